This is an optimization exercise on Yosys and OpenROAD, whose aim is a short achievable clock period and few clock cycles, not a production implementation. Only simulation tests tie the RTL to the original design; equivalence was not proved. Runs are listed by start time; runs that overlapped did not see each other's results, and the first one shown may already differ from the original design. Some runs may be left out. An edit can pass the tests and still lose a function that they never use.

==> design/flow/design.v <==
`timescale 1ns / 1ps
module ALUmod(
    input wire [15:0] A,
    input wire [15:0] B,
    input wire [3:0] opcode,
    output reg [15:0] S,
    input wire [3:0] opext,
    output reg [4:0] CLFZN
    );
always@(A,B,opcode,opext) 
	begin
	  casex({opcode, opext})
	    8'b0000_0101:  
		 begin
		   CLFZN = 0;
		   {CLFZN[4], S} = A + B;
			CLFZN[2] = (~A[15]&~B[15]&S[15]) | (A[15]&B[15]&~S[15]);
		 end
		 8'b0101_xxxx:  
		 begin
			CLFZN = 0;		 
		   {CLFZN[4], S} = A + B;
			CLFZN[2] = (~A[15]&~B[15]&S[15]) | (A[15]&B[15]&S[15]);
		 end
		 8'b0000_0110:  
		 begin
			CLFZN = 0;		 
		   {CLFZN[4], S} = A + B;			 
			CLFZN[2] = CLFZN[4];
		 end
		 8'b0110_xxxx:  
		 begin
			CLFZN = 0;
		   {CLFZN[4],S} = A + B;			 
			CLFZN[2] = CLFZN[4];	 
		 end
		8'b0000_1001:  
		begin
			CLFZN = 0;
			S = B - A;			
			if( A[15] != B[15] && B[15] == S[15]) CLFZN[2] = 1'b1;  
		end
		8'b1001_xxxx:  
		begin
			CLFZN = 0;
			S = B - A;			
			if( A[15] != B[15] && B[15] == S[15]) CLFZN[2] = 1'b1;  
		end 
		8'b0011_xxxx:  
		begin
			CLFZN = {1'b0,
				A > B,
				1'b0,
				A == B,
				$signed(A) > $signed(B)};
			S = 0;
		end 
		8'b1011_xxxx:  
		begin
			CLFZN = {1'b0,
						A > B,
						1'b0,
						A == B,
						$signed(A) > $signed(B)};
		   S = 0;
		end 		
		8'b0000_0001:  
		begin
		   CLFZN = 0;  
			S = A & B;
		end
		8'b0000_0010:  
		begin
			CLFZN = 0; 
			S = A | B;
		end
		8'b0000_0011:  
		begin
			CLFZN = 0;
			S = A ^ B;
		end
		8'b0000_0100:  
		begin
			CLFZN = 0;
			S = !A;
		end
		8'b0000_1100:  
		begin
			CLFZN = 0;
			S = A << 1;
		end
		8'b0000_1110:  
		begin
			CLFZN = 0;
			S = A >> 1;
		end
		8'b1110_xxxx:  
		begin
			CLFZN = 0;
			S = A >> 1;
		end
		8'b0000_0111:  
		begin
			CLFZN = 0;
			S = {A[14:0], A[0]};
		end
		8'b0000_1000:  
		begin
			CLFZN = 0;
			S = {A[15], A[15:1]};
		end
		8'b0000_1101:  
		begin
			CLFZN = 0;
			S = A;
		end
		8'b1000_xxxx:  
		begin
			CLFZN = 0;
			S = A;
		end
		8'b0111_xxxx:  
		begin
			CLFZN = 0;
			S = {A[15:8],B[7:0]};
		end
		default:
		begin
			CLFZN = 0;
			S = 0;
		end
	  endcase
	end
endmodule
`timescale 1ns / 1ps
module BusMux(
    input [1:0] Select,
    input [15:0] InputA,
    input [15:0] InputB,
    input [15:0] InputC,
	 input [15:0] InputD,
    output reg [15:0] Output
    );
	always @(*)
	begin
		case(Select)
			2'h0: Output = InputA;
			2'h1: Output = InputB;
			2'h2: Output = InputC;
			2'h3: Output = InputD;
		endcase
	end
endmodule
module Mux2(
    input [0:0] Select,
    input [15:0] InputA,
    input [15:0] InputB,
    output reg [15:0] Output
    );
	always @(*)
	begin
		case(Select)
			2'h0: Output = InputA;
			2'h1: Output = InputB;
		endcase
	end
endmodule
`timescale 1ns / 1ps
module program_counter(
    input Clock,
    input Reset,
    input increment,
	 input [7:0] In,
    input [15:0] ImmIn,
    input WriteEnable,
    output reg [15:0] PC
    );
always @(posedge Clock, negedge Reset)
begin
	if(~Reset)
		begin
		PC <= 16'H0000;
		end
	else if(WriteEnable == 1'b1)
		begin
		PC <= ImmIn;
		end
	else if(increment == 1'b1)
		begin
		PC <= PC + In;
		PC <= {PC[15],PC[15:0]} + {{9{In[7]}},In[7:0]};
		end
	else
		begin
		PC <= PC;
		end
end
endmodule
`timescale 1ns / 1ps
module Processor_Status_Register(
	 input clock,
	 input reset,
	 input enable,
    input [4:0] CZLFM_in,
    output reg[4:0] CZLFN_out 
    );
always@(posedge clock, negedge reset)
begin
	if (~reset)
		CZLFN_out <= 0;
	else	
	if (enable)
		CZLFN_out <= CZLFM_in;
end
endmodule
`timescale 1ns / 1ps
module Reg16(
    input Clock,
    input Reset,
    input Write,
    input [15:0] In,
    output reg [15:0] Out
    );
	always @(posedge Clock, negedge Reset)
	begin
		if (~Reset)
			Out <= 0;
		else if (Write)
			Out <= In;
	end
endmodule
`timescale 1ns / 1ps
module RegFile2(
    input Clock,
    input Reset,
    input WriteEnable,
    input [3:0] SelectInput,
    input [3:0] SelectA,
    input [3:0] SelectB,
    input [15:0] In,
    output [15:0] A,
    output [15:0] B
    ); 
	 reg [15:0] registers [15:0];
	 always @(posedge Clock, negedge Reset)
	 begin
		if (~Reset)
		begin
		registers[0] <= 16'h0000;
		registers[1] <= 16'h0000;
		registers[2] <= 16'h0000;
		registers[3] <= 16'h0000;
		registers[4] <= 16'h0000;
		registers[5] <= 16'h0000;
		registers[6] <= 16'h0000;
		registers[7] <= 16'h0000;
		registers[8] <= 16'h0000;
		registers[9] <= 16'h0000;
		registers[10] <= 16'h0000;
		registers[11] <= 16'h0000;
		registers[12] <= 16'h0000;
		registers[13] <= 16'h0000;
		registers[14] <= 16'h0000;
		registers[15] <= 16'h0000; 
		end
		else
		begin
			if (WriteEnable)
				registers[SelectInput] <= In;
		end
	end 
	assign A = registers[SelectA];
	assign B = registers[SelectB];
endmodule
`timescale 1ns / 1ps
module SystemClock(
    input Clock,
    input Reset,
    output reg [15:0] Time
    );
	reg [15:0] count;
	always @(posedge Clock, negedge Reset)
	begin
		if (~Reset)
			begin
				Time <= 0;
				count <= 0;
			end
		else
			begin
				if (count > 16'h61a8)
					begin
						Time <= Time + 16'h0001;
						count <= 16'h0000;
					end
				else
					count <= count + 16'h0001;
			end
	end
endmodule
`timescale 1ns / 1ps
module CPU_Controller(
    input Clock,
    input Reset,
    input [15:0] INS,
    input [4:0] PSR,
	 input [7:0] GamePad,
	 input [15:0] SerialDataIn,
	 input SerialValid,
	 input [15:0] Time,
    output reg [3:0] OpCode,
    output reg [3:0] OpExt,
    output reg RegWrite,
    output reg [3:0] RegIn,
    output reg [3:0] RegA,
    output reg [3:0] RegB,
    output reg [15:0] Immediate,
	 output reg [7:0] PCImmediate,
    output reg [1:0] SelALU,
    output reg SelMEM,
    output reg MemRW,
    output reg PCWrite,
    output reg PCIncrement,
    output reg PCReset,
    output reg IRReset,
    output reg IRWrite,
    output reg PSRReset,
	 output reg PSREnable,
	 output reg VGAS_R,
	 output reg VGAS_E,
	 output reg VGAR_R,
	 output reg VGAR_E,
	 output reg SerialWrite,
	 output reg SerialRead
    );
	 reg state;
	always@(posedge Clock, negedge Reset)
	begin
		if (~Reset)
		begin
			state <= 0;
		end
		else
		begin
			state <= ~state;
		end
	end
	always@(*)
	begin
		if (~Reset)
		begin
			OpCode = 0;
			OpExt = 0;
			RegWrite = 0;
			RegA = 0;
			RegB = 0; 
			RegIn = 0;
			Immediate = 0; 
			PCImmediate = 0;
			SelALU = 0;
			SelMEM = 0;
			MemRW = 0;
			PCWrite = 0; 
			PCIncrement = 0;
			PCReset = 0;
			IRReset = 0;
			IRWrite = 0;
			PSRReset = 0;
			PSREnable = 0;
		   VGAS_R = 0;
	      VGAS_E = 0;
	      VGAR_R = 0;
	      VGAR_E = 0;
	      SerialWrite = 0;
			SerialRead = 0;
		end
		else  
		begin
		if (~state)
		begin
			OpCode = 0;
			OpExt = 0;
			RegWrite = 0;
			RegA = 0;
			RegB = 0; 
			RegIn = 0;
			Immediate = 0; 
			PCImmediate = 0;
			SelALU = 0;
			SelMEM = 1;
			MemRW = 0;
			IRWrite = 1;
			PCWrite = 0;
			PCIncrement = 0;
			PCReset = 1;
			IRReset = 1;
			PSRReset = 1;
			PSREnable = 0;
			VGAS_R = 1;
	      VGAS_E = 0;
	      VGAR_R = 1;
	      VGAR_E = 0;
	      SerialWrite = 0;
			SerialRead = 0;
		end
		else
			begin
				PSREnable = 1;
			casex (INS[15:0])
				16'b0000_xxxx_xxxx_xxxx:
					begin
						OpCode = INS[15:12];
						OpExt = INS[11:8];
						RegWrite = 1'b1; 
						RegIn = INS[3:0];
						RegA = INS[7:4];
						RegB = INS[3:0];
						PCImmediate = 8'h01; 
						Immediate = 16'h0000; 
						SelALU = 2'b01; 
						SelMEM = 1'b0; 
						MemRW = 1'b0;
						IRWrite = 1'b0;
						PCWrite = 1'b0;
						PCIncrement = 1'b1; 
						PCReset = 1'b1;
						IRReset = 1'b1;
						PSRReset = 1'b1;
						VGAS_R = 1;
						VGAS_E = 0;
						VGAR_R = 1;
						VGAR_E = 0;
						SerialWrite = 0;
						SerialRead = 0;	
					end
				16'b0001_0000_xxxx_xxxx:
				begin
						OpCode = 4'h0;
						OpExt = 4'h0;
						RegWrite = 1'b0; 
						RegIn = 4'b0;
						RegA = 4'b0;
						RegB = 4'b0;
						if(PSR[1] == 1 || PSR[0] == 1)
							PCImmediate = 8'h01;
						else
							PCImmediate = 8'h02; 
						Immediate = 16'h0000; 
						SelALU = 2'b01; 
						SelMEM = 1'b0; 
						MemRW = 1'b0;
						IRWrite = 1'b0;
						PCWrite = 1'b0;
						PCIncrement = 1'b1; 
						PCReset = 1'b1;
						IRReset = 1'b1;
						PSRReset = 1'b1;
						VGAS_R = 1;
						VGAS_E = 0;
						VGAR_R = 1;
						VGAR_E = 0;
						SerialWrite = 0;
						SerialRead = 0;
				end
				16'b0001_0001_xxxx_xxxx:
				begin
						OpCode = 4'h0;
						OpExt = 4'h0;
						RegWrite = 1'b0; 
						RegIn = 4'b0;
						RegA = 4'b0;
						RegB = 4'b0;
						if(PSR[3] == 1 || PSR[1] == 1)
							PCImmediate = 8'h01;
						else
							PCImmediate = 8'h02; 
						Immediate = 16'h0000; 
						SelALU = 2'b01; 
						SelMEM = 1'b0; 
						MemRW = 1'b0;
						IRWrite = 1'b0;
						PCWrite = 1'b0;
						PCIncrement = 1'b1; 
						PCReset = 1'b1;
						IRReset = 1'b1;
						PSRReset = 1'b1;
						VGAS_R = 1;
						VGAS_E = 0;
						VGAR_R = 1;
						VGAR_E = 0;
						SerialWrite = 0;
						SerialRead = 0;	
				end
				16'b0001_0010_xxxx_xxxx:
				begin
						OpCode = 4'h0;
						OpExt = 4'h0;
						RegWrite = 1'b0; 
						RegIn = 4'b0;
						RegA = 4'b0;
						RegB = 4'b0;
						if(PSR[1] == 1)
							PCImmediate = 8'h01;
						else
							PCImmediate = 8'h02; 
						Immediate = 16'h0000; 
						SelALU = 2'b01; 
						SelMEM = 1'b0; 
						MemRW = 1'b0;
						IRWrite = 1'b0;
						PCWrite = 1'b0;
						PCIncrement = 1'b1; 
						PCReset = 1'b1;
						IRReset = 1'b1;
						PSRReset = 1'b1;
						VGAS_R = 1;
						VGAS_E = 0;
						VGAR_R = 1;
						VGAR_E = 0;
						SerialWrite = 0;
						SerialRead = 0;	
				end
				16'b0001_0011_xxxx_xxxx:
				begin
						OpCode = 4'h0;
						OpExt = 4'h0;
						RegWrite = 1'b0; 
						RegIn = 4'b0;
						RegA = 4'b0;
						RegB = 4'b0;
						if(PSR[1] == 0 && PSR[0] == 0)
							PCImmediate = 8'h01;
						else
							PCImmediate = 8'h02; 
						Immediate = 16'h0000; 
						SelALU = 2'b01; 
						SelMEM = 1'b0; 
						MemRW = 1'b0;
						IRWrite = 1'b0;
						PCWrite = 1'b0;
						PCIncrement = 1'b1; 
						PCReset = 1'b1;
						IRReset = 1'b1;
						PSRReset = 1'b1;
						VGAS_R = 1;
						VGAS_E = 0;
						VGAR_R = 1;
						VGAR_E = 0;
						SerialRead = 0;
						SerialWrite = 0;						
				end
				16'b0001_0100_xxxx_xxxx:
				begin
						OpCode = 4'h0;
						OpExt = 4'h0;
						RegWrite = 1'b0; 
						RegIn = 4'b0;
						RegA = 4'b0;
						RegB = 4'b0;
						if(PSR[3] == 0)
							PCImmediate = 8'h01;
						else
							PCImmediate = 8'h02; 
						Immediate = 16'h0000; 
						SelALU = 2'b01; 
						SelMEM = 1'b0; 
						MemRW = 1'b0;
						IRWrite = 1'b0;
						PCWrite = 1'b0;
						PCIncrement = 1'b1; 
						PCReset = 1'b1;
						IRReset = 1'b1;
						PSRReset = 1'b1;
						VGAS_R = 1;
						VGAS_E = 0;
						VGAR_R = 1;
						VGAR_E = 0;
						SerialRead = 0;
						SerialWrite = 0;						
				end				
				16'b0011_xxxx_xxxx_xxxx:
				begin 
						OpCode = INS[15:12];
						OpExt = INS[11:8];
						RegWrite = 1'b0;
						RegIn = 4'h0;
						RegA = INS[7:4];
						RegB = INS[3:0];
						PCImmediate = 8'h01;
						Immediate = 16'h0000; 
						SelALU = 2'b01; 
						SelMEM = 1'b0; 
						MemRW = 1'b0;
						IRWrite = 1'b0;
						PCWrite = 1'b0;
						PCIncrement = 1'b1; 
						PCReset = 1'b1;
						IRReset = 1'b1;
						PSRReset = 1'b1;
						VGAS_R = 1;
						VGAS_E = 0;
						VGAR_R = 1;
						VGAR_E = 0;
						SerialRead = 0;
						SerialWrite = 0;						
				end
				16'b0101_xxxx_xxxx_xxxx:
				begin
						OpCode = INS[15:12];
						OpExt = INS[11:8];
						RegWrite = 1'b1;
						RegIn = INS[3:0];
						RegA = 4'h0;
						RegB = INS[3:0];
						PCImmediate = 8'h01;
						Immediate = {{8{INS[11]}},INS[11:4]}; 
						SelALU = 2'b00; 
						SelMEM = 1'b0; 
						MemRW = 1'b0;
						IRWrite = 1'b0;
						PCWrite = 1'b0;
						PCIncrement = 1'b1; 
						PCReset = 1'b1;
						IRReset = 1'b1;
						PSRReset = 1'b1;
						VGAS_R = 1;
						VGAS_E = 0;
						VGAR_R = 1;
						VGAR_E = 0;
						SerialRead = 0;
						SerialWrite = 0;						
				end
				16'b0110_xxxx_xxxx_xxxx:
				begin
						OpCode = INS[15:12];
						OpExt = INS[11:8];
						RegWrite = 1'b1;
						RegIn = INS[3:0];
						RegA = 4'h0;
						RegB = INS[3:0];
						PCImmediate = 8'h01;
						Immediate = {{8{1'b0}},INS[11:4]}; 
						SelALU = 2'b00; 
						SelMEM = 1'b0; 
						MemRW = 1'b0;
						IRWrite = 1'b0;
						PCWrite = 1'b0;
						PCIncrement = 1'b1; 
						PCReset = 1'b1;
						IRReset = 1'b1;
						PSRReset = 1'b1;
						VGAS_R = 1;
						VGAS_E = 0;
						VGAR_R = 1;
						VGAR_E = 0;
						SerialRead = 0;
						SerialWrite = 0;						
				end
				16'b0111_xxxx_xxxx_xxxx:
				begin
						OpCode = INS[15:12];
						OpExt = INS[11:8];
						RegWrite = 1'b1;
						RegIn = INS[3:0];
						RegA = 4'h0;
						RegB = INS[3:0];
						PCImmediate = 8'h01;
						Immediate = {INS[11:4],{8{1'b0}}}; 
						SelALU = 2'b00; 
						SelMEM = 1'b0; 
						MemRW = 1'b0;
						IRWrite = 1'b0;
						PCWrite = 1'b0;
						PCIncrement = 1'b1; 
						PCReset = 1'b1;
						IRReset = 1'b1;
						PSRReset = 1'b1;
						VGAS_R = 1;
						VGAS_E = 0;
						VGAR_R = 1;
						VGAR_E = 0;
						SerialRead = 0;
						SerialWrite = 0;						
				end		
				16'b1000_xxxx_xxxx_xxxx:
				begin
						OpCode = INS[15:12];
						OpExt = INS[11:8];
						RegWrite = 1'b1;
						RegIn = INS[3:0];
						RegA = 4'h0;
						RegB = INS[3:0];
						PCImmediate = 8'h01;
						Immediate = {{8{1'b0}},INS[11:4]}; 
						SelALU = 2'b00; 
						SelMEM = 1'b0; 
						MemRW = 1'b0;
						IRWrite = 1'b0;
						PCWrite = 1'b0;
						PCIncrement = 1'b1; 
						PCReset = 1'b1;
						IRReset = 1'b1;
						PSRReset = 1'b1;
						VGAS_R = 1;
						VGAS_E = 0;
						VGAR_R = 1;
						VGAR_E = 0;
						SerialRead = 0;
						SerialWrite = 0;						
				end
				16'b1001_xxxx_xxxx_xxxx:
				begin
						OpCode = INS[15:12];
						OpExt = INS[11:8];
						RegWrite = 1'b1;
						RegIn = INS[3:0];
						RegA = 4'h0;
						RegB = INS[3:0];
						PCImmediate = 8'h01;
						Immediate = {{8{INS[11]}},INS[11:4]}; 
						SelALU = 2'b00; 
						SelMEM = 1'b0; 
						MemRW = 1'b0;
						IRWrite = 1'b0;
						PCWrite = 1'b0;
						PCIncrement = 1'b1; 
						PCReset = 1'b1;
						IRReset = 1'b1;
						PSRReset = 1'b1;
						VGAS_R = 1;
						VGAS_E = 0;
						VGAR_R = 1;
						VGAR_E = 0;
						SerialRead = 0;
						SerialWrite = 0;						
				end
				16'b1010_0000_xxxx_xxxx:
				begin
						OpCode = 4'h0;
						OpExt = 4'h0;
						RegWrite = 1'b0; 
						RegIn = 4'b0;
						RegA = 4'b0;
						RegB = 4'b0;
						if(PSR[1] == 1 || PSR[0] == 1)
							PCImmediate = INS[7:0];
						else
							PCImmediate = 8'h01; 
						Immediate = 16'h0000; 
						SelALU = 2'b01; 
						SelMEM = 1'b0; 
						MemRW = 1'b0;
						IRWrite = 1'b0;
						PCWrite = 1'b0;
						PCIncrement = 1'b1; 
						PCReset = 1'b1;
						IRReset = 1'b1;
						PSRReset = 1'b1;
						VGAS_R = 1;
						VGAS_E = 0;
						VGAR_R = 1;
						VGAR_E = 0;
						SerialRead = 0;
						SerialWrite = 0;						
				end
				16'b1010_0001_xxxx_xxxx:
				begin
						OpCode = 4'h0;
						OpExt = 4'h0;
						RegWrite = 1'b0; 
						RegIn = 4'b0;
						RegA = 4'b0;
						RegB = 4'b0;
						if(PSR[3] == 1 || PSR[1] == 1)
							PCImmediate = INS[7:0];
						else
							PCImmediate = 8'h01; 
						Immediate = 16'h0000; 
						SelALU = 2'b01; 
						SelMEM = 1'b0; 
						MemRW = 1'b0;
						IRWrite = 1'b0;
						PCWrite = 1'b0;
						PCIncrement = 1'b1; 
						PCReset = 1'b1;
						IRReset = 1'b1;
						PSRReset = 1'b1;
						VGAS_R = 1;
						VGAS_E = 0;
						VGAR_R = 1;
						VGAR_E = 0;
						SerialRead = 0;
						SerialWrite = 0;						
				end
				16'b1010_0010_xxxx_xxxx:
				begin
						OpCode = 4'h0;
						OpExt = 4'h0;
						RegWrite = 1'b0; 
						RegIn = 4'b0;
						RegA = 4'b0;
						RegB = 4'b0;
						if(PSR[1] == 1)
							PCImmediate = INS[7:0];
						else
							PCImmediate = 8'h01; 
						Immediate = 16'h0000; 
						SelALU = 2'b01; 
						SelMEM = 1'b0; 
						MemRW = 1'b0;
						IRWrite = 1'b0;
						PCWrite = 1'b0;
						PCIncrement = 1'b1; 
						PCReset = 1'b1;
						IRReset = 1'b1;
						PSRReset = 1'b1;
						VGAS_R = 1;
						VGAS_E = 0;
						VGAR_R = 1;
						VGAR_E = 0;
						SerialRead = 0;
						SerialWrite = 0;						
				end
				16'b1010_0011_xxxx_xxxx:
				begin
						OpCode = 4'h0;
						OpExt = 4'h0;
						RegWrite = 1'b0; 
						RegIn = 4'b0;
						RegA = 4'b0;
						RegB = 4'b0;
						if(PSR[1] == 0 && PSR[0] == 0)
							PCImmediate = INS[7:0];
						else
							PCImmediate = 8'h01; 
						Immediate = 16'h0000; 
						SelALU = 2'b01; 
						SelMEM = 1'b0; 
						MemRW = 1'b0;
						IRWrite = 1'b0;
						PCWrite = 1'b0;
						PCIncrement = 1'b1; 
						PCReset = 1'b1;
						IRReset = 1'b1;
						PSRReset = 1'b1;
						VGAS_R = 1;
						VGAS_E = 0;
						VGAR_R = 1;
						VGAR_E = 0;
						SerialRead = 0;
						SerialWrite = 0;						
				end
				16'b1010_0100_xxxx_xxxx:
				begin
						OpCode = 4'h0;
						OpExt = 4'h0;
						RegWrite = 1'b0; 
						RegIn = 4'b0;
						RegA = 4'b0;
						RegB = 4'b0;
						if(PSR[3] == 0)
							PCImmediate = INS[7:0];
						else
							PCImmediate = 8'h01; 
						Immediate = 16'h0000; 
						SelALU = 2'b01; 
						SelMEM = 1'b0; 
						MemRW = 1'b0;
						IRWrite = 1'b0;
						PCWrite = 1'b0;
						PCIncrement = 1'b1; 
						PCReset = 1'b1;
						IRReset = 1'b1;
						PSRReset = 1'b1;
						VGAS_R = 1;
						VGAS_E = 0;
						VGAR_R = 1;
						VGAR_E = 0;
						SerialRead = 0;
						SerialWrite = 0;						
				end
				16'b1010_0101_xxxx_xxxx:
				begin
						OpCode = 4'h0;
						OpExt = 4'h0;
						RegWrite = 1'b0; 
						RegIn = 4'b0;
						RegA = 4'b0;
						RegB = 4'b0;
						PCImmediate = INS[7:0]; 
						Immediate = 16'h0000; 
						SelALU = 2'b01; 
						SelMEM = 1'b0; 
						MemRW = 1'b0;
						IRWrite = 1'b0;
						PCWrite = 1'b0;
						PCIncrement = 1'b1; 
						PCReset = 1'b1;
						IRReset = 1'b1;
						PSRReset = 1'b1;
						VGAS_R = 1;
						VGAS_E = 0;
						VGAR_R = 1;
						VGAR_E = 0;
						SerialRead = 0;
						SerialWrite = 0;						
				end				
				16'b1100_0000_xxxx_xxxx:
				begin
						OpCode = 4'b0000;
						OpExt = 4'b1101;
						RegWrite = 1'b0; 
						RegIn = 4'b0;
						RegA = INS[7:4];
						RegB = 4'b0;
						PCImmediate = 8'h00;
						Immediate = 16'h0000; 
						SelALU = 2'b01; 
						SelMEM = 1'b0; 
						MemRW = 1'b0;
						IRWrite = 1'b0;
						PCWrite = 1'b1;
						PCIncrement = 1'b0; 
						PCReset = 1'b1;
						IRReset = 1'b1;
						PSRReset = 1'b1;
						VGAS_R = 1;
						VGAS_E = 0;
						VGAR_R = 1;
						VGAR_E = 0;
						SerialRead = 0;
						SerialWrite = 0;						
				end
				16'b1100_0001_xxxx_xxxx:
				begin
						OpCode = 4'b0000;
						OpExt = 4'b1101;
						RegWrite = 1'b1; 
						RegIn = INS[3:0];
						RegA = 4'b0;
						RegB = 4'b0;
						PCImmediate = 8'h01;
						Immediate = 16'h0000; 
						SelALU = 2'b11; 
						SelMEM = 1'b0; 
						MemRW = 1'b0;
						IRWrite = 1'b0;
						PCWrite = 1'b0;
						PCIncrement = 1'b1; 
						PCReset = 1'b1;
						IRReset = 1'b1;
						PSRReset = 1'b1;
						VGAS_R = 1;
						VGAS_E = 0;
						VGAR_R = 1;
						VGAR_E = 0;
						SerialRead = 0;
						SerialWrite = 0;						
				end
				16'b1011_xxxx_xxxx_xxxx:
				begin 
						OpCode = INS[15:12];
						OpExt = INS[11:8];
						RegWrite = 1'b0;
						RegIn = 4'h0;
						RegA = INS[7:4];
						RegB = INS[3:0];
						PCImmediate = 8'h01;
						Immediate = {{8{INS[11]}},INS[11:4]}; 
						SelALU = 2'b00; 
						SelMEM = 1'b0; 
						MemRW = 1'b0;
						IRWrite = 1'b0;
						PCWrite = 1'b0;
						PCIncrement = 1'b1; 
						PCReset = 1'b1;
						IRReset = 1'b1;
						PSRReset = 1'b1;
						VGAS_R = 1;
						VGAS_E = 0;
						VGAR_R = 1;
						VGAR_E = 0;
						SerialRead = 0;
						SerialWrite = 0;						
				end
				16'b0100_0000_XXXX_XXXX:
				begin
						OpCode = 4'b0000;
						OpExt = 4'b1101;
						RegWrite = 1'b1;
						RegIn = INS[3:0];
						RegA = 4'h0;
						RegB = INS[7:4];
						PCImmediate = 8'h01;
						Immediate = 16'h0000; 
						SelALU = 2'b10; 
						SelMEM = 1'b0; 
						MemRW = 1'b0;
						IRWrite = 1'b0;
						PCWrite = 1'b0;
						PCIncrement = 1'b1; 
						PCReset = 1'b1;
						IRReset = 1'b1;
						PSRReset = 1'b1;
						VGAS_R = 1;
						VGAS_E = 0;
						VGAR_R = 1;
						VGAR_E = 0;
						SerialRead = 0;
						SerialWrite = 0;						
				end
				16'b0100_0001_XXXX_XXXX:
				begin
						OpCode = 4'b0000;
						OpExt = 4'b1101;
						RegWrite = 1'b0;
						RegIn = 4'h0;
						RegA = INS[3:0];
						RegB = INS[7:4];
						PCImmediate = 8'h01;
						Immediate = 16'h0000; 
						SelALU = 2'b01; 
						SelMEM = 1'b0; 
						MemRW = 1'b1;
						IRWrite = 1'b1;
						PCWrite = 1'b0;
						PCIncrement = 1'b1; 
						PCReset = 1'b1;
						IRReset = 1'b1;
						PSRReset = 1'b1;
						VGAS_R = 1;
						VGAS_E = 0;
						VGAR_R = 1;
						VGAR_E = 0;
						SerialRead = 0;
						SerialWrite = 0;						
				end
				16'b1101_0000_xxxx_xxxx:
				begin
						OpCode = 4'b0000;
						OpExt = 4'b1101;
						RegWrite = 1'b0;
						RegIn = 4'h0;
						RegA = INS[7:4];
						RegB = 4'h0;
						PCImmediate = 8'h01;
						Immediate = 16'h0000; 
						SelALU = 2'b01; 
						SelMEM = 1'b0; 
						MemRW = 1'b0;
						IRWrite = 1'b0;
						PCWrite = 1'b0;
						PCIncrement = 1'b1; 
						PCReset = 1'b1;
						IRReset = 1'b1;
						PSRReset = 1'b1;
						VGAS_R = 1;
						VGAS_E = 1;
						VGAR_R = 1;
						VGAR_E = 0;
						SerialRead = 0;
						SerialWrite = 0;						
				end	
				16'b1101_0001_xxxx_xxxx:
				begin
						OpCode = 4'b0000;
						OpExt = 4'b1101;
						RegWrite = 1'b0;
						RegIn = 4'h0;
						RegA = INS[7:4];
						RegB = 4'h0;
						PCImmediate = 8'h01;
						Immediate = 16'h0000; 
						SelALU = 2'b01; 
						SelMEM = 1'b0; 
						MemRW = 1'b0;
						IRWrite = 1'b0;
						PCWrite = 1'b0;
						PCIncrement = 1'b1; 
						PCReset = 1'b1;
						IRReset = 1'b1;
						PSRReset = 1'b1;
						VGAS_R = 1;
						VGAS_E = 0;
						VGAR_R = 1;
						VGAR_E = 1;
						SerialRead = 0;
						SerialWrite = 0;						
				end	
				16'b1101_0010_xxxx_xxxx:
				begin
						OpCode = 4'b0000;
						OpExt = 4'b1101;
						RegWrite = SerialValid; 
						RegIn = INS[3:0];
						RegA = 4'b0;
						RegB = 4'b0;
						if(~SerialValid)
							PCImmediate = 8'h01;
						else
							PCImmediate = 8'h02; 
						Immediate = SerialDataIn; 
						SelALU = 2'b00; 
						SelMEM = 1'b0; 
						MemRW = 1'b0;
						IRWrite = 1'b0;
						PCWrite = 1'b0;
						PCIncrement = 1'b1; 
						PCReset = 1'b1;
						IRReset = 1'b1;
						PSRReset = 1'b1;
						VGAS_R = 1;
						VGAS_E = 0;
						VGAR_R = 1;
						VGAR_E = 0;
						SerialRead = 1;
						SerialWrite = 0;						
				end
				16'b1101_0011_xxxx_xxxx:
				begin
						OpCode = 4'b0000;
						OpExt = 4'b1101;
						RegWrite = 1'b0; 
						RegIn = 4'b0;
						RegA = INS[7:4];
						RegB = 4'b0;
						PCImmediate = 8'h01; 
						Immediate = 16'h0000; 
						SelALU = 2'b01; 
						SelMEM = 1'b0; 
						MemRW = 1'b0;
						IRWrite = 1'b0;
						PCWrite = 1'b0;
						PCIncrement = 1'b1; 
						PCReset = 1'b1;
						IRReset = 1'b1;
						PSRReset = 1'b1;
						VGAS_R = 1;
						VGAS_E = 0;
						VGAR_R = 1;
						VGAR_E = 0;
						SerialRead = 0;
						SerialWrite = 1;						
				end				
				16'b1101_0100_xxxx_xxxx:
				begin
						OpCode = 4'b0000;
						OpExt = 4'b1101;
						RegWrite = 1'b1;
						RegIn = INS[3:0];
						RegA = 4'h0;
						RegB = 4'h0;
						PCImmediate = 8'h01;
						Immediate = {8'h00,GamePad[7:0]}; 
						SelALU = 2'b00; 
						SelMEM = 1'b0; 
						MemRW = 1'b0;
						IRWrite = 1'b0;
						PCWrite = 1'b0;
						PCIncrement = 1'b1; 
						PCReset = 1'b1;
						IRReset = 1'b1;
						PSRReset = 1'b1;
						VGAS_R = 1;
						VGAS_E = 0;
						VGAR_R = 1;
						VGAR_E = 0;
						SerialRead = 0;
						SerialWrite = 0;						
				end
				16'b1101_0101_xxxx_xxxx:
				begin
						OpCode = 4'b0000;
						OpExt = 4'b1101;
						RegWrite = 1'b1;
						RegIn = INS[3:0];
						RegA = 4'h0;
						RegB = 4'h0;
						PCImmediate = 8'h01;
						Immediate = Time; 
						SelALU = 2'b00; 
						SelMEM = 1'b0; 
						MemRW = 1'b0;
						IRWrite = 1'b0;
						PCWrite = 1'b0;
						PCIncrement = 1'b1; 
						PCReset = 1'b1;
						IRReset = 1'b1;
						PSRReset = 1'b1;
						VGAS_R = 1;
						VGAS_E = 0;
						VGAR_R = 1;
						VGAR_E = 0;
						SerialRead = 0;
						SerialWrite = 0;						
				end								
				16'bXXXX_XXXX_XXXX_XXXX:
				begin
						OpCode = 0;
						OpExt = 0;
						RegWrite = 1'b0;
						RegIn = 0;
						RegA = 0;
						RegB = 0;
						PCImmediate = 8'h01;
						Immediate = {{8{1'b1}},INS[11:4]}; 
						SelALU = 2'b00; 
						SelMEM = 2'b00; 
						MemRW = 1'b0;
						IRWrite = 1'b0;
						PCWrite = 1'b0;
						PCIncrement = 1'b1; 
						PCReset = 1'b1;
						IRReset = 1'b1;
						PSRReset = 1'b1;
						VGAS_R = 1;
						VGAS_E = 0;
						VGAR_R = 1;
						VGAR_E = 0;
						SerialRead = 0;
						SerialWrite = 0;						
				end
			endcase
			end
		end
	end
endmodule
`timescale 1ns / 1ps
module CPU(
    input Clock,
    input Reset,
    input [15:0] Mem_Data,
	 input SerialValid,
	 input [15:0] SerialDataIn,
	 input [7:0] GamePad,
    output [15:0] Mem_Addr,
    output Mem_Write,
    output [15:0] Data_Out,
	 output [15:0] VGA_Start,
	 output [15:0] VGA_Row,
	 output SerialSend,
	 output SerialRead,
	 output [15:0] SerialDataOut
    );
	 wire [15:0] INS_TO_CPU;
	 wire [4:0] PSR_TO_CPU;
	 wire [3:0] OpCode;
	 wire [3:0] OpExt;
	 wire [3:0] RegIn;
	 wire [3:0] RegA;
	 wire [3:0] RegB;
	 wire [15:0] Immediate;
	 wire [7:0] PCImmediate;
	 wire [1:0] SelALU;
	 wire [15:0] A_to_Mux;
	 wire [15:0] A_to_ALU;
	 wire [15:0] B;
	 wire [15:0] S;
	 wire [15:0] PC_OUT;
	 wire [4:0] ALU_TO_PSR;
	 wire [15:0] Time;
	 CPU_Controller CPU_Control(Clock, Reset, INS_TO_CPU, PSR_TO_CPU, 
											GamePad, SerialDataIn, SerialValid, Time,
											OpCode, OpExt, RegWrite, RegIn, RegA, RegB, 
											Immediate, PCImmediate, SelALU, SelMEM, 
											Mem_Write, PCWrite, PCIncrement, 
											PCReset, IRReset, IRWrite, PSRReset, PSREnable,
											VGAS_R, VGAS_E, VGAR_R, VGAR_E,
											SerialSend, SerialRead);
	 RegFile2 rf(Clock, Reset, RegWrite, RegIn, RegA, RegB, S, A_to_Mux, B);
	 ALUmod brain(A_to_ALU, B, OpCode, S, OpExt, ALU_TO_PSR);
	 BusMux alu_mux(SelALU, Immediate, A_to_Mux, Mem_Data, PC_OUT, A_to_ALU);
	 Mux2 mem_mux(SelMEM, B, PC_OUT, Mem_Addr);
	 program_counter pc(Clock, PCReset, PCIncrement, PCImmediate, S, PCWrite, PC_OUT);
	 Processor_Status_Register psr( Clock, PSRReset, PSREnable, ALU_TO_PSR, PSR_TO_CPU);
	 Reg16 InstructionRegister( Clock, IRReset,IRWrite, Mem_Data, INS_TO_CPU);
	 Reg16 VGASRegister( Clock, VGAS_R, VGAS_E, S, VGA_Start);
	 Reg16 VGARRegister( Clock, VGAR_R, VGAR_E, S, VGA_Row);
	 SystemClock timer(Clock, Reset, Time);
	 assign Data_Out = S;
	 assign SerialDataOut = S;
endmodule
==> design/flow/run.sh <==
#!/bin/bash
# synth_recipe.tcl (not shown) runs the flow's synth.tcl, then flattens the netlist and writes it again
# the make line also repeats each setting of config.mk as NAME=value (left out here)
make -C /OpenROAD-flow-scripts/flow DESIGN_CONFIG=/design/flow/config.mk WORK_HOME=/design/flow/orfs CLKGATE_MAP_FILE= SYNTH_SCRIPT=/design/flow/synth_recipe.tcl finish
==> design/flow/config.mk <==
export PLATFORM = sky130hd
export DESIGN_NAME = CPU
export DESIGN_NICKNAME = CPU
export VERILOG_FILES = /design/flow/design.v
export SDC_FILE = /design/flow/constraint.sdc
export NUM_CORES = 4
export LEC_CHECK = 0
export CAP_MARGIN = 20
export CORE_MARGIN = 2
export CORE_UTILIZATION = 40
export PLACE_DENSITY = 0.6
export SLEW_MARGIN = 20
==> design/flow/constraint.sdc <==
create_clock -name core_clock -period 13.0 [get_ports {Clock}]
set_input_delay 2.6000 -clock core_clock [delete_from_list [all_inputs] [get_ports {Clock}]]
set_output_delay 2.6000 -clock core_clock [all_outputs]
set_load 0.01 [all_outputs]
==> results of run 1 <==
-- tightest hold or removal path, cell delays in order (launching register included) --
cell and delay, ps:
dfrtp_1 340, nand2_1 40, o21ai_0 60
-- state kept, by name, summed over array words and instances, names as in the netlist, 3 cells and up --
register	count
InstructionRegister.Out	16
timer.count	16
VGASRegister.Out	16
rf.registers	256
timer.Time	16
pc.PC	16
psr.CZLFN_out	3
VGARRegister.Out	16
-- cells by family after synthesis --
logic type / count (synthesis) / share of synthesized area
other: 1 / 0.000160
muxes: 135 / 0.0643
adders and majority gates: 85 / 0.0462
and+or+nand+nor: 801 / 0.167
xor gates and xnor gates: 40 / 0.0149
buffers and inverters: 317 / 0.0577
AOI/OAI and AO/OA: 910 / 0.271
DFF: 356 / 0.379
-- final cells by class --
| cell class | instances | area [µm²] |
|---|---|---|
| flip-flops and latches | 356 | 8910 |
| diodes | 1 | 2.50 |
| multi-input cells | 1972 | 13400 |
| repair buffers | 268 | 2350 |
| well taps | 765 | 957 |
| inverters | 90 | 339 |
| clock inverters | 30 | 352 |
| clock buffers | 48 | 1130 |
| fillers | 5683 | 30500 |
-- Yosys cell counts, drive strengths merged (47+ instances only) --
master	n
clkbuf	163
buf	64
a21oi	218
a222oi	47
mux2	128
dfrtp	356
o21ai	177
nor2	262
ha	82
inv	88
nand2	208
a22oi	102
nand3	68
-- per-stage QoR --
step	utilization	cell area, µm²	std cells
2_1_floorplan	-	23500	2645
3_3_place_gp	0.447	25900	3449
3_5_place_dp	0.448	25900	3450
4_1_cts	0.473	27400	3528
5_1_grt	0.474	27400	3529
6_report	0.474	27400	3530
-- routing by layer --
metal | vias to the layer above | wire length (µm) | share of wire | GRT usage
met5 | - | 11 | 0.000095 | 0
met4 | 2 | 7720 | 0.067 | 0.214
met2 | 1500 | 50800 | 0.44 | 0.577
met1 | 11900 | 46300 | 0.40 | 0.491
met3 | 428 | 10900 | 0.094 | 0.0814
li1 | 10100 | - | - | -
-- how the worst max path moves through the flow --
stage / from / end
5_1_grt: Reset / SerialDataOut[14]
2_1_floorplan: Reset / SerialDataOut[14]
6_report: Reset / Data_Out[14]
3_5_place_dp: Reset / Data_Out[14]
3_3_place_gp: Reset / SerialDataOut[14]
4_1_cts: Reset / Data_Out[14]
==> results.yml, run 1 <==
outcome:
  status: "timing/DRC/antenna clean"
worst_setup_path:
  cp_slowest_cell: "a221oi_1"
  crit_chain: "buf_8 -> nand2_2 -> nor4_1 -> o21ai_1 -> and2_1 -> buf_4 -> a221oi_1 -> a21oi_1 -> a2111o_1 -> o21a_1 -> ha_1 -> o21ai_0 -> a21oi_1 -> o211ai_1 -> a2111oi_0 -> buf_4 -> o31ai_1 -> o31ai_1 -> o221a_2 -> o2111a_1 -> inv_1 -> clkdlybuf4s50_1"
  critPathRequiredTime_ps: 10400
  path_delay_family: "compound AO/OA/AOI/OAI gates"
  cpPeakStageDelay_ps: 630
  endpoint_kind: "primary output"
  cp.arrival_ps: 10030
  r2r_cells: 21
  r2r-end: "rf.registers[11][14]$_DFFE_PN0P_"
  regToRegSetupSlack_ps: 4620
  path_class: "in -> out"
  crit_buf_inv: 5
  cp.depth: 22
  start_kind: "input pin"
  crit_fanout: 59
  r2r-start: "InstructionRegister.Out[9]$_DFFE_PN0P_"
synthesis:
  syn_area_per_cell_um2: 8.88
  synth_ff_type: "dfrtp_1"
  synthTopCellsByArea: "dfrtp_1, mux2_2, a21oi_1"
  yosysTopAreaCellShare: 0.379
  yosysSeqAreaShare: 0.379
  async_reset_ff_frac: 1.00
  synth_edf_count: 0
  synth_fp_nets: 2773
  ys_warn_count: 23
  ys_ff_latch: 356
  synth.distinct_cells: 101
  synthesis.area_um2: 23500
  netlist_instances: 2645
  synth_top_area_cell: "dfrtp_1"
run:
  drv_cap: 0
sta:
  rsz0062_at_grt: "false"
  finalWorstSetupSlack_ps: 370
  final_max_slew_viol_count: 0
  relSlewSlack: 0.225
  tightest_slew_ps: 1160
  worst_hold_slack_ps: 487
  setup_viol: 0
  hold_viol_final: 0
  period_needed_ps: 12630
  fin_skew_ps: 31.2
  fin_crit_sh: 0.972
  fin_tns_setup_ps: 0
  fmax_ghz: 0.0792
clocking:
  clk_pin_slew_ps: 60
  postCtsHoldBufs: 0
  clock_latency_ps: 600
  cts_buffers: 43
  cts_tree: "done"
  cts_setup_buffers: 0
  cts-root-buf: "clkbuf_16"
  clock-sinks: 356
  clock_path_buffers: 3
  cts_resized: 0
  cts_max_level: 2
hold_path:
  worstHoldStart: "VGARRegister.Out[6]$_DFFE_PN0P_"
  min_path_cells: 2
  min_path_type: "reg -> reg"
  worstHoldEndpoint: "VGARRegister.Out[6]$_DFFE_PN0P_"
place:
  io_buffers: 125
  place_hpwl_mm: 83.8
  place_ws_ps: 724
  place.gp.congestion: 1.04
routing:
  drt.antenna.violating_nets: 0
  drt-initial-drc-count: 3309
  wire_per_inst_um: 32.8
  vias_per_cell: 6.79
  drt_drc_violations_left: 0
  drt_wl_total_mm: 116
  num_vias: 24000
  drtPass1Iterations: 9
global_routing:
  grt_usage: 0.377
  overflow: 0
  grt_pass1_wl_mm: 165
  grt_pass1_vias: 22900
  antenna_found_initial: 4
  grt_max_degree: 82
die:
  start_util: 0.406
  fp.dieW_um: 246
  io_pins: 126
  die_y_um: 246
  num_rows: 88
  coreArea_um2: 57900
  die-area_um2: 60700
final_layout:
  final_cell_mix: "dfrtp_1, nor2_1, a21oi_1, nand2_1, o21ai_0"
  final_common_cell: "dfrtp_1"
  drive_gt1_frac: 0.156
  syn2layout_area_growth_pct: 16.7
  fin_nets: 2859
Testbench counts, summed over its fixed seeds: cycles 134,012.
Power of run 1 is not shown: the default activity estimate is doubtful for this run.
==> run 2: changes to the inputs <==
==> design/flow/design.v (replaced) <==
`timescale 1ns / 1ps
module CPU(
    input Clock,
    input Reset,
    input [15:0] Mem_Data,
    input SerialValid,
    input [15:0] SerialDataIn,
    input [7:0] GamePad,
    output [15:0] Mem_Addr,
    output Mem_Write,
    output [15:0] Data_Out,
    output [15:0] VGA_Start,
    output [15:0] VGA_Row,
    output SerialSend,
    output SerialRead,
    output [15:0] SerialDataOut
    );
    reg        mop;           
    reg        mld;           
    reg [15:0] mrd_oh;        
    reg [15:0] maddr;         
    reg [15:0] mdata;         
    reg        mwe;           
    reg        irv;           
    reg [15:0] fpc;           
    reg        s_mad, s_fpc, s_tgt, s_pc2, s_pc1;    
    reg [15:0] ir;
    reg [15:0] pc1, pc2, tgt;        
    reg [15:0] ra_oh;         
    reg [15:0] rb_oh;         
    reg [15:0] rd_oh;         
    reg [15:0] immv;          
    reg        p_wr, p_cmp, p_ld, p_st, p_jr, p_vgas, p_vgar, p_send, p_rdser;
    reg        a_add, a_sub, a_and, a_or, a_xor, a_not, a_lsh, a_rsh, a_alsh, a_arsh, a_mov, a_moviu;
    reg        fl, fz, fn;    
    reg        sr_q, ss_q;
    reg [15:0] sdo;
    reg [15:0] vgas, vgar;
    reg [7:0]  pad;
    reg [15:0] rf [0:15];
    reg [15:0] count, Time;
    wire [15:0] addr = ({16{s_mad}} & maddr) | ({16{s_fpc}} & fpc) | ({16{s_tgt}} & tgt)
                     | ({16{s_pc2}} & pc2) | ({16{s_pc1}} & pc1);
    assign Mem_Addr = addr;
    assign Mem_Write = mwe & Reset;
    assign Data_Out = mdata;
    assign VGA_Start = vgas;
    assign VGA_Row = vgar;
    assign SerialSend = ss_q & Reset;
    assign SerialRead = sr_q & Reset;
    assign SerialDataOut = sdo;
    wire exec = irv & ~mop;
    reg [15:0] rfa, rfb;
    integer k;
    always @(*) begin
        rfa = 16'h0000;
        rfb = 16'h0000;
        for (k = 0; k < 16; k = k + 1) begin
            rfa = rfa | ({16{ra_oh[k]}} & rf[k]);
            rfb = rfb | ({16{rb_oh[k]}} & rf[k]);
        end
    end
    wire [15:0] opa = rfa | immv;
    wire [15:0] opb = rfb;
    wire [15:0] r_add = opa + opb;
    wire [15:0] r_sub = opb - opa;
    wire [15:0] result =
          ({16{a_add}}   & r_add)
        | ({16{a_sub}}   & r_sub)
        | ({16{a_and}}   & (opa & opb))
        | ({16{a_or}}    & (opa | opb))
        | ({16{a_xor}}   & (opa ^ opb))
        | ({16{a_not}}   & {15'b0, ~|opa})
        | ({16{a_lsh}}   & {opa[14:0], 1'b0})
        | ({16{a_rsh}}   & {1'b0, opa[15:1]})
        | ({16{a_alsh}}  & {opa[14:0], opa[0]})
        | ({16{a_arsh}}  & {opa[15], opa[15:1]})
        | ({16{a_mov}}   & opa)
        | ({16{a_moviu}} & {opa[15:8], opb[7:0]});
    wire c_l = opa > opb;
    wire c_z = opa == opb;
    wire c_n = $signed(opa) > $signed(opb);
    wire nf_l = exec ? (p_cmp & c_l) : fl;
    wire nf_z = exec ? (p_cmp & c_z) : fz;
    wire nf_n = exec ? (p_cmp & c_n) : fn;
    wire x_jr   = exec & p_jr;
    wire x_ldst = exec & (p_ld | p_st);
    wire x_sv   = exec & p_rdser & SerialValid;    
    wire [15:0] wdata = mop ? Mem_Data : (p_rdser ? SerialDataIn : result);
    wire        wen_m = mop & mld;
    wire        wen_e = exec & (p_wr | (p_rdser & SerialValid));
    wire [15:0] ins = Mem_Data;
    wire [3:0] op  = ins[15:12];
    wire [3:0] ext = ins[11:8];
    wire [7:0] imm = ins[11:4];
    wire d_alu   = op == 4'h0;
    wire d_cmp   = op == 4'h3;
    wire d_ld    = op == 4'h4 && ext == 4'h0;
    wire d_st    = op == 4'h4 && ext == 4'h1;
    wire d_addi  = op == 4'h5;
    wire d_addui = op == 4'h6;
    wire d_moviu = op == 4'h7;
    wire d_movi  = op == 4'h8;
    wire d_subi  = op == 4'h9;
    wire d_cmpi  = op == 4'hB;
    wire d_jr    = op == 4'hC && ext == 4'h0;
    wire d_spc   = op == 4'hC && ext == 4'h1;
    wire d_vgas  = op == 4'hD && ext == 4'h0;
    wire d_vgar  = op == 4'hD && ext == 4'h1;
    wire d_rdser = op == 4'hD && ext == 4'h2;
    wire d_send  = op == 4'hD && ext == 4'h3;
    wire d_pad   = op == 4'hD && ext == 4'h4;
    wire d_clk   = op == 4'hD && ext == 4'h5;
    wire d_immA = d_addi | d_addui | d_moviu | d_movi | d_subi | d_cmpi | d_spc | d_pad | d_clk;
    wire d_regA = d_alu | d_cmp | d_ld | d_st | d_jr | d_vgas | d_vgar | d_send;
    wire d_regB = d_alu | d_cmp | d_st | d_addi | d_addui | d_moviu | d_subi | d_cmpi;
    wire [15:0] d_immv =
          (d_addi | d_subi | d_cmpi) ? {{8{imm[7]}}, imm}
        : (d_addui | d_movi)         ? {8'h00, imm}
        : d_moviu                    ? {imm, 8'h00}
        : d_spc                      ? addr
        : d_pad                      ? {8'h00, pad}
        : d_clk                      ? Time
        :                              16'h0000;
    wire [15:0] oh_a = 16'h0001 << ins[7:4];
    wire [15:0] oh_b = 16'h0001 << ins[3:0];
    wire [3:0] j_op  = mop ? ir[15:12] : op;
    wire [3:0] j_ext = mop ? ir[11:8]  : ext;
    wire j_isj = (j_op == 4'hA) && (j_ext <= 4'h5);
    wire j_isb = (j_op == 4'h1) && (j_ext <= 4'h4);
    wire j_rdser = mop ? p_rdser : d_rdser;
    reg cond;
    always @(*) begin
        case (j_ext)
            4'h0: cond = nf_z | nf_n;
            4'h1: cond = nf_l | nf_z;
            4'h2: cond = nf_z;
            4'h3: cond = ~nf_z & ~nf_n;
            4'h4: cond = ~nf_l;
            default: cond = 1'b1;
        endcase
    end
    wire n_mop = x_ldst;
    wire n_fo_kill = x_jr | x_sv;              
    wire n_norm = ~n_mop & ~n_fo_kill;         
    always @(posedge Clock, negedge Reset) begin
        if (~Reset) begin
            mop <= 1'b0;
            mld <= 1'b0;
            mwe <= 1'b0;
            irv <= 1'b0;
            fpc <= 16'h0000;
            s_mad <= 1'b0; s_fpc <= 1'b1; s_tgt <= 1'b0; s_pc2 <= 1'b0; s_pc1 <= 1'b0;
            fl <= 1'b0; fz <= 1'b0; fn <= 1'b0;
            sr_q <= 1'b0;
            ss_q <= 1'b0;
            vgas <= 16'h0000;
            vgar <= 16'h0000;
        end else begin
            mop <= n_mop;
            mld <= exec & p_ld;
            mwe <= exec & p_st;
            if (~mop) irv <= ~n_fo_kill;
            if (x_jr) fpc <= rfa;
            else if (x_sv) fpc <= pc2;
            s_mad <= n_mop;
            s_fpc <= ~n_mop & n_fo_kill;
            s_tgt <= n_norm & j_isj & cond;
            s_pc2 <= n_norm & j_isb & ~cond;
            s_pc1 <= n_norm & ~(j_isj & cond) & ~(j_isb & ~cond);
            if (exec) begin
                fl <= p_cmp & c_l;
                fz <= p_cmp & c_z;
                fn <= p_cmp & c_n;
            end
            sr_q <= n_norm & j_rdser;
            ss_q <= exec & p_send;
            if (exec & p_vgas) vgas <= opa;
            if (exec & p_vgar) vgar <= opa;
        end
    end
    always @(posedge Clock) begin
        pad <= GamePad;
        sdo <= opa;
        maddr <= opa;
        mdata <= opb;
        mrd_oh <= rd_oh;
        if (~mop) begin
            ir <= ins;
            pc1 <= addr + 16'h0001;
            pc2 <= addr + 16'h0002;
            tgt <= addr + {{8{ins[7]}}, ins[7:0]};
            ra_oh <= d_regA ? oh_a : 16'h0000;
            rb_oh <= d_regB ? oh_b : 16'h0000;
            rd_oh <= oh_b;
            immv <= d_immv;
            p_wr <= d_alu | d_addi | d_addui | d_moviu | d_movi | d_subi | d_spc | d_pad | d_clk;
            p_cmp <= d_cmp | d_cmpi;
            p_ld <= d_ld;
            p_st <= d_st;
            p_jr <= d_jr;
            p_vgas <= d_vgas;
            p_vgar <= d_vgar;
            p_send <= d_send;
            p_rdser <= d_rdser;
            a_and  <= d_alu & ext == 4'h1;
            a_or   <= d_alu & ext == 4'h2;
            a_xor  <= d_alu & ext == 4'h3;
            a_not  <= d_alu & ext == 4'h4;
            a_add  <= (d_alu & (ext == 4'h5 || ext == 4'h6)) | d_addi | d_addui;
            a_alsh <= d_alu & ext == 4'h7;
            a_arsh <= d_alu & ext == 4'h8;
            a_sub  <= (d_alu & ext == 4'h9) | d_subi;
            a_lsh  <= d_alu & ext == 4'hC;
            a_mov  <= (d_alu & ext == 4'hD) | d_movi | d_spc | d_pad | d_clk;
            a_rsh  <= d_alu & ext == 4'hE;
            a_moviu <= d_moviu;
        end
    end
    integer i;
    always @(posedge Clock, negedge Reset) begin
        if (~Reset) begin
            for (i = 0; i < 16; i = i + 1) rf[i] <= 16'h0000;
        end else begin
            for (i = 0; i < 16; i = i + 1)
                if ((wen_m & mrd_oh[i]) | (wen_e & rd_oh[i])) rf[i] <= wdata;
        end
    end
    always @(posedge Clock, negedge Reset) begin
        if (~Reset) begin
            Time <= 16'h0000;
            count <= 16'h0000;
        end else if (count > 16'h61a8) begin
            Time <= Time + 16'h0001;
            count <= 16'h0000;
        end else begin
            count <= count + 16'h0001;
        end
    end
endmodule
==> run 2 against run 1 <==
Net effect: still clean on timing, DRC and antenna; core utilization is 0.78 points lower; via count down 6.1%; setup slack better by 6000 ps; critical path depth down 18; highest routed layer unchanged.
==> results.yml, run 2 <==
outcome:
  status: "timing/DRC/antenna clean"
synthesis:
  synth-xor-area-share: 0.0232
  synthMuxAreaShare: 0.0887
  synth_top_family_by_area: "compound AO/OA/AOI/OAI gates"
  synth_compound_area_frac: 0.189
  yosysSeqAreaShare: 0.511
  yosys-top-cells-count: "dfrtp_1, nand2_1, mux2_2, nor2_1, edfxtp_1"
  synth_ff_type: "dfrtp_1"
  synth_fp_nets: 2658
  netlist_instances: 2530
  synth.distinct_cells: 84
  syn_area_per_cell_um2: 10.9
  synth_top_area_cell: "dfrtp_1"
  synthesis.area_um2: 27600
  synthTopCellsByArea: "dfrtp_1, edfxtp_1, mux2_2"
  async_reset_ff_frac: 0.639
  synth_edf_count: 140
  synthSimpleGateAreaFrac: 0.111
  yosysMostFrequentCell: "dfrtp_1"
  ys_warn_count: 2
  synth_fa_ha_area_frac: 0.0394
  yosysTopAreaCellShare: 0.316
  ys_ff_latch: 546
die:
  coreArea_um2: 68500
  io_pins: 126
  num_rows: 96
  fp.dieW_um: 267
  start_util: 0.403
  die-area_um2: 71000
  die_y_um: 267
worst_setup_path:
  cpPeakStageDelay_ps: 540
  regToRegSetupSlack_ps: 6800
  start_kind: "input pin"
  crit_fanout: 35
  cp.arrival_ps: 4030
  cp_slowest_cell: "clkdlybuf4s50_1"
  path_class: "in -> out"
  endpoint_kind: "primary output"
  critPathRequiredTime_ps: 10400
  crit_buf_inv: 3
  crit_chain: "buf_8 -> buf_4 -> and2_1 -> clkdlybuf4s50_1"
  path_delay_family: "buffers and inverters"
routing:
  drt.antenna.violating_nets: 0
  drt-initial-drc-count: 3151
  wire_per_inst_um: 28.1
  drt_wl_total_mm: 99.7
  vias_per_cell: 6.35
  drt_drc_violations_left: 0
  num_vias: 22500
  drtPass1Iterations: 6
place:
  place.gp.congestion: 0.941
  place_hpwl_mm: 64.5
  placed_cells: 3427
  io_buffers: 125
clocking:
  cts_max_level: 2
  clock_path_buffers: 3
  cts_setup_buffers: 0
  clock_latency_ps: 630
  clk_pin_slew_ps: 60
  clock-sinks: 546
  cts_buffers: 59
  postCtsHoldBufs: 0
  cts-root-buf: "clkbuf_16"
  cts_tree: "done"
  cts_resized: 0
final_layout:
  syn2layout_area_growth_pct: 15.7
  fin_nets: 2736
  largest_reg_flops: 256
  final_cell_mix: "dfrtp_1, nand2_1, mux2_2, nor2_1, edfxtp_1"
  fin_cells: 3545
  top_register: "rf"
  final_common_cell: "dfrtp_1"
  drive_gt1_frac: 0.167
global_routing:
  grt_pass1_wl_mm: 146
  grt_pass1_vias: 22000
  overflow: 0
  antenna_found_initial: 8
  grt_usage: 0.278
  grt_max_degree: 124
sta:
  final_max_slew_viol_count: 0
  relSlewSlack: 0.163
  period_needed_ps: 6630
  fin_crit_sh: 0.510
  setup_viol: 0
  fin_tns_setup_ps: 0
  hold_viol_final: 0
  fin_skew_ps: 32.3
  rsz0062_at_grt: "false"
  fmax_ghz: 0.151
  tightest_slew_ps: 1260
hold_path:
  min_path_type: "reg -> reg"
run:
  drv_cap: 0
-- run 2: cells by family (layout without fill, tap and decap cells) --
| group | count (synthesis) | after routing |
|---|---|---|
| muxes | 218 | 218 |
| xor gates and xnor gates | 73 | 73 |
| other | 1 | 5 |
| adders and majority gates | 85 | 85 |
| AOI/OAI and AO/OA | 709 | 709 |
| DFF | 546 | 546 |
| buffers and inverters | 256 | 385 |
| and+or+nand+nor | 642 | 642 |
-- run 2: path summary, 6_finish.rpt --
check / startpoint / endpoint / cells past startpoint
worst min-delay path: rd_oh[10]$_DFFE_PN_ / mrd_oh[10]$_DFF_P_ / 0
worst min register to register: rd_oh[10]$_DFFE_PN_ / mrd_oh[10]$_DFF_P_ / 0
worst max register to register: ra_oh[10]$_SDFFCE_PN0N_ / rf[8][13]$_DFFE_PN0P_ / 14
min in group asynchronous: Reset / vgar[9]$_DFFE_PN0P_ / 1
max in group asynchronous: Reset / rf[4][9]$_DFFE_PN0P_ / 3
worst max-delay path: Reset / SerialRead / 4
-- run 2: metal layers --
layer,global-route usage,up-vias,share of wire
met4,0.120,2,0.049
li1,-,9646,-
met3,0.0799,302,0.12
met5,0,-,0.00011
met2,0.396,1392,0.41
met1,0.392,11200,0.42
-- run 2: worst register-to-register path, delay by kind of cell (launching register included) --
kind / cells / cell delay [ps]
compound gates: 6 / 2350
fa+ha+maj: 1 / 440
buf+inv: 2 / 550
flops: 1 / 890
mux: 1 / 310
simple gates: 4 / 1590
-- run 2: cell type report --
cell class              count  area (µm²)
fillers                  6219       36600
flip-flops and latches    546       14100
multi-input cells        1728       12500
repair buffers            198        1850
clock buffers              84        1700
well taps                 882        1100
clock inverters            28         320
inverters                  75         287
diodes                      4        10.0
-- run 2: through the flow --
| stage | utilization | setup WS (ps) | hold slack (ps) | area, µm² |
|---|---|---|---|---|
| floorplan | - | 6840 | 348 | 27600 |
| global placement | 0.435 | 5290 | 378 | 29800 |
| detailed placement | 0.435 | 5250 | 380 | 29800 |
| CTS | 0.465 | 5250 | 393 | 31800 |
| global route | 0.466 | 6230 | 397 | 31900 |
| finish | 0.466 | 6370 | 392 | 31900 |
Testbench counts for the RTL of run 2, summed over its fixed seeds: cycles 74,209.
Power of run 2 is not shown: the default activity estimate is doubtful for this run.
==> run 3: changes to the inputs <==
--- a/design/flow/config.mk
+++ b/design/flow/config.mk
@@ -5,6 +5,7 @@
 export SDC_FILE = /design/flow/constraint.sdc
 export NUM_CORES = 4
 export LEC_CHECK = 0
+export ABC_CLOCK_PERIOD_IN_PS = 4000
 export CAP_MARGIN = 20
 export CORE_MARGIN = 2
 export CORE_UTILIZATION = 40
==> run 3 against run 2 <==
Net effect: synthesized cell count did not move; count of clock-buffer cells in the layout did not move; global-route usage is the same; setup slack unchanged.
==> results.yml, run 3 <==
worst_setup_path:
  start_kind: "input pin"
  cp.depth: 4
  cpPeakStageDelay_ps: 540
  crit_buf_inv: 3
  r2r_cells: 14
  critPathRequiredTime_ps: 10400
  crit_chain: "buf_8 -> buf_4 -> and2_1 -> clkdlybuf4s50_1"
  cp_slowest_cell: "clkdlybuf4s50_1"
  path_delay_family: "buffers and inverters"
  cp.arrival_ps: 4030
  endpoint_kind: "primary output"
  path_class: "in -> out"
  crit_fanout: 35
final_layout:
  n_fill_cell: 6219
  drive_gt1_frac: 0.167
  top_register: "rf"
  final_cell_mix: "dfrtp_1, nand2_1, mux2_2, nor2_1, edfxtp_1"
  syn2layout_area_growth_pct: 15.7
  largest_reg_flops: 256
  final_common_cell: "dfrtp_1"
  fin_nets: 2736
  postLayoutCoreUtil: 0.466
die:
  io_pins: 126
  num_rows: 96
  start_util: 0.403
  die_y_um: 267
  fp.dieW_um: 267
  coreArea_um2: 68500
  die-area_um2: 71000
sta:
  tightest_slew_ps: 1260
  fin_skew_ps: 32.3
  relSlewSlack: 0.163
  finalWorstSetupSlack_ps: 6370
  fmax_ghz: 0.151
  worst_hold_slack_ps: 392
  setup_viol: 0
  rsz0062_at_grt: "false"
  final_max_slew_viol_count: 0
  period_needed_ps: 6630
  hold_viol_final: 0
  fin_tns_setup_ps: 0
  fin_crit_sh: 0.510
routing:
  vias_per_cell: 6.35
  drt-initial-drc-count: 3151
  drt.antenna.violating_nets: 0
  wire_per_inst_um: 28.1
  drtPass1Iterations: 6
  num_vias: 22500
  drt_wl_total_mm: 99.7
  drt_drc_violations_left: 0
synthesis:
  synth_edf_count: 140
  yosys-top-cells-count: "dfrtp_1, nand2_1, mux2_2, nor2_1, edfxtp_1"
  ys_warn_count: 2
  synth_ff_type: "dfrtp_1"
  synth.distinct_cells: 84
  synth_fp_nets: 2658
  yosysMostFrequentCell: "dfrtp_1"
  ys_ff_latch: 546
  synth_top_area_cell: "dfrtp_1"
  yosysSeqAreaShare: 0.511
  synthesis.area_um2: 27600
  netlist_instances: 2530
  synthTopCellsByArea: "dfrtp_1, edfxtp_1, mux2_2"
  syn_area_per_cell_um2: 10.9
  async_reset_ff_frac: 0.639
  yosysTopAreaCellShare: 0.316
place:
  io_buffers: 125
  place_hpwl_mm: 64.5
  place.gp.congestion: 0.941
  place_ws_ps: 5250
clocking:
  cts-root-buf: "clkbuf_16"
  clock_path_buffers: 3
  cts_setup_buffers: 0
  cts_max_level: 2
  cts_buffers: 59
  clock_latency_ps: 630
  postCtsHoldBufs: 0
  clock-sinks: 546
  clk_pin_slew_ps: 60
  cts_resized: 0
  cts_tree: "done"
run:
  drv_cap: 0
hold_path:
  min_path_cells: 0
  min_path_type: "reg -> reg"
global_routing:
  overflow: 0
  antenna_found_initial: 8
  grt_pass1_wl_mm: 146
  grt_pass1_vias: 22000
  grt_max_degree: 124
  grt_usage: 0.278
outcome:
  status: "timing/DRC/antenna clean"
## run 3: cell counts after synthesis
Identical to the previous run, type by type.
## run 3: per-stage QoR
stage                     instance area [µm²]  instances
after floorplan                         27600       2530
after global placement                  29800       3427
after detailed placement                29800       3427
after CTS                               31800       3539
after global routing                    31900       3541
final                                   31900       3545
## run 3: final timing paths
| kind | end | startpoint | slack, ps |
|---|---|---|---|
| worst max-delay path | SerialRead | Reset | 6370 |
| worst min-delay path | mrd_oh[10]$_DFF_P_ | rd_oh[10]$_DFFE_PN_ | 390 |
| worst max register to register | rf[8][13]$_DFFE_PN0P_ | ra_oh[10]$_SDFFCE_PN0N_ | 6800 |
| worst min register to register | mrd_oh[10]$_DFF_P_ | rd_oh[10]$_DFFE_PN_ | 390 |
| max in group asynchronous | rf[4][9]$_DFFE_PN0P_ | Reset | 9430 |
| min in group asynchronous | vgar[9]$_DFFE_PN0P_ | Reset | 1840 |
## run 3: cell families after synthesis
kind of cell | count (synthesis) | share of synthesized area
xor+xnor | 73 | 0.0232
simple gates | 642 | 0.111
compound gates | 709 | 0.189
mux | 218 | 0.0887
other cells | 1 | 0.000136
flops | 546 | 0.511
buf+inv | 256 | 0.0380
fa+ha+maj | 85 | 0.0394
## run 3: layout make-up
type                    count  area [µm²]  area share
clock inverters            28         320      0.0100
clock buffers              84        1700      0.0534
inverters                  75         287     0.00898
multi-input cells        1728       12500       0.393
diodes                      4        10.0    0.000314
flip-flops and latches    546       14100       0.442
repair buffers            198        1850      0.0579
well taps                 882        1100      0.0346
## run 3: metal layers
| layer | track usage | vias up | part of all wire |
|---|---|---|---|
| met4 | 0.120 | 2 | 0.049 |
| met5 | 0 | - | 0.00011 |
| met1 | 0.392 | 11200 | 0.42 |
| li1 | - | 9646 | - |
| met2 | 0.396 | 1392 | 0.41 |
| met3 | 0.0799 | 302 | 0.12 |
Power of run 3 is not shown: the default activity estimate is doubtful for this run.
==> run 4: changes to the inputs <==
--- a/design/flow/design.v
+++ b/design/flow/design.v
@@ -23,7 +23,8 @@
     reg        mwe;           
     reg        irv;           
     reg [15:0] fpc;           
-    reg        s_mad, s_fpc, s_tgt, s_pc2, s_pc1;    
+    reg        s_mad, s_fpc, s_tgt, s_pc2, s_pc1, s_jrt;    
+    reg [15:0] jrt;           
     reg [15:0] ir;
     reg [15:0] pc1, pc2, tgt;        
     reg [15:0] ra_oh;         
@@ -39,7 +40,7 @@
     reg [7:0]  pad;
     reg [15:0] rf [0:15];
     reg [15:0] count, Time;
-    wire [15:0] addr = ({16{s_mad}} & maddr) | ({16{s_fpc}} & fpc) | ({16{s_tgt}} & tgt)
+    wire [15:0] addr = ({16{s_mad}} & maddr) | ({16{s_fpc}} & fpc) | ({16{s_tgt}} & tgt) | ({16{s_jrt}} & jrt)
                      | ({16{s_pc2}} & pc2) | ({16{s_pc1}} & pc1);
     assign Mem_Addr = addr;
     assign Mem_Write = mwe & Reset;
@@ -83,7 +84,6 @@
     wire nf_l = exec ? (p_cmp & c_l) : fl;
     wire nf_z = exec ? (p_cmp & c_z) : fz;
     wire nf_n = exec ? (p_cmp & c_n) : fn;
-    wire x_jr   = exec & p_jr;
     wire x_ldst = exec & (p_ld | p_st);
     wire x_sv   = exec & p_rdser & SerialValid;    
     wire [15:0] wdata = mop ? Mem_Data : (p_rdser ? SerialDataIn : result);
@@ -140,8 +140,18 @@
             default: cond = 1'b1;
         endcase
     end
+    wire j_jr = mop ? p_jr : d_jr;
+    reg [15:0] rfj;
+    always @(*) begin
+        rfj = 16'h0000;
+        for (k = 0; k < 16; k = k + 1)
+            rfj = rfj | ({16{oh_a[k]}} & rf[k]);
+    end
+    wire [15:0] ir_ra_oh = 16'h0001 << ir[7:4];
+    wire [15:0] jrt_next = mop ? (((mld & |(mrd_oh & ir_ra_oh)) ? Mem_Data : jrt))
+                               : ((wen_e & |(rd_oh & oh_a)) ? wdata : rfj);
     wire n_mop = x_ldst;
-    wire n_fo_kill = x_jr | x_sv;              
+    wire n_fo_kill = x_sv;                     
     wire n_norm = ~n_mop & ~n_fo_kill;         
     always @(posedge Clock, negedge Reset) begin
         if (~Reset) begin
@@ -150,7 +160,7 @@
             mwe <= 1'b0;
             irv <= 1'b0;
             fpc <= 16'h0000;
-            s_mad <= 1'b0; s_fpc <= 1'b1; s_tgt <= 1'b0; s_pc2 <= 1'b0; s_pc1 <= 1'b0;
+            s_mad <= 1'b0; s_fpc <= 1'b1; s_tgt <= 1'b0; s_pc2 <= 1'b0; s_pc1 <= 1'b0; s_jrt <= 1'b0;
             fl <= 1'b0; fz <= 1'b0; fn <= 1'b0;
             sr_q <= 1'b0;
             ss_q <= 1'b0;
@@ -161,13 +171,13 @@
             mld <= exec & p_ld;
             mwe <= exec & p_st;
             if (~mop) irv <= ~n_fo_kill;
-            if (x_jr) fpc <= rfa;
-            else if (x_sv) fpc <= pc2;
+            if (x_sv) fpc <= pc2;
             s_mad <= n_mop;
             s_fpc <= ~n_mop & n_fo_kill;
             s_tgt <= n_norm & j_isj & cond;
             s_pc2 <= n_norm & j_isb & ~cond;
-            s_pc1 <= n_norm & ~(j_isj & cond) & ~(j_isb & ~cond);
+            s_jrt <= n_norm & j_jr;
+            s_pc1 <= n_norm & ~j_jr & ~(j_isj & cond) & ~(j_isb & ~cond);
             if (exec) begin
                 fl <= p_cmp & c_l;
                 fz <= p_cmp & c_z;
@@ -185,6 +195,7 @@
         maddr <= opa;
         mdata <= opb;
         mrd_oh <= rd_oh;
+        jrt <= jrt_next;
         if (~mop) begin
             ir <= ins;
             pc1 <= addr + 16'h0001;
--- a/design/flow/config.mk
+++ b/design/flow/config.mk
@@ -5,7 +5,6 @@
 export SDC_FILE = /design/flow/constraint.sdc
 export NUM_CORES = 4
 export LEC_CHECK = 0
-export ABC_CLOCK_PERIOD_IN_PS = 4000
 export CAP_MARGIN = 20
 export CORE_MARGIN = 2
 export CORE_UTILIZATION = 40
==> run 4 against run 3 <==
Net effect: still clean; fmax grew 4.5%; routed wire length grew 44%; flip-flop and latch count grew 21; die area grew 9.4%; non-clock buffer count grew 42; critical path type unchanged; critical endpoint unchanged; largest cell class unchanged.
==> results.yml, run 4 <==
outcome:
  status: "timing/DRC/antenna clean"
sta:
  fin_tns_setup_ps: 0
  period_needed_ps: 6340
  fin_crit_sh: 0.488
  hold_viol_final: 0
  fin_skew_ps: 35.6
  setup_viol: 0
  final_max_slew_viol_count: 0
  tightest_slew_ps: 1210
  relSlewSlack: 0.193
  rsz0062_at_grt: "false"
  fmax_ghz: 0.158
die:
  fp.dieW_um: 279
  start_util: 0.405
  die-area_um2: 77700
  coreArea_um2: 74600
  die_y_um: 279
  io_pins: 126
  num_rows: 100
clocking:
  clock_latency_ps: 640
  postCtsHoldBufs: 0
  cts_tree: "done"
  cts-root-buf: "clkbuf_16"
  cts_resized: 0
  cts_setup_buffers: 0
  clock_path_buffers: 3
  cts_buffers: 67
  clock-sinks: 567
  clk_pin_slew_ps: 60
  cts_max_level: 3
synthesis:
  async_reset_ff_frac: 0.617
  syn_area_per_cell_um2: 9.72
  netlist_instances: 3107
  synth_ff_type: "dfrtp_1"
  synth_top_area_cell: "dfrtp_1"
  synth_fp_nets: 3236
  yosysSeqAreaShare: 0.487
  yosys-top-cells-count: "nor2_1, dfrtp_1, a22oi_1, clkbuf_1, nand2_1"
  ys_warn_count: 2
  ys_ff_latch: 567
  synthTopCellsByArea: "dfrtp_1, edfxtp_1, a22oi_1"
  synth.distinct_cells: 80
  synthesis.area_um2: 30200
  yosysMostFrequentCell: "nor2_1"
  synth_edf_count: 159
  yosysTopAreaCellShare: 0.289
final_layout:
  finalInstanceArea_um2: 35000
  fin_nets: 3304
  final_common_cell: "nor2_1"
  largest_reg_flops: 256
  top_register: "rf"
  syn2layout_area_growth_pct: 15.8
  final_cell_mix: "nor2_1, dfrtp_1, a22oi_1, nand2_1, edfxtp_1"
  drive_gt1_frac: 0.113
  n_fill_cell: 6993
routing:
  num_vias: 28100
  vias_per_cell: 6.69
  drt-initial-drc-count: 4621
  drt_wl_total_mm: 144
  drt.antenna.violating_nets: 0
  drtPass1Iterations: 13
  drt_drc_violations_left: 0
  route.met3.wl_mm: 15.6
  wl_met2_mm: 60.9
  wl_met1_mm: 57.9
  top_layer: "met4"
  wire_per_inst_um: 34.2
worst_setup_path:
  start_kind: "input pin"
  critPathRequiredTime_ps: 10400
  cpPeakStageDelay_ps: 540
  regToRegSetupSlack_ps: 6750
  crit_fanout: 55
  crit_buf_inv: 2
  cp_slowest_cell: "clkdlybuf4s50_1"
  crit_chain: "buf_8 -> and2_1 -> clkdlybuf4s50_1"
  path_class: "in -> out"
  endpoint_kind: "primary output"
  cp.arrival_ps: 3740
  path_delay_family: "buffers and inverters"
run:
  drv_cap: 0
place:
  place.gp.congestion: 0.976
  dpl_cell_area_um2: 32700
  place_hpwl_mm: 94.9
  io_buffers: 125
global_routing:
  grt_max_degree: 82
  antenna_found_initial: 2
  grt_pass1_wl_mm: 202
  grt_pass1_vias: 26900
  grt_usage: 0.363
  overflow: 0
hold_path:
  min_path_type: "reg -> reg"
## run 4: through the flow
step | hold slack, ps | cells | utilization | setup WS, ps
CTS | 462 | 4197 | 0.469 | 6660
floorplan | 393 | 3107 | - | 6310
global route | 489 | 4198 | 0.469 | 6480
global placement | 445 | 4072 | 0.438 | 6480
detailed placement | 447 | 4074 | 0.438 | 6660
finish | 468 | 4199 | 0.469 | 6660
## run 4: area by class of cell
class / instances / area, µm² / area share
Tap cell: 969 / 1210 / 0.0346
Clock buffer: 96 / 1990 / 0.0569
Timing Repair Buffer: 240 / 2130 / 0.0609
Clock inverter: 27 / 322 / 0.00919
Inverter: 74 / 283 / 0.00808
Multi-Input combinational cell: 2225 / 14400 / 0.410
Antenna cell: 1 / 2.50 / 0.0000715
Sequential cell: 567 / 14700 / 0.420
## run 4: final timing paths
path | cells after the start | start | end
setup / recovery | 3 | Reset | SerialRead
hold / removal | 0 | rd_oh[2]$_DFFE_PN_ | mrd_oh[2]$_DFF_P_
setup reg to reg | 16 | rb_oh[0]$_SDFFCE_PN0N_ | rf[6][13]$_DFFE_PN0P_
hold reg to reg | 0 | rd_oh[2]$_DFFE_PN_ | mrd_oh[2]$_DFF_P_
max in group asynchronous | 3 | Reset | rf[3][13]$_DFFE_PN0P_
min in group asynchronous | 1 | Reset | rf[2][8]$_DFFE_PN0P_
## run 4: metal layers
layer / global-route usage / up-vias
met2: 0.537 / 1982
met4: 0.201 / 0
met3: 0.0831 / 488
li1: - / 11700
met5: 0 / -
met1: 0.491 / 14000
## run 4: cell families after synthesis
logic type / after synthesis / share of synthesized area
XOR/XNOR: 82 / 0.0238
flip-flops: 567 / 0.487
buffers and inverters: 315 / 0.0427
other: 1 / 0.000124
AND/OR/NAND/NOR: 1042 / 0.151
AO/OA/AOI/OAI: 939 / 0.231
multiplexers: 75 / 0.0278
adder cells (fa/ha/maj): 86 / 0.0364
## run 4: worst register-to-register path, cell delays in order, from the launching register on
cell	delay, ps
edfxtp_1	370
buf_4	270
a22o_1	260
a221oi_1	290
nand3_1	120
nor2_1	820
inv_1	220
ha_1	470
nor3b_2	310
nor4_1	110
o31ai_1	550
a221oi_1	270
o31ai_1	320
xnor2_1	110
a221oi_1	780
a211o_1	590
o21ai_0	220
Testbench counts for the RTL of run 4, summed over its fixed seeds: cycles 73,441.
Power of run 4 is not shown: the default activity estimate is doubtful for this run.
==> run 5: changes to the inputs <==
==> design/flow/flow/run.sh (new file) <==
#!/bin/bash
set -euo pipefail
bash standard.sh SETUP_SLACK_MARGIN=8 finish > make_finish.log 2>&1
==> design/flow/standard.sh (new file) <==
#!/bin/bash
# synth_recipe.tcl (not shown) runs the flow's synth.tcl, then flattens the netlist and writes it again
# the make line also repeats each setting of config.mk as NAME=value (left out here)
make -C /OpenROAD-flow-scripts/flow DESIGN_CONFIG=/design/flow/config.mk WORK_HOME=/design/flow/orfs CLKGATE_MAP_FILE= SYNTH_SCRIPT=/design/flow/synth_recipe.tcl "${@:-finish}"
removed: design/flow/run.sh
==> run 5 against run 4 <==
Net effect: via count grew 2.1%; global-route usage shrank 0.82 points; worst hold slack gained 6.7 ps; critical path type unchanged; critical path depth is the same; sequential share of layout area shrank 1.1 points; flip-flop and latch count is the same; fmax grew 13%; die area is the same; register-to-register slack gained 1300 ps.
==> results.yml, run 5 <==
synthesis:
  async_reset_ff_frac: 0.617
  synth_edf_count: 159
  yosysTopAreaCellShare: 0.289
  yosysMostFrequentCell: "nor2_1"
  yosysSeqAreaShare: 0.487
  synthTopCellsByArea: "dfrtp_1, edfxtp_1, a22oi_1"
  ys_warn_count: 2
  yosys-top-cells-count: "nor2_1, dfrtp_1, a22oi_1, clkbuf_1, nand2_1"
  ys_ff_latch: 567
  netlist_instances: 3107
  synthesis.area_um2: 30200
  synth_ff_type: "dfrtp_1"
  syn_area_per_cell_um2: 9.72
  synth_fp_nets: 3236
  synth_top_area_cell: "dfrtp_1"
  synth.distinct_cells: 80
global_routing:
  antenna_found_initial: 4
  use_met2: 0.515
  overflow: 0
  grt_pass1_wl_mm: 199
  grt_usage: 0.355
  busiest_layer: "met2"
  use_met1: 0.453
  grt_max_degree: 77
  grtUsageMet3: 0.122
  grt_pass1_vias: 27400
clocking:
  clock_path_buffers: 3
  postCtsHoldBufs: 0
  clock_latency_ps: 630
  cts_buffers: 67
  clock-sinks: 567
  cts_tree: "done"
  clk_pin_slew_ps: 60
  cts-root-buf: "clkbuf_16"
  cts_max_level: 3
final_layout:
  final_cell_mix: "nor2_1, dfrtp_1, a22oi_1, nand2_1, buf_4"
  multi_input_area_um2: 14800
  seq_area_um2: 14700
  largest_reg_flops: 256
  syn2layout_area_growth_pct: 18.9
  fin_nets: 3373
  drive_gt1_frac: 0.152
  top_register: "rf"
  n_fill_cell: 6918
  final_common_cell: "nor2_1"
sta:
  setup_viol: 0
  fin_tns_setup_ps: 0
  final_max_slew_viol_count: 0
  tightest_slew_ps: 1210
  rsz0062_at_grt: "true"
  fin_crit_sh: 0.431
  period_needed_ps: 5600
  fmax_ghz: 0.179
  fin_skew_ps: 31.1
  relSlewSlack: 0.184
  hold_viol_final: 0
place:
  place_hpwl_mm: 90.0
  place.gp.congestion: 1.00
  io_buffers: 125
die:
  die_y_um: 279
  fp.dieW_um: 279
  die-area_um2: 77700
  coreArea_um2: 74600
  num_rows: 100
  start_util: 0.405
  io_pins: 126
worst_setup_path:
  r2r-start: "ra_oh[3]$_SDFFCE_PN0N_"
  crit_fanout: 7
  regToRegSetupSlack_ps: 8050
  endpoint_kind: "primary output"
  start_kind: "input pin"
  r2r-end: "rf[13][14]$_DFFE_PN0P_"
  r2r_cells: 19
  cp.arrival_ps: 3000
  critPathRequiredTime_ps: 10400
  path_class: "in -> out"
hold_path:
  worstHoldEndpoint: "Time[15]$_DFFE_PN0N_"
  min_path_cells: 1
  worstHoldStart: "Time[15]$_DFFE_PN0N_"
  min_path_type: "reg -> reg"
routing:
  drt_drc_violations_left: 0
  drt-initial-drc-count: 5254
  drt_wl_total_mm: 141
  drt.antenna.violating_nets: 0
  vias_per_cell: 6.73
  wire_per_inst_um: 33.0
  drtPass1Iterations: 12
  num_vias: 28700
outcome:
  status: "timing/DRC/antenna clean"
run:
  drv_cap: 0
==> run 5: cell types whose count changed in the layout (fill, tap and decap cells not counted), moves of 5 or more <==
cell / previous run / this run
buf_4: 112 / 160
nand3_1: 75 / 58
a21oi_1: 124 / 108
a21oi_2: 1 / 16
nand3_2: 0 / 15
buf_6: 1 / 15
clkdlybuf4s50_1: 124 / 114
a22o_1: 62 / 68
a22o_2: 9 / 3
buf_12: 0 / 6
clkbuf_8: 12 / 7
clkinv_2: 9 / 14
o21ai_1: 3 / 8
==> run 5: area by class of cell <==
cell class	count	area share
clock inverter	29	0.00641
antenna	1	0.0000697
clock buffer	89	0.0518
multi-input combinational	2225	0.411
sequential	567	0.409
inverter	74	0.00798
tap	969	0.0337
timing repair buffer	309	0.0790
==> run 5: worst max-delay path, stage by stage <==
cell and delay (ps):
buf_16 130, and2_4 140, buf_6 110
==> run 5: repair_timing <==
item | CTS | global route
endpoints found under the setup margin | 182 | 218
resized for setup | 73 | 86
cloned | 2 | 1
setup buffers | 28 | 35
pin swaps | 12 | 21
==> run 5: layer usage <==
metal | part of all wire | wire, µm
met3 | 0.13 | 18100
met1 | 0.37 | 52500
met4 | 0.076 | 10600
met5 | 0.000092 | 13
met2 | 0.42 | 59500
==> run 5: worst max path at each step <==
stage,endpoint,startpoint,cells after the start
after floorplan,Mem_Write,Reset,1
final,SerialRead,Reset,3
after global placement,Mem_Write,Reset,3
after detailed placement,Mem_Write,Reset,3
after CTS,SerialRead,Reset,3
after global routing,SerialSend,Reset,3
==> run 5: through the flow <==
| stage | area (µm²) | cells | utilization | hold slack, ps | setup slack, ps |
|---|---|---|---|---|---|
| final | 35900 | 4263 | 0.482 | 474 | 7400 |
| after global routing | 35900 | 4263 | 0.482 | 485 | 7400 |
| after CTS | 35300 | 4225 | 0.473 | 472 | 7400 |
| after detailed placement | 32700 | 4077 | 0.438 | 461 | 6460 |
| after global placement | 32600 | 4077 | 0.438 | 460 | 6470 |
| after floorplan | 30200 | 3107 | - | 393 | 7680 |
==> run 5: cells by family after synthesis <==
| logic type | synth area share |
|---|---|
| compound gates | 0.231 |
| fa+ha+maj | 0.0364 |
| other cells | 0.000124 |
| mux | 0.0278 |
| simple gates | 0.151 |
| xor+xnor | 0.0238 |
| buf+inv | 0.0427 |
| flops | 0.487 |
Power of run 5 is not shown: the default activity estimate is doubtful for this run.
==> run 6: changes to the inputs <==
--- a/design/flow/design.v
+++ b/design/flow/design.v
@@ -23,7 +23,7 @@
     reg        mwe;           
     reg        irv;           
     reg [15:0] fpc;           
-    reg        s_mad, s_fpc, s_tgt, s_pc2, s_pc1, s_jrt;    
+    reg        s_fpc, s_tgt, s_pc2, s_pc1, s_jrt;    
     reg [15:0] jrt;           
     reg [15:0] ir;
     reg [15:0] pc1, pc2, tgt;        
@@ -40,9 +40,12 @@
     reg [7:0]  pad;
     reg [15:0] rf [0:15];
     reg [15:0] count, Time;
-    wire [15:0] addr = ({16{s_mad}} & maddr) | ({16{s_fpc}} & fpc) | ({16{s_tgt}} & tgt) | ({16{s_jrt}} & jrt)
-                     | ({16{s_pc2}} & pc2) | ({16{s_pc1}} & pc1);
-    assign Mem_Addr = addr;
+    reg        cv   [0:31];
+    reg [10:0] ctag [0:31];
+    reg [15:0] cdat [0:31];
+    wire [15:0] faddr = ({16{s_fpc}} & fpc) | ({16{s_tgt}} & tgt) | ({16{s_jrt}} & jrt)
+                      | ({16{s_pc2}} & pc2) | ({16{s_pc1}} & pc1);
+    assign Mem_Addr = mop ? maddr : faddr;
     assign Mem_Write = mwe & Reset;
     assign Data_Out = mdata;
     assign VGA_Start = vgas;
@@ -50,7 +53,11 @@
     assign SerialSend = ss_q & Reset;
     assign SerialRead = sr_q & Reset;
     assign SerialDataOut = sdo;
-    wire exec = irv & ~mop;
+    wire [4:0]  cidx  = faddr[4:0];
+    wire        chit  = cv[cidx] & (ctag[cidx] == faddr[15:5]);
+    wire [15:0] cword = cdat[cidx];
+    wire dep  = mld & |(mrd_oh & (ra_oh | rb_oh));    
+    wire exec = irv & ~(mop & dep);
     reg [15:0] rfa, rfb;
     integer k;
     always @(*) begin
@@ -85,11 +92,14 @@
     wire nf_z = exec ? (p_cmp & c_z) : fz;
     wire nf_n = exec ? (p_cmp & c_n) : fn;
     wire x_ldst = exec & (p_ld | p_st);
-    wire x_sv   = exec & p_rdser & SerialValid;    
-    wire [15:0] wdata = mop ? Mem_Data : (p_rdser ? SerialDataIn : result);
+    wire x_nv   = exec & p_rdser & ~SerialValid;
+    wire [15:0] wdata = p_rdser ? SerialDataIn : result;
+    wire        wen_e = exec & (p_wr | (p_rdser & SerialValid));
     wire        wen_m = mop & mld;
-    wire        wen_e = exec & (p_wr | (p_rdser & SerialValid));
-    wire [15:0] ins = Mem_Data;
+    wire ir_free = ~irv | exec;
+    wire got     = ~mop | chit;
+    wire load_ir = ir_free & got;
+    wire [15:0] ins = mop ? cword : Mem_Data;
     wire [3:0] op  = ins[15:12];
     wire [3:0] ext = ins[11:8];
     wire [7:0] imm = ins[11:4];
@@ -111,24 +121,34 @@
     wire d_send  = op == 4'hD && ext == 4'h3;
     wire d_pad   = op == 4'hD && ext == 4'h4;
     wire d_clk   = op == 4'hD && ext == 4'h5;
-    wire d_immA = d_addi | d_addui | d_moviu | d_movi | d_subi | d_cmpi | d_spc | d_pad | d_clk;
     wire d_regA = d_alu | d_cmp | d_ld | d_st | d_jr | d_vgas | d_vgar | d_send;
     wire d_regB = d_alu | d_cmp | d_st | d_addi | d_addui | d_moviu | d_subi | d_cmpi;
     wire [15:0] d_immv =
           (d_addi | d_subi | d_cmpi) ? {{8{imm[7]}}, imm}
         : (d_addui | d_movi)         ? {8'h00, imm}
         : d_moviu                    ? {imm, 8'h00}
-        : d_spc                      ? addr
+        : d_spc                      ? faddr
         : d_pad                      ? {8'h00, pad}
         : d_clk                      ? Time
         :                              16'h0000;
     wire [15:0] oh_a = 16'h0001 << ins[7:4];
     wire [15:0] oh_b = 16'h0001 << ins[3:0];
-    wire [3:0] j_op  = mop ? ir[15:12] : op;
-    wire [3:0] j_ext = mop ? ir[11:8]  : ext;
-    wire j_isj = (j_op == 4'hA) && (j_ext <= 4'h5);
-    wire j_isb = (j_op == 4'h1) && (j_ext <= 4'h4);
-    wire j_rdser = mop ? p_rdser : d_rdser;
+    reg [15:0] rfj;
+    always @(*) begin
+        rfj = 16'h0000;
+        for (k = 0; k < 16; k = k + 1)
+            rfj = rfj | ({16{oh_a[k]}} & rf[k]);
+    end
+    wire [15:0] ir_ra_oh = 16'h0001 << ir[7:4];
+    wire [15:0] jrt_new  = (wen_e & |(rd_oh & oh_a)) ? wdata
+                         : (wen_m & |(mrd_oh & oh_a)) ? Mem_Data : rfj;
+    wire [15:0] jrt_held = (wen_m & |(mrd_oh & ir_ra_oh)) ? Mem_Data : jrt;
+    wire [3:0] j_op  = load_ir ? op  : ir[15:12];
+    wire [3:0] j_ext = load_ir ? ext : ir[11:8];
+    wire j_isj   = (j_op == 4'hA) && (j_ext <= 4'h5);
+    wire j_isb   = (j_op == 4'h1) && (j_ext <= 4'h4);
+    wire j_rdser = load_ir ? d_rdser : p_rdser;
+    wire j_jr    = load_ir ? d_jr : p_jr;
     reg cond;
     always @(*) begin
         case (j_ext)
@@ -140,19 +160,9 @@
             default: cond = 1'b1;
         endcase
     end
-    wire j_jr = mop ? p_jr : d_jr;
-    reg [15:0] rfj;
-    always @(*) begin
-        rfj = 16'h0000;
-        for (k = 0; k < 16; k = k + 1)
-            rfj = rfj | ({16{oh_a[k]}} & rf[k]);
-    end
-    wire [15:0] ir_ra_oh = 16'h0001 << ir[7:4];
-    wire [15:0] jrt_next = mop ? (((mld & |(mrd_oh & ir_ra_oh)) ? Mem_Data : jrt))
-                               : ((wen_e & |(rd_oh & oh_a)) ? wdata : rfj);
-    wire n_mop = x_ldst;
-    wire n_fo_kill = x_sv;                     
-    wire n_norm = ~n_mop & ~n_fo_kill;         
+    wire n_irv = ir_free ? (got & ~x_nv) : 1'b1;
+    wire j_tk  = j_isj & cond;
+    wire j_sk  = (j_isb & ~cond) | j_rdser;
     always @(posedge Clock, negedge Reset) begin
         if (~Reset) begin
             mop <= 1'b0;
@@ -160,30 +170,30 @@
             mwe <= 1'b0;
             irv <= 1'b0;
             fpc <= 16'h0000;
-            s_mad <= 1'b0; s_fpc <= 1'b1; s_tgt <= 1'b0; s_pc2 <= 1'b0; s_pc1 <= 1'b0; s_jrt <= 1'b0;
+            s_fpc <= 1'b1; s_tgt <= 1'b0; s_pc2 <= 1'b0; s_pc1 <= 1'b0; s_jrt <= 1'b0;
             fl <= 1'b0; fz <= 1'b0; fn <= 1'b0;
             sr_q <= 1'b0;
             ss_q <= 1'b0;
             vgas <= 16'h0000;
             vgar <= 16'h0000;
         end else begin
-            mop <= n_mop;
+            mop <= x_ldst;
             mld <= exec & p_ld;
             mwe <= exec & p_st;
-            if (~mop) irv <= ~n_fo_kill;
-            if (x_sv) fpc <= pc2;
-            s_mad <= n_mop;
-            s_fpc <= ~n_mop & n_fo_kill;
-            s_tgt <= n_norm & j_isj & cond;
-            s_pc2 <= n_norm & j_isb & ~cond;
-            s_jrt <= n_norm & j_jr;
-            s_pc1 <= n_norm & ~j_jr & ~(j_isj & cond) & ~(j_isb & ~cond);
+            irv <= n_irv;
+            if (x_nv) fpc <= pc1;
+            else if (ir_free & ~got) fpc <= faddr;
+            s_fpc <= ~n_irv;
+            s_tgt <= n_irv & j_tk;
+            s_pc2 <= n_irv & j_sk;
+            s_jrt <= n_irv & j_jr;
+            s_pc1 <= n_irv & ~j_jr & ~j_tk & ~j_sk;
             if (exec) begin
                 fl <= p_cmp & c_l;
                 fz <= p_cmp & c_z;
                 fn <= p_cmp & c_n;
             end
-            sr_q <= n_norm & j_rdser;
+            sr_q <= n_irv & j_rdser;
             ss_q <= exec & p_send;
             if (exec & p_vgas) vgas <= opa;
             if (exec & p_vgar) vgar <= opa;
@@ -192,15 +202,17 @@
     always @(posedge Clock) begin
         pad <= GamePad;
         sdo <= opa;
-        maddr <= opa;
-        mdata <= opb;
-        mrd_oh <= rd_oh;
-        jrt <= jrt_next;
-        if (~mop) begin
+        if (exec) begin
+            maddr <= opa;
+            mdata <= opb;
+            mrd_oh <= rd_oh;
+        end
+        jrt <= load_ir ? jrt_new : jrt_held;
+        if (load_ir) begin
             ir <= ins;
-            pc1 <= addr + 16'h0001;
-            pc2 <= addr + 16'h0002;
-            tgt <= addr + {{8{ins[7]}}, ins[7:0]};
+            pc1 <= faddr + 16'h0001;
+            pc2 <= faddr + 16'h0002;
+            tgt <= faddr + {{8{ins[7]}}, ins[7:0]};
             ra_oh <= d_regA ? oh_a : 16'h0000;
             rb_oh <= d_regB ? oh_b : 16'h0000;
             rd_oh <= oh_b;
@@ -234,7 +246,24 @@
             for (i = 0; i < 16; i = i + 1) rf[i] <= 16'h0000;
         end else begin
             for (i = 0; i < 16; i = i + 1)
-                if ((wen_m & mrd_oh[i]) | (wen_e & rd_oh[i])) rf[i] <= wdata;
+                if (wen_e & rd_oh[i]) rf[i] <= wdata;
+                else if (wen_m & mrd_oh[i]) rf[i] <= Mem_Data;
+        end
+    end
+    wire [4:0] sidx = maddr[4:0];
+    always @(posedge Clock, negedge Reset) begin
+        if (~Reset) begin
+            for (i = 0; i < 32; i = i + 1) cv[i] <= 1'b0;
+        end else if (~mop) begin
+            cv[cidx] <= 1'b1;
+        end
+    end
+    always @(posedge Clock) begin
+        if (~mop) begin
+            ctag[cidx] <= faddr[15:5];
+            cdat[cidx] <= Mem_Data;
+        end else if (mwe & cv[sidx] & (ctag[sidx] == maddr[15:5])) begin
+            cdat[sidx] <= mdata;
         end
     end
     always @(posedge Clock, negedge Reset) begin
==> run 6 against run 5 <==
Net effect: worst hold slack better by 2.3 ps; core utilization increased by 1.6 points; synthesized cell count grew 97%; sequential share of layout area is 6.2 points higher; setup slack worse by 210 ps; die area grew 140%; routed wire length is 120% higher; cell count increased by 110%; first-iteration DRC count grew 97%; fmax fell by 3.5%; largest cell class is now registers.
==> results.yml, run 6 <==
outcome:
  status: "timing/DRC/antenna clean"
final_layout:
  syn2layout_area_growth_pct: 23.6
  reg.largest.list: "cdat (512), ctag (352), rf (256)"
  multi_input_area_um2: 29900
  finalInstanceArea_um2: 89900
  largest_reg_flops: 512
  final_cell_mix: "edfxtp_1, nand2_1, o21ai_0, buf_4, dfrtp_1"
  top_register: "cdat"
  drive_gt1_frac: 0.253
  n_fill_cell: 15600
  fin_nets: 6714
  seq_area_um2: 42400
  final_common_cell: "edfxtp_1"
synthesis:
  ys_ff_latch: 1484
  netlist_instances: 6107
  synth_fp_nets: 6240
  synthesis.area_um2: 72700
  synth.distinct_cells: 106
  syn_area_per_cell_um2: 11.9
  synth_edf_count: 1071
  synthTopCellsByArea: "edfxtp_1, dfrtp_1, nand2_1"
  async_reset_ff_frac: 0.257
  synth_top_area_cell: "edfxtp_1"
  yosysTopAreaCellShare: 0.442
  yosysSeqAreaShare: 0.582
  synth_ff_type: "edfxtp_1"
  yosysMostFrequentCell: "edfxtp_1"
  ys_warn_count: 3
  yosys-top-cells-count: "edfxtp_1, nand2_1, o21ai_0, dfrtp_1, clkbuf_1"
worst_setup_path:
  start_kind: "register"
  cpPeakStageDelay_ps: 510
  cp_slowest_cell: "dfstp_4"
  critPathRequiredTime_ps: 13590
  r2r_cells: 27
  r2r-end: "tgt[14]$_DFFE_PP_"
  path_class: "reg -> reg"
  crit_fanout: 25
  endpoint_kind: "register"
  regToRegSetupSlack_ps: 7190
  cp.arrival_ps: 6390
  r2r-start: "s_fpc$_DFF_PN1_"
die:
  io_pins: 126
  fp.dieW_um: 430
  start_util: 0.402
  die_y_um: 430
  die-area_um2: 185000
  num_rows: 156
  coreArea_um2: 181000
place:
  place.gp.congestion: 1.03
  place_hpwl_mm: 179
  dpl_cell_area_um2: 77000
  io_buffers: 125
routing:
  drt_drc_violations_left: 0
  drt.antenna.violating_nets: 0
  drtPass1Iterations: 15
  vias_per_cell: 6.61
  num_vias: 60100
  wire_per_inst_um: 34.6
  drt-initial-drc-count: 10300
  drt_wl_total_mm: 314
global_routing:
  grt_pass1_vias: 55300
  grt_max_degree: 146
  grt_pass1_wl_mm: 426
  overflow: 0
  antenna_found_initial: 11
  grt_usage: 0.324
clocking:
  cts_max_level: 4
  clock-sinks: 1484
  clock_latency_ps: 870
  clock_path_buffers: 3
  cts_buffers: 157
  clk_pin_slew_ps: 70
  cts_tree: "done"
  cts-root-buf: "clkbuf_16"
  postCtsHoldBufs: 0
sta:
  worst_hold_slack_ps: 477
  rsz0062_at_grt: "true"
  fin_skew_ps: 46.5
  final_max_slew_viol_count: 0
  fmax_ghz: 0.172
  fin_tns_setup_ps: 0
  period_needed_ps: 5810
  hold_viol_final: 0
  relSlewSlack: 0.153
  setup_viol: 0
  fin_crit_sh: 0.447
  tightest_slew_ps: 1260
run:
  drv_cap: 0
hold_path:
  worstHoldEndpoint: "Time[15]$_DFFE_PN0N_"
  min_path_cells: 1
  worstHoldStart: "Time[15]$_DFFE_PN0N_"
  min_path_type: "reg -> reg"
-- run 6: timing repair --
action,CTS,global route
gates cloned,49,20
buffers inserted,274,100
resized for setup,527,270
pin swaps,125,118
setup endpoints to repair,1564,956
-- run 6: cell families after synthesis --
group,after synthesis,synth area share
other cells,1,0.0000516
fa+ha+maj,90,0.0158
flops,1484,0.582
simple gates,1807,0.112
mux,564,0.101
buf+inv,587,0.0361
compound gates,1478,0.141
xor+xnor,96,0.0116
-- run 6: cell type report --
cell class              instances  area share
inverters                     107     0.00537
flip-flops and latches       1484       0.471
repair buffers                784       0.101
repair inverters                6    0.000932
clock buffers                 233      0.0493
multi-input cells            4041       0.332
diodes                          5    0.000139
clock inverters                56     0.00685
well taps                    2370      0.0330
-- run 6: critical path, delay by kind of cell (launching register included) --
family / cells / cell delay (ps)
AND/OR/NAND/NOR: 6 / 1070
buffers and inverters: 5 / 790
AO/OA/AOI/OAI: 13 / 2460
adder cells (fa/ha/maj): 2 / 580
XOR/XNOR: 1 / 80
flip-flops: 1 / 510
-- run 6: worst max path at each step --
stage | startpoint | to | cells after the start
2_1_floorplan | s_jrt$_DFF_PN0_ | jrt[5]$_DFFE_PP_ | 26
3_3_place_gp | s_jrt$_DFF_PN0_ | jrt[13]$_DFFE_PP_ | 18
3_5_place_dp | s_jrt$_DFF_PN0_ | jrt[13]$_DFFE_PP_ | 17
4_1_cts | jrt[0]$_DFFE_PP_ | tgt[14]$_DFFE_PP_ | 28
5_1_grt | s_fpc$_DFF_PN1_ | tgt[15]$_DFFE_PP_ | 28
6_report | s_fpc$_DFF_PN1_ | tgt[14]$_DFFE_PP_ | 27
-- run 6: routing by layer --
layer / wire length [µm] / share of wire / GRT usage / vias up
li1: - / - / - / 24200
met1: 115000 / 0.37 / 0.425 / 29800
met2: 132000 / 0.42 / 0.466 / 4811
met3: 43800 / 0.14 / 0.107 / 1225
met4: 23200 / 0.074 / 0.194 / 6
met5: 39 / 0.00012 / 0.00182 / -
-- run 6: metrics by stage --
stage | worst slack, ps | cells | util
after floorplan | 7170 | 6107 | -
after global placement | 4940 | 8347 | 0.426
after detailed placement | 4880 | 8348 | 0.426
after CTS | 7270 | 8960 | 0.485
after global routing | 7060 | 9082 | 0.497
final | 7190 | 9086 | 0.497
Testbench counts for the RTL of run 6, summed over its fixed seeds: cycles 70,277.
Power of run 6 is not shown: default switching activity piles up to over one toggle a cycle in this logic, so the estimate is an artifact.
==> run 7: changes to the inputs <==
==> design/flow/run.sh (new file) <==
#!/bin/bash
# synth_recipe.tcl (not shown) runs the flow's synth.tcl, then flattens the netlist and writes it again
# the make line also repeats each setting of config.mk as NAME=value (left out here)
make -C /OpenROAD-flow-scripts/flow DESIGN_CONFIG=/design/flow/config.mk WORK_HOME=/design/flow/orfs CLKGATE_MAP_FILE= SYNTH_SCRIPT=/design/flow/synth_recipe.tcl finish
removed: design/flow/flow/run.sh
removed: design/flow/standard.sh
==> run 7 against run 6 <==
Net effect: design area fell by 8.4%; still clean on timing, DRC and antenna; largest cell class unchanged; critical path depth shrank 12; fmax fell by 32%; flip-flop and latch count is the same; highest routed layer unchanged.
==> results.yml, run 7 <==
synthesis:
  synth_fp_nets: 6240
  synth.distinct_cells: 106
  netlist_instances: 6107
  yosysTopAreaCellShare: 0.442
  ys_warn_count: 3
  synthTopCellsByArea: "edfxtp_1, dfrtp_1, nand2_1"
  synth_edf_count: 1071
  yosysSeqAreaShare: 0.582
  yosysMostFrequentCell: "edfxtp_1"
  yosys-top-cells-count: "edfxtp_1, nand2_1, o21ai_0, dfrtp_1, clkbuf_1"
  syn_area_per_cell_um2: 11.9
  synth_top_area_cell: "edfxtp_1"
  ys_ff_latch: 1484
  synthesis.area_um2: 72700
  synth_ff_type: "edfxtp_1"
  async_reset_ff_frac: 0.257
die:
  start_util: 0.402
  die-area_um2: 185000
  num_rows: 156
  fp.dieW_um: 430
  die_y_um: 430
  coreArea_um2: 181000
  io_pins: 126
routing:
  wl_met2_mm: 125
  route.met3.wl_mm: 37.2
  drt_drc_violations_left: 0
  drt_wl_total_mm: 290
  wl_met1_mm: 111
  num_vias: 56400
  drtPass1Iterations: 10
  vias_per_cell: 6.52
  top_layer: "met5"
  wire_per_inst_um: 33.5
  drt.antenna.violating_nets: 0
  drt-initial-drc-count: 9069
sta:
  tightest_slew_ps: 1240
  setup_viol: 0
  rsz0062_at_grt: "false"
  fin_tns_setup_ps: 0
  relSlewSlack: 0.173
  period_needed_ps: 8600
  fmax_ghz: 0.116
  fin_skew_ps: 31.4
  hold_viol_final: 0
  final_max_slew_viol_count: 0
  fin_crit_sh: 0.662
worst_setup_path:
  critPathRequiredTime_ps: 13580
  start_kind: "register"
  endpoint_kind: "register"
  cp.arrival_ps: 9180
  path_class: "reg -> reg"
  crit_fanout: 130
clocking:
  cts-root-buf: "clkbuf_16"
  clock_latency_ps: 840
  cts_tree: "done"
  cts_resized: 0
  clock-sinks: 1484
  cts_max_level: 4
  postCtsHoldBufs: 0
  cts_buffers: 159
  cts_setup_buffers: 0
  clk_pin_slew_ps: 60
  clock_path_buffers: 3
run:
  drv_cap: 0
hold_path:
  min_path_type: "reg -> reg"
final_layout:
  final_common_cell: "edfxtp_1"
  syn2layout_area_growth_pct: 13.2
  final_cell_mix: "edfxtp_1, nand2_1, o21ai_0, dfrtp_1, mux2_2"
  reg.largest.list: "cdat (512), ctag (352), rf (256)"
  seq_area_um2: 42400
  top_register: "cdat"
  fin_nets: 6278
  multi_input_area_um2: 28200
  n_fill_cell: 16200
  drive_gt1_frac: 0.164
  largest_reg_flops: 512
global_routing:
  grt_pass1_vias: 53300
  grt_pass1_wl_mm: 406
  antenna_found_initial: 14
  grt_max_degree: 166
  grt_usage: 0.306
  overflow: 0
place:
  place.gp.congestion: 1.03
  io_buffers: 125
  place_hpwl_mm: 180
outcome:
  status: "timing/DRC/antenna clean"
-- run 7: layout make-up --
class / count / area share
clock inverters: 85 / 0.0123
multi-input cells: 4036 / 0.343
diodes: 6 / 0.000182
flip-flops and latches: 1484 / 0.514
inverters: 107 / 0.00500
clock buffers: 207 / 0.0522
repair buffers: 357 / 0.0372
well taps: 2370 / 0.0360
-- run 7: final timing paths --
path                               startpoint               endpoint  slack, ps  depth (start not counted)
setup reg to reg              s_jrt$_DFF_PN0_       jrt[6]$_DFFE_PP_       4400                         15
max in group asynchronous               Reset  rf[12][1]$_DFFE_PN0P_       8940                          3
hold reg to reg            rd_oh[7]$_DFFE_PP_    mrd_oh[7]$_DFFE_PP_        480                          0
min in group asynchronous               Reset   vgas[15]$_DFFE_PN0P_       1760                          1
setup / recovery              s_jrt$_DFF_PN0_       jrt[6]$_DFFE_PP_       4400                         15
hold / removal             rd_oh[7]$_DFFE_PP_    mrd_oh[7]$_DFFE_PP_        480                          0
-- run 7: kinds of logic (layout without fill, tap and decap cells) --
kind of cell	Yosys count	after routing	share of synthesized area
and+or+nand+nor	1807	1807	0.112
DFF	1484	1484	0.582
buffers and inverters	587	756	0.0361
AOI/OAI and AO/OA	1478	1478	0.141
xor gates and xnor gates	96	96	0.0116
muxes	564	564	0.101
adders and majority gates	90	90	0.0158
other	1	7	0.0000516
-- run 7: stage by stage --
stage / worst slack, ps / hold slack (ps) / util / std cells / cell area, µm²
after CTS: 4760 / 475 / 0.455 / 8645 / 82300
after global placement: 4940 / 452 / 0.426 / 8352 / 76900
after global routing: 4260 / 501 / 0.455 / 8647 / 82300
after floorplan: 5880 / 427 / - / 6107 / 72700
after detailed placement: 4780 / 469 / 0.426 / 8353 / 77000
final: 4400 / 482 / 0.455 / 8652 / 82300
-- run 7: worst max-delay path, stage by stage (launching register included) --
cell and delay, ps:
dfrtp_1 580, a222oi_1 410, buf_4 570, nand2_8 610, inv_8 880, buf_4 610, mux2i_1 300, o22ai_1 110
nor4_1 800, o221ai_4 520, or2_1 550, nor2_4 710, a221oi_2 180, a41oi_2 340, o21ai_2 300, a221o_1 470
-- run 7: layer usage --
layer / GRT usage / vias to the layer above
met4: 0.157 / 12
met5: 0 / -
met1: 0.404 / 28000
met3: 0.0990 / 941
li1: - / 23300
met2: 0.450 / 4123
Power of run 7 is not shown: the default activity estimate is doubtful for this run.
==> run 8: changes to the inputs <==
==> design/flow/design.v (replaced) <==
`timescale 1ns / 1ps
module CPU(
    input Clock,
    input Reset,
    input [15:0] Mem_Data,
    input SerialValid,
    input [15:0] SerialDataIn,
    input [7:0] GamePad,
    output [15:0] Mem_Addr,
    output Mem_Write,
    output [15:0] Data_Out,
    output [15:0] VGA_Start,
    output [15:0] VGA_Row,
    output SerialSend,
    output SerialRead,
    output [15:0] SerialDataOut
    );
    function [11:0] dec_aop;
        input [15:0] w;
        reg [3:0] o, e;
        begin
            o = w[15:12];
            e = w[11:8];
            dec_aop = 12'b0;
            if (o == 4'h0) begin
                case (e)
                    4'h1: dec_aop[2] = 1'b1;
                    4'h2: dec_aop[3] = 1'b1;
                    4'h3: dec_aop[4] = 1'b1;
                    4'h4: dec_aop[5] = 1'b1;
                    4'h5, 4'h6: dec_aop[0] = 1'b1;
                    4'h7: dec_aop[8] = 1'b1;
                    4'h8: dec_aop[9] = 1'b1;
                    4'h9: dec_aop[1] = 1'b1;
                    4'hC: dec_aop[6] = 1'b1;
                    4'hD: dec_aop[10] = 1'b1;
                    4'hE: dec_aop[7] = 1'b1;
                    default: ;
                endcase
            end
            if (o == 4'h5 || o == 4'h6) dec_aop[0] = 1'b1;
            if (o == 4'h9) dec_aop[1] = 1'b1;
            if (o == 4'h7) dec_aop[11] = 1'b1;
            if (o == 4'h8 || (o == 4'hC && e == 4'h1) || (o == 4'hD && (e == 4'h4 || e == 4'h5)))
                dec_aop[10] = 1'b1;
        end
    endfunction
    function [16:0] fadd;
        input [15:0] a, b;
        input ci;
        reg [4:0] s0, s1;
        reg c;
        integer n;
        begin
            s0 = {1'b0, a[3:0]} + {1'b0, b[3:0]} + {4'b0, ci};
            fadd[3:0] = s0[3:0];
            c = s0[4];
            for (n = 1; n < 4; n = n + 1) begin
                s0 = {1'b0, a[4*n +: 4]} + {1'b0, b[4*n +: 4]};
                s1 = {1'b0, a[4*n +: 4]} + {1'b0, b[4*n +: 4]} + 5'd1;
                fadd[4*n +: 4] = c ? s1[3:0] : s0[3:0];
                c = c ? s1[4] : s0[4];
            end
            fadd[16] = c;
        end
    endfunction
    function gt16;
        input [15:0] a, b;
        reg [15:0] g, e;
        integer d, n;
        begin
            g = a & ~b;
            e = ~(a ^ b);
            for (d = 1; d < 16; d = d * 2)
                for (n = 0; n < 16; n = n + 2 * d) begin
                    g[n + 2 * d - 1] = g[n + 2 * d - 1] | (e[n + 2 * d - 1] & g[n + d - 1]);
                    e[n + 2 * d - 1] = e[n + 2 * d - 1] & e[n + d - 1];
                end
            gt16 = g[15];
        end
    endfunction
    function [15:0] alu;
        input [15:0] a, b, sum, diff;
        input [11:0] f;
        begin
            alu = ({16{f[0]}}  & sum)
                | ({16{f[1]}}  & diff)
                | ({16{f[2]}}  & (a & b))
                | ({16{f[3]}}  & (a | b))
                | ({16{f[4]}}  & (a ^ b))
                | ({16{f[5]}}  & {15'b0, ~|a})
                | ({16{f[6]}}  & {a[14:0], 1'b0})
                | ({16{f[7]}}  & {1'b0, a[15:1]})
                | ({16{f[8]}}  & {a[14:0], a[0]})
                | ({16{f[9]}}  & {a[15], a[15:1]})
                | ({16{f[10]}} & a)
                | ({16{f[11]}} & {a[15:8], b[7:0]});
        end
    endfunction
    function dec_wr;
        input [15:0] w;
        reg [3:0] o, e;
        begin
            o = w[15:12];
            e = w[11:8];
            dec_wr = o == 4'h0 || o == 4'h5 || o == 4'h6 || o == 4'h7 || o == 4'h8 || o == 4'h9
                  || (o == 4'hC && e == 4'h1) || (o == 4'hD && (e == 4'h4 || e == 4'h5));
        end
    endfunction
    function dec_rega;
        input [15:0] w;
        reg [3:0] o, e;
        begin
            o = w[15:12];
            e = w[11:8];
            dec_rega = o == 4'h0 || o == 4'h3 || (o == 4'h4 && (e == 4'h0 || e == 4'h1))
                    || (o == 4'hC && e == 4'h0) || (o == 4'hD && (e == 4'h0 || e == 4'h1 || e == 4'h3));
        end
    endfunction
    function dec_regb;
        input [15:0] w;
        reg [3:0] o, e;
        begin
            o = w[15:12];
            e = w[11:8];
            dec_regb = o == 4'h0 || o == 4'h3 || (o == 4'h4 && e == 4'h1) || o == 4'h5 || o == 4'h6
                    || o == 4'h7 || o == 4'h9 || o == 4'hB;
        end
    endfunction
    function dec_simple;
        input [15:0] w;
        reg [3:0] o, e;
        begin
            o = w[15:12];
            e = w[11:8];
            dec_simple = ~((o == 4'h1 && e <= 4'h4) || (o == 4'hA && e <= 4'h5)
                        || (o == 4'h4 && (e == 4'h0 || e == 4'h1)) || (o == 4'hC && e == 4'h0)
                        || (o == 4'hD && e <= 4'h3));
        end
    endfunction
    function dec_cmp;
        input [15:0] w;
        begin
            dec_cmp = w[15:12] == 4'h3 || w[15:12] == 4'hB;
        end
    endfunction
    reg        mop;           
    reg        mld;           
    reg [15:0] mrd_oh;        
    reg [15:0] maddr;         
    reg [15:0] mdata;         
    reg        mwe;           
    reg        dep;           
    reg        irv;           
    reg [15:0] fpc;           
    reg        s_fpc, s_tgt, s_pc2, s_pc1, s_jrt;    
    reg        c_fpc, c_tgt, c_pc2, c_pc1, c_jrt;    
    reg        o_mad, o_fpc, o_tgt, o_pc2, o_pc1, o_jrt;    
    reg [15:0] jrt;           
    reg        jhaz;          
    reg [15:0] ir;
    reg [15:0] pc1, pc2, tgt;        
    reg [15:0] pc3, tgt1, fpc1;      
    reg [15:0] ra_oh;         
    reg [15:0] rb_oh;         
    reg [15:0] rd_oh;         
    reg [15:0] immv;          
    reg        p_wr, p_cmp, p_ld, p_st, p_jr, p_vgas, p_vgar, p_send, p_rdser;
    reg [11:0] aop;
    reg        pv;            
    reg [15:0] ra2_oh, rb2_oh, rd2_oh, immv2, immb2;
    reg        p2_wr, p2_cmp;
    reg [11:0] aop2;
    reg        fl, fz, fn;    
    reg        sr_q, ss_q;
    reg [15:0] sdo;
    reg [15:0] vgas, vgar;
    reg [7:0]  pad;
    reg [15:0] rf [0:15];
    reg [15:0] count, Time;
    reg        cv   [0:31];
    reg [10:0] ctag [0:31];
    reg [15:0] cdat [0:31];
    wire [15:0] faddr = ({16{s_fpc}} & fpc) | ({16{s_tgt}} & tgt) | ({16{s_jrt}} & jrt)
                      | ({16{s_pc2}} & pc2) | ({16{s_pc1}} & pc1);
    assign Mem_Addr = ({16{o_mad}} & maddr) | ({16{o_fpc}} & fpc) | ({16{o_tgt}} & tgt)
                    | ({16{o_jrt}} & jrt) | ({16{o_pc2}} & pc2) | ({16{o_pc1}} & pc1);
    assign Mem_Write = mwe & Reset;
    assign Data_Out = mdata;
    assign VGA_Start = vgas;
    assign VGA_Row = vgar;
    assign SerialSend = ss_q & Reset;
    assign SerialRead = sr_q & Reset;
    assign SerialDataOut = sdo;
    wire [15:0] caddr = ({16{c_fpc}} & fpc) | ({16{c_tgt}} & tgt) | ({16{c_jrt}} & jrt)
                      | ({16{c_pc2}} & pc2) | ({16{c_pc1}} & pc1);
    wire [4:0]  cidx  = faddr[4:0];
    wire [4:0]  cridx = caddr[4:0];
    wire        chit  = cv[cridx] & (ctag[cridx] == caddr[15:5]);
    wire [15:0] cword = cdat[cridx];
    wire [16:0] faddr1_c = fadd(faddr, 16'h0001, 1'b0);
    wire [16:0] faddr2_c = fadd(faddr, 16'h0002, 1'b0);
    wire [15:0] faddr1 = faddr1_c[15:0];
    wire [15:0] faddr2 = faddr2_c[15:0];
    wire [15:0] faddr1r = ({16{s_fpc}} & fpc1) | ({16{s_tgt}} & tgt1)
                        | ({16{s_pc2}} & pc3) | ({16{s_pc1}} & pc2);
    wire [4:0]  cidx2  = faddr1r[4:0];
    wire        chit2  = ~s_jrt & cv[cidx2] & (ctag[cidx2] == faddr1r[15:5]);
    wire [15:0] cword2 = cdat[cidx2];
    wire exec = irv & ~dep;
    wire exec2 = exec & pv;
    reg [15:0] rfa, rfb, rfa2, rfb2;
    integer k;
    always @(*) begin
        rfa = 16'h0000;
        rfb = 16'h0000;
        rfa2 = 16'h0000;
        rfb2 = 16'h0000;
        for (k = 0; k < 16; k = k + 1) begin
            rfa = rfa | ({16{ra_oh[k]}} & rf[k]);
            rfb = rfb | ({16{rb_oh[k]}} & rf[k]);
            rfa2 = rfa2 | ({16{ra2_oh[k]}} & rf[k]);
            rfb2 = rfb2 | ({16{rb2_oh[k]}} & rf[k]);
        end
    end
    wire [15:0] opa = rfa | immv;
    wire [15:0] opb = rfb;
    wire [15:0] opa2 = rfa2 | immv2;
    wire [15:0] opb2 = rfb2 | immb2;
    wire [16:0] sum1 = fadd(opa, opb, 1'b0);
    wire [16:0] dif1 = fadd(opb, ~opa, 1'b1);
    wire [16:0] sum2 = fadd(opa2, opb2, 1'b0);
    wire [16:0] dif2 = fadd(opb2, ~opa2, 1'b1);
    wire [15:0] result = alu(opa, opb, sum1[15:0], dif1[15:0], aop);
    wire [15:0] result2 = alu(opa2, opb2, sum2[15:0], dif2[15:0], aop2);
    wire c_l = gt16(opa, opb);
    wire c_z = opa == opb;
    wire c_n = gt16({~opa[15], opa[14:0]}, {~opb[15], opb[14:0]});
    wire c2_l = gt16(opa2, opb2);
    wire c2_z = opa2 == opb2;
    wire c2_n = gt16({~opa2[15], opa2[14:0]}, {~opb2[15], opb2[14:0]});
    wire x_l = pv ? (p2_cmp & c2_l) : (p_cmp & c_l);
    wire x_z = pv ? (p2_cmp & c2_z) : (p_cmp & c_z);
    wire x_n = pv ? (p2_cmp & c2_n) : (p_cmp & c_n);
    wire nf_l = exec ? x_l : fl;
    wire nf_z = exec ? x_z : fz;
    wire nf_n = exec ? x_n : fn;
    wire x_ldst = exec & (p_ld | p_st);
    wire x_nv   = exec & p_rdser & ~SerialValid;
    wire x_jk   = exec & p_jr & jhaz;              
    wire [15:0] wdata = p_rdser ? SerialDataIn : result;
    wire        wen_e = exec & (p_wr | (p_rdser & SerialValid));
    wire        wen_2 = exec2 & p2_wr;
    wire        wen_m = mop & mld;
    wire ir_free = ~irv | exec;
    wire got     = ~mop | chit;
    wire [15:0] ins = mop ? cword : Mem_Data;
    wire [8:0]  tgt_lo = {1'b0, faddr[7:0]} + {1'b0, ins[7:0]};
    wire [7:0]  tgt_h0 = faddr[15:8];
    wire [7:0]  tgt_hp = faddr[15:8] + 8'h01;
    wire [7:0]  tgt_hm = faddr[15:8] - 8'h01;
    wire [7:0]  tgt_hi = ins[7] ? (tgt_lo[8] ? tgt_h0 : tgt_hm) : (tgt_lo[8] ? tgt_hp : tgt_h0);
    wire [8:0]  tg1_lo = {1'b0, faddr[7:0]} + {1'b0, ins[7:0]} + 9'd1;
    wire [7:0]  tg1_hi = ins[7] ? (tg1_lo[8] ? tgt_h0 : tgt_hm) : (tg1_lo[8] ? tgt_hp : tgt_h0);
    wire [16:0] faddr3_c = fadd(faddr, 16'h0003, 1'b0);
    wire [16:0] opa1_c = fadd(opa, 16'h0001, 1'b0);
    wire [3:0] op  = ins[15:12];
    wire [3:0] ext = ins[11:8];
    wire [7:0] imm = ins[11:4];
    wire d_ld    = op == 4'h4 && ext == 4'h0;
    wire d_st    = op == 4'h4 && ext == 4'h1;
    wire d_addi  = op == 4'h5;
    wire d_addui = op == 4'h6;
    wire d_moviu = op == 4'h7;
    wire d_movi  = op == 4'h8;
    wire d_subi  = op == 4'h9;
    wire d_cmpi  = op == 4'hB;
    wire d_jr    = op == 4'hC && ext == 4'h0;
    wire d_spc   = op == 4'hC && ext == 4'h1;
    wire d_vgas  = op == 4'hD && ext == 4'h0;
    wire d_vgar  = op == 4'hD && ext == 4'h1;
    wire d_rdser = op == 4'hD && ext == 4'h2;
    wire d_send  = op == 4'hD && ext == 4'h3;
    wire d_pad   = op == 4'hD && ext == 4'h4;
    wire d_clk   = op == 4'hD && ext == 4'h5;
    wire [15:0] d_immv =
          (d_addi | d_subi | d_cmpi) ? {{8{imm[7]}}, imm}
        : (d_addui | d_movi)         ? {8'h00, imm}
        : d_moviu                    ? {imm, 8'h00}
        : d_spc                      ? faddr
        : d_pad                      ? {8'h00, pad}
        : d_clk                      ? Time
        :                              16'h0000;
    wire [15:0] oh_a = 16'h0001 << ins[7:4];
    wire [15:0] oh_b = 16'h0001 << ins[3:0];
    wire [15:0] w2 = cword2;
    wire [3:0] op2  = w2[15:12];
    wire [3:0] ext2 = w2[11:8];
    wire [7:0] imm2 = w2[11:4];
    wire e_addi  = op2 == 4'h5;
    wire e_addui = op2 == 4'h6;
    wire e_moviu = op2 == 4'h7;
    wire e_movi  = op2 == 4'h8;
    wire e_subi  = op2 == 4'h9;
    wire e_cmpi  = op2 == 4'hB;
    wire e_spc   = op2 == 4'hC && ext2 == 4'h1;
    wire e_pad   = op2 == 4'hD && ext2 == 4'h4;
    wire e_clk   = op2 == 4'hD && ext2 == 4'h5;
    wire [15:0] e_immv =
          (e_addi | e_subi | e_cmpi) ? {{8{imm2[7]}}, imm2}
        : (e_addui | e_movi)         ? {8'h00, imm2}
        : e_moviu                    ? {imm2, 8'h00}
        : e_spc                      ? faddr1
        : e_pad                      ? {8'h00, pad}
        : e_clk                      ? Time
        :                              16'h0000;
    wire [15:0] oh_a2 = 16'h0001 << w2[7:4];
    wire [15:0] oh_b2 = 16'h0001 << w2[3:0];
    wire fuse = d_movi & e_moviu & (ins[3:0] == w2[3:0]);
    wire reads_rd1 = (dec_wr(ins) | d_ld) & ((dec_rega(w2) & (w2[7:4] == ins[3:0]))
                                          | (dec_regb(w2) & (w2[3:0] == ins[3:0]) & ~fuse));
    wire waw_ld = d_ld & dec_wr(w2) & (w2[3:0] == ins[3:0]);
    wire first_ok = dec_simple(ins) | d_ld | d_st | d_vgas | d_vgar | d_send;
    wire pair = chit2 & first_ok & dec_simple(w2) & ~reads_rd1 & ~waw_ld;
    wire [15:0] n_reads = (dec_rega(ins) ? oh_a : 16'h0000) | (dec_regb(ins) ? oh_b : 16'h0000)
                        | ((first_ok & dec_rega(w2)) ? oh_a2 : 16'h0000)
                        | ((first_ok & dec_regb(w2)) ? oh_b2 : 16'h0000);
    wire n_dep = exec & p_ld & |(rd_oh & n_reads);
    reg [15:0] rfj;
    always @(*) begin
        rfj = 16'h0000;
        for (k = 0; k < 16; k = k + 1)
            rfj = rfj | ({16{oh_a[k]}} & rf[k]);
    end
    wire [15:0] ir_ra_oh = 16'h0001 << ir[7:4];
    wire        jr_haz   = (wen_2 & |(rd2_oh & oh_a)) | (wen_e & |(rd_oh & oh_a));
    wire [15:0] jrt_new  = (wen_m & |(mrd_oh & oh_a)) ? Mem_Data : rfj;
    wire [15:0] jrt_held = (wen_m & |(mrd_oh & ir_ra_oh)) ? Mem_Data : jrt;
    wire [3:0] j_op  = ir_free ? op  : ir[15:12];
    wire [3:0] j_ext = ir_free ? ext : ir[11:8];
    wire j_isj   = (j_op == 4'hA) && (j_ext <= 4'h5);
    wire j_isb   = (j_op == 4'h1) && (j_ext <= 4'h4);
    wire j_rdser = ir_free ? d_rdser : p_rdser;
    wire j_jr    = ir_free ? d_jr : p_jr;
    wire j_pair  = ir_free ? pair : pv;
    wire j_haz   = ir_free ? jr_haz : jhaz;
    wire j_jrt   = j_jr & ~j_haz;
    reg cond;
    always @(*) begin
        case (j_ext)
            4'h0: cond = nf_z | nf_n;
            4'h1: cond = nf_l | nf_z;
            4'h2: cond = nf_z;
            4'h3: cond = ~nf_z & ~nf_n;
            4'h4: cond = ~nf_l;
            default: cond = 1'b1;
        endcase
    end
    wire n_irv = ir_free ? (got & ~x_nv & ~x_jk) : 1'b1;
    wire j_tk  = j_isj & cond;
    wire j_sk  = (j_isb & ~cond) | j_rdser;
    always @(posedge Clock, negedge Reset) begin
        if (~Reset) begin
            mop <= 1'b0;
            mld <= 1'b0;
            mwe <= 1'b0;
            dep <= 1'b0;
            irv <= 1'b0;
            pv <= 1'b0;
            jhaz <= 1'b0;
            fpc <= 16'h0000;
            fpc1 <= 16'h0001;
            s_fpc <= 1'b1; s_tgt <= 1'b0; s_pc2 <= 1'b0; s_pc1 <= 1'b0; s_jrt <= 1'b0;
            o_mad <= 1'b0;
            o_fpc <= 1'b1; o_tgt <= 1'b0; o_pc2 <= 1'b0; o_pc1 <= 1'b0; o_jrt <= 1'b0;
            fl <= 1'b0; fz <= 1'b0; fn <= 1'b0;
            sr_q <= 1'b0;
            ss_q <= 1'b0;
            vgas <= 16'h0000;
            vgar <= 16'h0000;
        end else begin
            mop <= x_ldst;
            mld <= exec & p_ld;
            mwe <= exec & p_st;
            dep <= n_dep;
            irv <= n_irv;
            if (ir_free) pv <= pair;
            if (ir_free) jhaz <= jr_haz;
            if (x_nv) begin
                fpc <= pc1;
                fpc1 <= pc2;
            end else if (x_jk) begin
                fpc <= opa;
                fpc1 <= opa1_c[15:0];
            end else if (ir_free & ~got) begin
                fpc <= faddr;
                fpc1 <= faddr1;
            end
            s_fpc <= ~n_irv;
            s_tgt <= n_irv & j_tk;
            s_pc2 <= n_irv & (j_sk | j_pair);
            s_jrt <= n_irv & j_jrt;
            s_pc1 <= n_irv & ~j_jrt & ~j_tk & ~j_sk & ~j_pair;
            o_mad <= x_ldst;
            o_fpc <= ~x_ldst & ~n_irv;
            o_tgt <= ~x_ldst & n_irv & j_tk;
            o_pc2 <= ~x_ldst & n_irv & (j_sk | j_pair);
            o_jrt <= ~x_ldst & n_irv & j_jrt;
            o_pc1 <= ~x_ldst & n_irv & ~j_jrt & ~j_tk & ~j_sk & ~j_pair;
            if (exec) begin
                fl <= x_l;
                fz <= x_z;
                fn <= x_n;
            end
            sr_q <= n_irv & j_rdser & ~n_dep;
            ss_q <= exec & p_send;
            if (exec & p_vgas) vgas <= opa;
            if (exec & p_vgar) vgar <= opa;
        end
    end
    always @(posedge Clock) begin
        c_fpc <= ~n_irv | ~Reset;
        c_tgt <= n_irv & j_tk & Reset;
        c_pc2 <= n_irv & (j_sk | j_pair) & Reset;
        c_jrt <= n_irv & j_jrt & Reset;
        c_pc1 <= n_irv & ~j_jrt & ~j_tk & ~j_sk & ~j_pair & Reset;
        pad <= GamePad;
        sdo <= opa;
        if (exec) begin
            maddr <= opa;
            mdata <= opb;
            mrd_oh <= rd_oh;
        end
        jrt <= ir_free ? jrt_new : jrt_held;
        if (ir_free) begin
            ir <= ins;
            pc1 <= faddr1;
            pc2 <= faddr2;
            pc3 <= faddr3_c[15:0];
            tgt1 <= {tg1_hi, tg1_lo[7:0]};
            tgt <= {tgt_hi, tgt_lo[7:0]};
            ra_oh <= dec_rega(ins) ? oh_a : 16'h0000;
            rb_oh <= dec_regb(ins) ? oh_b : 16'h0000;
            rd_oh <= oh_b;
            immv <= d_immv;
            p_wr <= dec_wr(ins);
            p_cmp <= dec_cmp(ins);
            p_ld <= d_ld;
            p_st <= d_st;
            p_jr <= d_jr;
            p_vgas <= d_vgas;
            p_vgar <= d_vgar;
            p_send <= d_send;
            p_rdser <= d_rdser;
            aop <= dec_aop(ins);
            ra2_oh <= (pair & dec_rega(w2)) ? oh_a2 : 16'h0000;
            rb2_oh <= (pair & dec_regb(w2) & ~fuse) ? oh_b2 : 16'h0000;
            rd2_oh <= oh_b2;
            immv2 <= e_immv;
            immb2 <= fuse ? {8'h00, imm} : 16'h0000;
            p2_wr <= dec_wr(w2);
            p2_cmp <= dec_cmp(w2);
            aop2 <= dec_aop(w2);
        end
    end
    integer i;
    always @(posedge Clock, negedge Reset) begin
        if (~Reset) begin
            for (i = 0; i < 16; i = i + 1) rf[i] <= 16'h0000;
        end else begin
            for (i = 0; i < 16; i = i + 1)
                if (wen_2 & rd2_oh[i]) rf[i] <= result2;
                else if (wen_e & rd_oh[i]) rf[i] <= wdata;
                else if (wen_m & mrd_oh[i]) rf[i] <= Mem_Data;
        end
    end
    wire [4:0] sidx = maddr[4:0];
    always @(posedge Clock, negedge Reset) begin
        if (~Reset) begin
            for (i = 0; i < 32; i = i + 1) cv[i] <= 1'b0;
        end else if (~mop) begin
            cv[cidx] <= 1'b1;
        end
    end
    always @(posedge Clock) begin
        if (~mop) begin
            ctag[cidx] <= faddr[15:5];
            cdat[cidx] <= Mem_Data;
        end else if (mwe & cv[sidx] & (ctag[sidx] == maddr[15:5])) begin
            cdat[sidx] <= mdata;
        end
    end
    always @(posedge Clock, negedge Reset) begin
        if (~Reset) begin
            Time <= 16'h0000;
            count <= 16'h0000;
        end else if (count > 16'h61a8) begin
            Time <= Time + 16'h0001;
            count <= 16'h0000;
        end else begin
            count <= count + 16'h0001;
        end
    end
endmodule
==> design/flow/flow/run.sh (new file) <==
#!/bin/bash
set -euo pipefail
bash standard.sh SETUP_SLACK_MARGIN=8 finish > make_finish.log 2>&1
==> design/flow/standard.sh (new file) <==
#!/bin/bash
# synth_recipe.tcl (not shown) runs the flow's synth.tcl, then flattens the netlist and writes it again
# the make line also repeats each setting of config.mk as NAME=value (left out here)
make -C /OpenROAD-flow-scripts/flow DESIGN_CONFIG=/design/flow/config.mk WORK_HOME=/design/flow/orfs CLKGATE_MAP_FILE= SYNTH_SCRIPT=/design/flow/synth_recipe.tcl "${@:-finish}"
removed: design/flow/run.sh
==> run 8 against run 7 <==
Net effect: routed wire length grew 120%; flip-flop and latch count grew 146; count of clock-buffer cells in the layout up 39; core utilization grew 5.1 points; global-route usage grew 18 points; cell count is 57% higher; critical endpoint is now rf[11][15]$_DFFE_PN0P_; sequential share of layout area fell by 13 points; highest routed layer unchanged; die area increased by 33%; setup slack better by 2500 ps; first-iteration DRC count increased by 140%; design area grew 48%; register-to-register slack improved by 2500 ps.
==> results.yml, run 8 <==
final_layout:
  syn2layout_area_growth_pct: 25.9
  seq_area_um2: 46600
  final_cell_mix: "nand2_1, edfxtp_1, buf_4, a22oi_1, nand3_1"
  largest_reg_flops: 512
  multi_input_area_um2: 51000
  n_fill_cell: 21100
  drive_gt1_frac: 0.218
  reg.largest.list: "cdat (512), ctag (352), rf (256)"
  postLayoutCoreUtil: 0.507
  top_register: "cdat"
  final_common_cell: "nand2_1"
  fin_nets: 10400
die:
  start_util: 0.402
  die-area_um2: 246000
  io_pins: 126
  coreArea_um2: 241000
  fp.dieW_um: 496
  num_rows: 180
  die_y_um: 496
clocking:
  clock_path_buffers: 3
  cts_buffers: 192
  clock_latency_ps: 960
  cts_max_level: 4
  cts_tree: "done"
  clock-sinks: 1630
  cts-root-buf: "clkbuf_16"
  clk_pin_slew_ps: 60
hold_path:
  min_path_type: "reg -> reg"
worst_setup_path:
  start_kind: "register"
  crit_fanout: 17
  critPathRequiredTime_ps: 13700
  cp.arrival_ps: 6750
  endpoint_kind: "register"
  path_class: "reg -> reg"
synthesis:
  synth_edf_count: 1188
  netlist_instances: 9711
  ys_ff_latch: 1630
  yosysSeqAreaShare: 0.481
  yosysTopAreaCellShare: 0.368
  syn_area_per_cell_um2: 9.98
  synthTopCellsByArea: "edfxtp_1, dfrtp_1, nand2_1"
  synth_fp_nets: 9954
  yosys-top-cells-count: "nand2_1, edfxtp_1, clkbuf_1, a22oi_1, nand3_1"
  yosysMostFrequentCell: "nand2_1"
  synth_ff_type: "edfxtp_1"
  async_reset_ff_frac: 0.249
  synth_top_area_cell: "edfxtp_1"
  synthesis.area_um2: 96900
  synth.distinct_cells: 108
  ys_warn_count: 3
routing:
  drt_wl_total_mm: 628
  vias_per_cell: 7.66
  num_vias: 104000
  drt-initial-drc-count: 22200
  wire_per_inst_um: 46.2
  drtPass1Iterations: 12
  drt.antenna.violating_nets: 0
  drt_drc_violations_left: 0
run:
  drv_cap: 0
sta:
  hold_viol_final: 0
  rsz0062_at_grt: "true"
  period_needed_ps: 6050
  setup_viol: 0
  finalWorstSetupSlack_ps: 6950
  relSlewSlack: 0.124
  fin_tns_setup_ps: 0
  fin_crit_sh: 0.465
  fin_skew_ps: 92.9
  final_max_slew_viol_count: 0
  tightest_slew_ps: 1310
  fmax_ghz: 0.165
place:
  place_ws_ps: 4860
  place.gp.congestion: 1.06
  place_hpwl_mm: 366
  io_buffers: 125
global_routing:
  grtUsageMet3: 0.272
  grt_max_degree: 141
  overflow: 0
  grt_pass1_vias: 92800
  grt_usage: 0.489
  use_met2: 0.623
  busiest_layer: "met2"
  antenna_found_initial: 76
  use_met1: 0.607
  grt_pass1_wl_mm: 821
outcome:
  status: "timing/DRC/antenna clean"
==> run 8: what timing repair did <==
action	CTS	global route
hold buffers	0	0
gates cloned	86	21
pin swaps	182	174
endpoints found under the setup margin	1581	916
resized for setup	855	485
setup buffers	357	133
==> run 8: final timing paths <==
path / cells past startpoint / slack [ps] / end / startpoint
max in group asynchronous: 6 / 8970 / rf[3][8]$_DFFE_PN0P_ / Reset
max reg2reg: 23 / 6950 / rf[11][15]$_DFFE_PN0P_ / ra_oh[4]$_DFFE_PN_
min: 2 / 490 / vgar[1]$_DFFE_PN0P_ / vgar[1]$_DFFE_PN0P_
min reg2reg: 2 / 490 / vgar[1]$_DFFE_PN0P_ / vgar[1]$_DFFE_PN0P_
min in group asynchronous: 2 / 1640 / cv[29]$_DFFE_PN0P_ / Reset
max: 23 / 6950 / rf[11][15]$_DFFE_PN0P_ / ra_oh[4]$_DFFE_PN_
==> run 8: stage by stage <==
stage / cells / hold WS [ps] / area [µm²]
2_1_floorplan: 9711 / 427 / 97400
3_5_place_dp: 12500 / 467 / 103000
6_report: 13600 / 487 / 122000
3_3_place_gp: 12500 / 463 / 102000
4_1_cts: 13400 / 481 / 118000
5_1_grt: 13500 / 505 / 122000
==> run 8: critical path: stages, from the launching register on <==
cell and delay, ps:
edfxtp_1 350, buf_4 560, a22o_1 260, a221oi_1 40
and3_1 200, nand4_1 120, clkinv_1 770, ha_1 570
o21bai_1 190, xor2_1 330, nor3_4 100, xnor2_4 290
nand2_2 120, nor3b_4 260, xnor2_2 160, buf_4 150
nand4_1 110, xnor2_1 170, a22oi_2 290, a2bb2oi_4 130
buf_12 170, clkbuf_16 170, mux2i_1 140, o221ai_1 140
==> run 8: layout make-up <==
| cell class | instances | share of cell area |
|---|---|---|
| diodes | 89 | 0.00183 |
| clock buffers | 246 | 0.0431 |
| clock inverters | 118 | 0.0109 |
| inverters | 201 | 0.00713 |
| multi-input cells | 7045 | 0.418 |
| flip-flops and latches | 1630 | 0.382 |
| well taps | 3185 | 0.0327 |
| repair buffers | 1077 | 0.104 |
| repair inverters | 3 | 0.000154 |
==> run 8: cells by family (layout without fill, tap and decap cells) <==
| group | Yosys count | after routing | share of synthesized area |
|---|---|---|---|
| AOI/OAI and AO/OA | 2591 | 2595 | 0.198 |
| xor gates and xnor gates | 208 | 208 | 0.0188 |
| adders and majority gates | 203 | 203 | 0.0275 |
| buffers and inverters | 1064 | 1645 | 0.0452 |
| DFF | 1630 | 1630 | 0.481 |
| muxes | 465 | 465 | 0.0643 |
| other | 1 | 90 | 0.0000387 |
| and+or+nand+nor | 3549 | 3573 | 0.165 |
==> run 8: per-layer routing <==
metal	routed length [µm]	part of all wire	vias up
met1	218000	0.35	51000
met2	233000	0.37	11500
li1	-	-	38300
met3	113000	0.18	3321
met5	1650	0.0026	-
met4	62200	0.099	58
Testbench counts for the RTL of run 8, summed over its fixed seeds: cycles 63,901.
Power of run 8 is not shown: the default activity estimate is doubtful for this run.
==> run 9: changes to the inputs <==
--- a/design/flow/config.mk
+++ b/design/flow/config.mk
@@ -7,6 +7,6 @@
 export LEC_CHECK = 0
 export CAP_MARGIN = 20
 export CORE_MARGIN = 2
-export CORE_UTILIZATION = 40
-export PLACE_DENSITY = 0.6
+export CORE_UTILIZATION = 30
+export PLACE_DENSITY = 0.5
 export SLEW_MARGIN = 20
==> run 9 against run 8 <==
Net effect: critical path type unchanged; die area rose by 33%; setup slack improved by 130 ps; core utilization fell by 12 points; via count fell by 3.1%; the layout now fails its checks (capacitance limit, slew limit); global-route usage fell by 13 points; synthesized cell count did not move; design area rose by 2.8%; clock skew fell by 4.9 ps; count of clock-buffer cells in the layout fell by 8; routed wire length fell by 0.86%; area after synthesis did not move; non-clock buffer count rose by 127.
==> results.yml, run 9 <==
outcome:
  status: "complete, but fails checks"
  so_faults: "capacitance limit, slew limit"
global_routing:
  antenna_found_initial: 64
  grt_usage: 0.362
  grt_max_degree: 131
  grt_pass1_wl_mm: 818
  overflow: 0
  grt_pass1_vias: 92100
sta:
  relSlewSlack: -0.0280
  fin_tns_setup_ps: 0
  tightest_slew_ps: 1540
  rsz0062_at_grt: "true"
  worst_hold_slack_ps: 448
  fmax_ghz: 0.169
  fin_crit_sh: 0.455
  finalWorstSetupSlack_ps: 7080
  final_max_slew_viol_count: 21
  setup_viol: 0
  fin_skew_ps: 88.0
  period_needed_ps: 5920
  hold_viol_final: 0
place:
  place_ws_ps: 4830
  place.gp.congestion: 1.05
  place_hpwl_mm: 368
  io_buffers: 125
  placed_cells: 13700
synthesis:
  synthTopCellsByArea: "edfxtp_1, dfrtp_1, nand2_1"
  syn_area_per_cell_um2: 9.98
  ys_ff_latch: 1630
  synthesis.area_um2: 96900
  synth_fp_nets: 9954
  async_reset_ff_frac: 0.249
  ys_warn_count: 3
  yosys-top-cells-count: "nand2_1, edfxtp_1, clkbuf_1, a22oi_1, nand3_1"
  synth_edf_count: 1188
  synth.distinct_cells: 108
  synth_ff_type: "edfxtp_1"
  netlist_instances: 9711
  yosysMostFrequentCell: "nand2_1"
  synth_top_area_cell: "edfxtp_1"
  yosysSeqAreaShare: 0.481
  yosysTopAreaCellShare: 0.368
final_layout:
  largest_reg_flops: 512
  syn2layout_area_growth_pct: 29.4
  fin_nets: 10500
  final_common_cell: "nand2_1"
  top_register: "cdat"
  drive_gt1_frac: 0.240
  fin_cells: 14800
  reg.largest.list: "cdat (512), ctag (352), rf (256)"
  final_cell_mix: "nand2_1, edfxtp_1, buf_4, a22oi_1, nand3_1"
die:
  num_rows: 208
  coreArea_um2: 321000
  start_util: 0.302
  fp.dieW_um: 572
  die-area_um2: 327000
  die_y_um: 572
  io_pins: 126
routing:
  drt_wl_total_mm: 622
  wire_per_inst_um: 42.0
  drtPass1Iterations: 20
  vias_per_cell: 6.82
  drt-initial-drc-count: 18900
  num_vias: 101000
  drt.antenna.violating_nets: 0
  drt_drc_violations_left: 0
clocking:
  cts_max_level: 4
  clock-sinks: 1630
  cts-root-buf: "clkbuf_16"
  clk_pin_slew_ps: 70
  clock_latency_ps: 970
  cts_tree: "done"
  cts_buffers: 200
  clock_path_buffers: 4
worst_setup_path:
  regToRegSetupSlack_ps: 7080
  critPathRequiredTime_ps: 13640
  crit_start: "jrt[0]$_DFFE_PP_"
  crit_fanout: 6
  cp.arrival_ps: 6570
  cp_slowest_cell: "a222oi_1"
  path_class: "reg -> reg"
  r2r-start: "jrt[0]$_DFFE_PP_"
  start_kind: "register"
  cpPeakStageDelay_ps: 810
  endpoint_kind: "register"
hold_path:
  min_path_type: "reg -> reg"
  worstHoldStart: "p_send$_DFFE_PN_"
run:
  drv_cap: 2
[run 9: cell types whose count changed in the layout (fill, tap and decap cells not counted), moves of 18 or more]
cell / before / now
clkinv_1: 19 / 39
o21ai_0: 217 / 169
diode_2: 89 / 49
a21oi_2: 27 / 55
a21oi_1: 243 / 214
buf_4: 581 / 659
clkinv_2: 47 / 29
buf_6: 133 / 160
o21ai_1: 60 / 96
[run 9: layer usage]
layer	routed length [µm]	track usage
met1	218000	0.439
met2	249000	0.507
met3	90600	0.146
met4	64100	0.283
met5	212	0.00103
[run 9: path summary, 6_finish.rpt]
kind	cells past startpoint	end
setup / recovery	26	tgt1[14]$_DFFE_PN_
hold reg to reg	1	ss_q$_DFF_PN0_
max in group asynchronous	7	count[14]$_DFF_PN0_
setup reg to reg	26	tgt1[14]$_DFFE_PN_
min in group asynchronous	1	rf[9][8]$_DFFE_PN0P_
hold / removal	1	ss_q$_DFF_PN0_
[run 9: worst max-delay path: cells and delay by family (launching register included)]
family | cells | cell delay, ps
AOI/OAI and AO/OA | 10 | 1980
DFF | 1 | 510
xor gates and xnor gates | 3 | 530
adders and majority gates | 1 | 160
and+or+nand+nor | 5 | 1250
buffers and inverters | 7 | 1160
[run 9: final cells by class]
cell class / instances / area [µm²]
Fill cell: 31100 / 196000
Multi-Input combinational cell: 7046 / 51800
Sequential cell: 1630 / 46600
Timing Repair Buffer: 1204 / 13800
Tap cell: 4305 / 5390
Clock buffer: 238 / 5240
Clock inverter: 132 / 1520
Inverter: 201 / 866
Antenna cell: 49 / 123
Timing Repair inverter: 4 / 35.0
[run 9: per-stage QoR]
step / area [µm²] / util
2_1_floorplan: 97400 / -
3_3_place_gp: 104000 / 0.324
3_5_place_dp: 104000 / 0.324
4_1_cts: 121000 / 0.377
5_1_grt: 125000 / 0.390
6_report: 125000 / 0.390
[run 9: kinds of logic (layout without fill, tap and decap cells)]
logic type | after synthesis | in the layout | synth area share
XOR/XNOR | 208 | 208 | 0.0188
multiplexers | 465 | 465 | 0.0643
flip-flops | 1630 | 1630 | 0.481
AO/OA/AOI/OAI | 2591 | 2596 | 0.198
buffers and inverters | 1064 | 1779 | 0.0452
other | 1 | 50 | 0.0000387
adder cells (fa/ha/maj) | 203 | 203 | 0.0275
AND/OR/NAND/NOR | 3549 | 3573 | 0.165
[run 9: timing repair]
| item | 4_1_cts | 5_1_grt |
|---|---|---|
| setup buffers | 430 | 161 |
| cloned | 86 | 17 |
| pin swaps | 245 | 214 |
| hold buffers | 0 | 0 |
| endpoints found under the hold margin | 0 | 0 |
| endpoints found under the setup margin | 1569 | 877 |
| gates resized for setup | 1050 | 581 |
Power of run 9 is not shown: the default activity estimate is doubtful for this run.

==> what the ideal ports hide <==
No port has a modelled driver above. Below, the same layouts with a new extraction and two added sets of constraints.
Step 1: set_driving_cell puts a clkbuf_16 on Clock and a buf_2 on each other input, an assumption about the parent block.
Step 2 adds t to the input delays and takes it off the output delays; t is the mean of the earliest and latest rising clock arrival at the registers after step 1. Input paths then give back, and output paths get back, about the clock's delay inside the block.
a / b / c = no drivers / after step 1 / after step 2; a / b = the first two.
run	t (ns)	setup slack, ns	worst setup path after step 2	clock arrival spread, ns	worst data-port slew with drivers (ns)
run 1	0.653	0.370 / 0.318 / 0.318	input to output	0.031 / 0.031	0.05
run 2	0.681	6.372 / 6.322 / 6.322	input to output	0.032 / 0.032	0.06
run 3	0.681	6.372 / 6.322 / 6.322	input to output	0.032 / 0.032	0.06
run 4	0.692	6.660 / 6.605 / 6.605	input to output	0.035 / 0.035	0.09
run 5	0.691	7.400 / 7.224 / 7.224	input to output	0.031 / 0.031	0.21
run 6	0.939	7.194 / 7.126 / 6.500	input to register	0.047 / 0.047	0.24
run 7	0.913	4.400 / 4.400 / 4.400	register to register	0.032 / 0.031	0.10
run 8	1.014	6.949 / 6.949 / 6.327	input to register	0.093 / 0.093	0.15
run 9	1.022	7.079 / 7.030 / 6.324	input to register	0.089 / 0.089	0.20
For run 9, which loses most, drivers alone change the setup slack by -0.049 ns; drivers and shift together by -0.755 ns.
